Source: an optimization exercise on an open RTL-to-GDS flow (aim: small area). Production flows keep margins and buffers that such runs may drop. The RTL was checked by simulation tests, not by an equivalence proof against the original design. The runs stand in the order in which they began. Some may have run side by side, so a run need not build on the results above it, and the first need not be the original design. Not every run is shown, and edits may drop behaviour that the tests do not exercise. No activity file was given, so power comes from the tool's default toggle rates.

`flow/design.v`:
```
`timescale 1ns / 1ps
module counter(clk , rst , count
    );
    input clk,rst;
    output [6:0] count;
    reg [6:0] count;
    always@(posedge clk)
    begin
        if(rst)
        count <= 7'b1;
        else if(count<77)
        count <= count + 1;
    end
endmodule
`timescale 1ns / 1ps
module SIPO(a,b,clk,count
    );
    input [63:0] a;input clk;input [6:0] count;
    output [1599:0] b;
    reg [1599:0] c;
    assign b=c;
    always@(posedge clk)
    begin
     if(count<27)
     c<={a,c[1599:64]};
     else
     c<=c;      
    end
endmodule
`timescale 1ns / 1ps
module PISO(a,b,clk,count
    );
    input [1599:0] a;input clk; input [6:0] count;
    output  [63:0] b;reg [1599:0]c;
   assign b=c[1599:1536];
   always@(posedge clk)
   begin
        if(count ==52)
        c<=a;
      if(count<77&&count>52)
      begin
           c<={c[1535:0],64'd0};
      end  
   end
endmodule
module stringtostate (str,a00,a01,a02,a03,a04,a10,a11,a12,a13,a14,a20,a21,a22,a23,a24,a30,a31,a32,a33,a34,a40,a41,a42,a43,a44);
input [1599:0] str;
output [63:0]a00,a01,a02,a03,a04;
output [63:0]a10,a11,a12,a13,a14;
output [63:0]a20,a21,a22,a23,a24;
output [63:0]a30,a31,a32,a33,a34;
output [63:0]a40,a41,a42,a43,a44;
assign  a00[63:0]= str[63:0];
assign  a01[63:0]= str[383:320];
assign  a02[63:0]= str[703:640];
assign  a03[63:0]= str[1023:960];
assign  a04[63:0]= str[1343:1280];
assign  a10[63:0]= str[127:64];
assign  a11[63:0]= str[447:384];
assign  a12[63:0]= str[767:704];
assign  a13[63:0]= str[1087:1024];
assign  a14[63:0]= str[1407:1344];
assign  a20[63:0]= str[191:128];
assign  a21[63:0]= str[511:448];
assign  a22[63:0]= str[831:768];
assign  a23[63:0]= str[1151:1088];
assign  a24[63:0]= str[1471:1408];
assign  a30[63:0]= str[255:192];
assign  a31[63:0]= str[575:512];
assign  a32[63:0]= str[895:832];
assign  a33[63:0]= str[1215:1152];
assign  a34[63:0]= str[1535:1472];
assign  a40[63:0]= str[319:256];
assign  a41[63:0]= str[639:576];
assign  a42[63:0]= str[959:896];
assign  a43[63:0]= str[1279:1216];
assign  a44[63:0]= str[1599:1536];
endmodule
`timescale 1ns / 1ps
module statetostring(a00,a01,a02,a03,a04,a10,a11,a12,a13,a14,a20,a21,a22,a23,a24,a30,a31,a32,a33,a34,a40,a41,a42,a43,a44,str);
input [63:0]a00,a01,a02,a03,a04;
input [63:0]a10,a11,a12,a13,a14;
input [63:0]a20,a21,a22,a23,a24;
input [63:0]a30,a31,a32,a33,a34;
input [63:0]a40,a41,a42,a43,a44;
output [1599:0] str;
assign str[1599:0]={a00,a10,a20,a30,a40,a01,a11,a21,a31,a41,a02,a12,a22,a32,a42,a03,a13,a23,a33,a43,a04,a14,a24,a34,a44};
endmodule
`timescale 1ns / 1ps
module ROL(offset,a,b
    );
    input [31:0] offset;input [63:0]a;output [63:0]b;
    assign b= (a<<offset) ^ (a>>64-offset); 
endmodule
`timescale 1ns / 1ps
module theta(a00,a01,a02,a03,a04,a10,a11,a12,a13,a14,a20,a21,a22,a23,a24,a30,a31,a32,a33,a34,a40,a41,a42,a43,a44,
b00,b01,b02,b03,b04,b10,b11,b12,b13,b14,b20,b21,b22,b23,b24,b30,b31,b32,b33,b34,b40,b41,b42,b43,b44
    );
input [63:0]a00,a01,a02,a03,a04;
input [63:0]a10,a11,a12,a13,a14;
input [63:0]a20,a21,a22,a23,a24;
input [63:0]a30,a31,a32,a33,a34;
input [63:0]a40,a41,a42,a43,a44;
output [63:0]b00,b01,b02,b03,b04;
output [63:0]b10,b11,b12,b13,b14;
output [63:0]b20,b21,b22,b23,b24;
output [63:0]b30,b31,b32,b33,b34;
output [63:0]b40,b41,b42,b43,b44;
wire [63:0] C [4:0];
assign C[0]=a00^a01^a02^a03^a04;
assign C[1]=a10^a11^a12^a13^a14;
assign C[2]=a20^a21^a22^a23^a24;
assign C[3]=a30^a31^a32^a33^a34;
assign C[4]=a40^a41^a42^a43^a44;
wire [63:0] D [4:0];
wire [63:0] E [4:0];
  ROL A1 (1,C[0],E[0]);
  ROL A2 (1,C[1],E[1]);
  ROL A3 (1,C[2],E[2]);
  ROL A4 (1,C[3],E[3]);
  ROL A5 (1,C[4],E[4]);
assign D[0]=C[4]^E[1];
assign D[1]=C[0]^E[2];
assign D[2]=C[1]^E[3];
assign D[3]=C[2]^E[4];
assign D[4]=C[3]^E[0];
assign b00 = a00^D[0],b01=a01^D[0],b02=a02^D[0],b03=a03^D[0],b04=a04^D[0];
assign b10 = a10^D[1],b11=a11^D[1],b12=a12^D[1],b13=a13^D[1],b14=a14^D[1];
assign b20 = a20^D[2],b21=a21^D[2],b22=a22^D[2],b23=a23^D[2],b24=a24^D[2];
assign b30 = a30^D[3],b31=a31^D[3],b32=a32^D[3],b33=a33^D[3],b34=a34^D[3];
assign b40 = a40^D[4],b41=a41^D[4],b42=a42^D[4],b43=a43^D[4],b44=a44^D[4];
endmodule
`timescale 1ns / 1ps
module rhoo(a00,a01,a02,a03,a04,a10,a11,a12,a13,a14,a20,a21,a22,a23,a24,a30,a31,a32,a33,a34,a40,a41,a42,a43,a44,
b00,b01,b02,b03,b04,b10,b11,b12,b13,b14,b20,b21,b22,b23,b24,b30,b31,b32,b33,b34,b40,b41,b42,b43,b44
    );
input [63:0]a00,a01,a02,a03,a04;
input [63:0]a10,a11,a12,a13,a14;
input [63:0]a20,a21,a22,a23,a24;
input [63:0]a30,a31,a32,a33,a34;
input [63:0]a40,a41,a42,a43,a44;
output [63:0]b00,b01,b02,b03,b04;
output [63:0]b10,b11,b12,b13,b14;
output [63:0]b20,b21,b22,b23,b24;
output [63:0]b30,b31,b32,b33,b34;
output [63:0]b40,b41,b42,b43,b44;
    ROL A1 (0,a00,b00);
    ROL A2 (1,a10,b10);
    ROL A3 (3,a02,b02);
    ROL A4 (6,a21,b21);
    ROL A5 (10,a12,b12);
    ROL A6 (15,a23,b23);
    ROL A7 (21,a33,b33);
    ROL A8 (28,a30,b30);
    ROL A9 (36,a01,b01);
    ROL A10(45,a13,b13);
    ROL A11 (55,a31,b31);
    ROL A12 (2,a14,b14);
    ROL A13 (14,a44,b44);
    ROL A14 (27,a40,b40);
    ROL A15 (41,a03,b03);
    ROL A16 (56,a34,b34);
    ROL A17 (8,a43,b43);
    ROL A18 (25,a32,b32);
    ROL A19 (43,a22,b22);
    ROL A20 (62,a20,b20);
    ROL A21 (18,a04,b04);
    ROL A22 (39,a42,b42);
    ROL A23 (61,a24,b24);
    ROL A24 (20,a41,b41);
    ROL A25 (44,a11,b11);
endmodule
`timescale 1ns / 1ps
module pi(a00,a01,a02,a03,a04,a10,a11,a12,a13,a14,a20,a21,a22,a23,a24,a30,a31,a32,a33,a34,a40,a41,a42,a43,a44,
b00,b01,b02,b03,b04,b10,b11,b12,b13,b14,b20,b21,b22,b23,b24,b30,b31,b32,b33,b34,b40,b41,b42,b43,b44
    );
input [63:0]a00,a01,a02,a03,a04;
input [63:0]a10,a11,a12,a13,a14;
input [63:0]a20,a21,a22,a23,a24;
input [63:0]a30,a31,a32,a33,a34;
input [63:0]a40,a41,a42,a43,a44;
output [63:0]b00,b01,b02,b03,b04;
output [63:0]b10,b11,b12,b13,b14;
output [63:0]b20,b21,b22,b23,b24;
output [63:0]b30,b31,b32,b33,b34;
output [63:0]b40,b41,b42,b43,b44;
assign b00=a00,b01=a30,b02=a10,b03=a40,b04=a20;
assign b10=a11,b11=a41,b12=a21,b13=a01,b14=a31;
assign b20=a22,b21=a02,b22=a32,b23=a12,b24=a42;
assign b30=a33,b31=a13,b32=a43,b33=a23,b34=a03;
assign b40=a44,b41=a24,b42=a04,b43=a34,b44=a14;
endmodule
`timescale 1ns / 1ps
module Xita(a00,a01,a02,a03,a04,a10,a11,a12,a13,a14,a20,a21,a22,a23,a24,a30,a31,a32,a33,a34,a40,a41,a42,a43,a44,
b00,b01,b02,b03,b04,b10,b11,b12,b13,b14,b20,b21,b22,b23,b24,b30,b31,b32,b33,b34,b40,b41,b42,b43,b44
    );
input [63:0]a00,a01,a02,a03,a04;
input [63:0]a10,a11,a12,a13,a14;
input [63:0]a20,a21,a22,a23,a24;
input [63:0]a30,a31,a32,a33,a34;
input [63:0]a40,a41,a42,a43,a44;
output [63:0]b00,b01,b02,b03,b04;
output [63:0]b10,b11,b12,b13,b14;
output [63:0]b20,b21,b22,b23,b24;
output [63:0]b30,b31,b32,b33,b34;
output [63:0]b40,b41,b42,b43,b44;
assign b00 = a00^((~(a10))&a20),b10 = a10^((~(a20))&a30),b20 = a20^((~(a30))&a40),b30 = a30^((~(a40))&a00),b40 = a40^((~(a00))&a10);
assign b01 = a01^((~(a11))&a21),b11 = a11^((~(a21))&a31),b21 = a21^((~(a31))&a41),b31 = a31^((~(a41))&a01),b41 = a41^((~(a01))&a11);
assign b02 = a02^((~(a12))&a22),b12 = a12^((~(a22))&a32),b22 = a22^((~(a32))&a42),b32 = a32^((~(a42))&a02),b42 = a42^((~(a02))&a12);
assign b03 = a03^((~(a13))&a23),b13 = a13^((~(a23))&a33),b23 = a23^((~(a33))&a43),b33 = a33^((~(a43))&a03),b43 = a43^((~(a03))&a13);
assign b04 = a04^((~(a14))&a24),b14 = a14^((~(a24))&a34),b24 = a24^((~(a34))&a44),b34 = a34^((~(a44))&a04),b44 = a44^((~(a04))&a14);
endmodule
`timescale 1ns / 1ps
module thota(a00,a01,a02,a03,a04,a10,a11,a12,a13,a14,a20,a21,a22,a23,a24,a30,a31,a32,a33,a34,a40,a41,a42,a43,a44,
b00,b01,b02,b03,b04,b10,b11,b12,b13,b14,b20,b21,b22,b23,b24,b30,b31,b32,b33,b34,b40,b41,b42,b43,b44
,ir
    );
input [63:0]a00,a01,a02,a03,a04;
input [63:0]a10,a11,a12,a13,a14;
input [63:0]a20,a21,a22,a23,a24;
input [63:0]a30,a31,a32,a33,a34;
input [63:0]a40,a41,a42,a43,a44;
input [6:0]ir;
output [63:0]b00,b01,b02,b03,b04;
output [63:0]b10,b11,b12,b13,b14;
output [63:0]b20,b21,b22,b23,b24;
output [63:0]b30,b31,b32,b33,b34;
output [63:0]b40,b41,b42,b43,b44;
wire [63:0] rc;
assign rc= ir==0?64'h0000000000000001:ir==1?64'h0000000000008082:ir==2?64'h800000000000808a:
ir==3?64'h8000000080008000:ir==4?64'h000000000000808b:ir==5?64'h0000000080000001:
ir==6?64'h8000000080008081:ir==7?64'h8000000000008009:ir==8?64'h000000000000008a:ir==9?64'h0000000000000088
:ir==10?64'h0000000080008009:ir==11?64'h000000008000000a:ir==12?64'h000000008000808b:
ir==13?64'h800000000000008b:ir==14?64'h8000000000008089:ir==15?64'h8000000000008003:
ir==16?64'h8000000000008002:ir==17?64'h8000000000000080:ir==18?64'h000000000000800a:
ir==19?64'h800000008000000a:ir==20?64'h8000000080008081:ir==21?64'h8000000000008080:
ir==22?64'h0000000080000001:ir==23?64'h8000000080008008:0;
assign b00 = a00^rc,b01 = a01,b02 = a02,b03 = a03,b04 = a04;
assign b10 = a10,b11 = a11,b12 = a12,b13 = a13,b14 = a14;
assign b20 = a20,b21 = a21,b22 = a22,b23 = a23,b24 = a24;
assign b30 = a30,b31 = a31,b32 = a32,b33 = a33,b34 = a34;
assign b40 = a40,b41 = a41,b42 = a42,b43 = a43,b44 = a44;
endmodule
`timescale 1ns / 1ps
module round(a00,a01,a02,a03,a04,a10,a11,a12,a13,a14,a20,a21,a22,a23,a24,a30,a31,a32,a33,a34,a40,a41,a42,a43,a44,
b00,b01,b02,b03,b04,b10,b11,b12,b13,b14,b20,b21,b22,b23,b24,b30,b31,b32,b33,b34,b40,b41,b42,b43,b44
,ir
    );
input [6:0] ir;   
input [63:0]a00,a01,a02,a03,a04;
input [63:0]a10,a11,a12,a13,a14;
input [63:0]a20,a21,a22,a23,a24;
input [63:0]a30,a31,a32,a33,a34;
input [63:0]a40,a41,a42,a43,a44;
output [63:0]b00,b01,b02,b03,b04;
output [63:0]b10,b11,b12,b13,b14;
output [63:0]b20,b21,b22,b23,b24;
output [63:0]b30,b31,b32,b33,b34;
output [63:0]b40,b41,b42,b43,b44;
wire [63:0]c00,c01,c02,c03,c04;
wire [63:0]c10,c11,c12,c13,c14;
wire [63:0]c20,c21,c22,c23,c24;
wire [63:0]c30,c31,c32,c33,c34;
wire [63:0]c40,c41,c42,c43,c44;
wire [63:0]d00,d01,d02,d03,d04;
wire [63:0]d10,d11,d12,d13,d14;
wire [63:0]d20,d21,d22,d23,d24;
wire [63:0]d30,d31,d32,d33,d34;
wire [63:0]d40,d41,d42,d43,d44;
wire [63:0]e00,e01,e02,e03,e04;
wire [63:0]e10,e11,e12,e13,e14;
wire [63:0]e20,e21,e22,e23,e24;
wire [63:0]e30,e31,e32,e33,e34;
wire [63:0]e40,e41,e42,e43,e44;
wire [63:0]f00,f01,f02,f03,f04;
wire [63:0]f10,f11,f12,f13,f14;
wire [63:0]f20,f21,f22,f23,f24;
wire [63:0]f30,f31,f32,f33,f34;
wire [63:0]f40,f41,f42,f43,f44;
theta A1(a00,a01,a02,a03,a04,a10,a11,a12,a13,a14,a20,a21,a22,a23,a24,a30,a31,a32,a33,a34,a40,a41,a42,a43,a44
,c00,c01,c02,c03,c04,c10,c11,c12,c13,c14,c20,c21,c22,c23,c24,c30,c31,c32,c33,c34,c40,c41,c42,c43,c44);
rhoo A2(c00,c01,c02,c03,c04,c10,c11,c12,c13,c14,c20,c21,c22,c23,c24,c30,c31,c32,c33,c34,c40,c41,c42,c43,c44,
d00,d01,d02,d03,d04,d10,d11,d12,d13,d14,d20,d21,d22,d23,d24,d30,d31,d32,d33,d34,d40,d41,d42,d43,d44);
pi A3(d00,d01,d02,d03,d04,d10,d11,d12,d13,d14,d20,d21,d22,d23,d24,d30,d31,d32,d33,d34,d40,d41,d42,d43,d44,
e00,e01,e02,e03,e04,e10,e11,e12,e13,e14,e20,e21,e22,e23,e24,e30,e31,e32,e33,e34,e40,e41,e42,e43,e44);
Xita A4(e00,e01,e02,e03,e04,e10,e11,e12,e13,e14,e20,e21,e22,e23,e24,e30,e31,e32,e33,e34,e40,e41,e42,e43,e44,
f00,f01,f02,f03,f04,f10,f11,f12,f13,f14,f20,f21,f22,f23,f24,f30,f31,f32,f33,f34,f40,f41,f42,f43,f44);
thota A5(f00,f01,f02,f03,f04,f10,f11,f12,f13,f14,f20,f21,f22,f23,f24,f30,f31,f32,f33,f34,f40,f41,f42,f43,f44,
b00,b01,b02,b03,b04,b10,b11,b12,b13,b14,b20,b21,b22,b23,b24,b30,b31,b32,b33,b34,b40,b41,b42,b43,b44,ir-7'd28);
endmodule
`timescale 1ns / 1ps
module Keccakf(string1 ,string2 , count,clk);
input [1599:0]string1;input [6:0]count;input clk;
output [1599:0] string2;
wire [63:0]a00,a01,a02,a03,a04;
wire [63:0]a10,a11,a12,a13,a14;
wire [63:0]a20,a21,a22,a23,a24;
wire [63:0]a30,a31,a32,a33,a34;
wire [63:0]a40,a41,a42,a43,a44;
wire [63:0]d00,d01,d02,d03,d04;
wire [63:0]d10,d11,d12,d13,d14;
wire [63:0]d20,d21,d22,d23,d24;
wire [63:0]d30,d31,d32,d33,d34;
wire [63:0]d40,d41,d42,d43,d44;
reg [63:0]e00,e01,e02,e03,e04;
reg [63:0]e10,e11,e12,e13,e14;
reg [63:0]e20,e21,e22,e23,e24;
reg [63:0]e30,e31,e32,e33,e34;
reg [63:0]e40,e41,e42,e43,e44;
wire [63:0]c00,c01,c02,c03,c04;
wire [63:0]c10,c11,c12,c13,c14;
wire [63:0]c20,c21,c22,c23,c24;
wire [63:0]c30,c31,c32,c33,c34;
wire [63:0]c40,c41,c42,c43,c44;
assign d00=e00,d01=e01,d02=e02,d03=e03,d04=e04;
assign d10=e10,d11=e11,d12=e12,d13=e13,d14=e14;
assign d20=e20,d21=e21,d22=e22,d23=e23,d24=e24;
assign d30=e30,d31=e31,d32=e32,d33=e33,d34=e34;
assign d40=e40,d41=e41,d42=e42,d43=e43,d44=e44;
stringtostate S1 (string1,a00,a01,a02,a03,a04,a10,a11,a12,a13,a14,a20,a21,a22,a23,a24,a30,a31,a32,a33,a34,a40,a41,a42,a43,a44);
 round A2(d00,d01,d02,d03,d04,d10,d11,d12,d13,d14,d20,d21,d22,d23,d24,d30,d31,d32,d33,d34,d40,d41,d42,d43,d44,
 c00,c01,c02,c03,c04,c10,c11,c12,c13,c14,c20,c21,c22,c23,c24,c30,c31,c32,c33,c34,c40,c41,c42,c43,c44,count);
always@( posedge clk)
begin
        if(count ==27)
        begin
        e00<=a00;e01<=a01;e02<=a02;e03<=a03;e04<=a04;
        e10<=a10;e11<=a11;e12<=a12;e13<=a13;e14<=a14;
        e20<=a20;e21<=a21;e22<=a22;e23<=a23;e24<=a24;
        e30<=a30;e31<=a31;e32<=a32;e33<=a33;e34<=a34;
        e40<=a40;e41<=a41;e42<=a42;e43<=a43;e44<=a44;
        end
        if(count<52&&count>27)
        begin
           e00<=c00;e01<=c01;e02<=c02;e03<=c03;e04<=c04;
           e10<=c10;e11<=c11;e12<=c12;e13<=c13;e14<=c14;
           e20<=c20;e21<=c21;e22<=c22;e23<=c23;e24<=c24;
           e30<=c30;e31<=c31;e32<=c32;e33<=c33;e34<=c34;
           e40<=c40;e41<=c41;e42<=c42;e43<=c43;e44<=c44;
        end
end
statetostring O1 (d00,d01,d02,d03,d04,d10,d11,d12,d13,d14,d20,d21,d22,d23,d24,d30,d31,d32,d33,d34,d40,d41,d42,d43,d44,string2);
endmodule
`timescale 1ns / 1ps
module completekeccak(a,b,clk,rst
    );
    input [63:0]a;output [63:0] b;input clk;input rst;wire [6:0]count;wire[1599:0] keccakin;wire[1599:0] keccakout;
    counter C (clk,rst,count);
    SIPO s1 (a,keccakin,clk,count);
    Keccakf K1(keccakin,keccakout,count,clk);
    PISO P1(keccakout,b,clk,count);
endmodule
```
`flow/run.sh`:
```
#!/bin/bash
# synth_recipe.tcl (not shown) runs the flow's synth.tcl, then flattens the netlist and writes it again
# the make line also repeats each setting of config.mk as NAME=value (left out here)
make -C /OpenROAD-flow-scripts/flow DESIGN_CONFIG=/design/flow/config.mk WORK_HOME=/design/flow/orfs CLKGATE_MAP_FILE= SYNTH_SCRIPT=/design/flow/synth_recipe.tcl finish
```
`flow/config.mk`:
```
export PLATFORM = sky130hd
export DESIGN_NAME = completekeccak
export DESIGN_NICKNAME = completekeccak
export VERILOG_FILES = /design/flow/design.v
export SDC_FILE = /design/flow/constraint.sdc
export NUM_CORES = 4
export LEC_CHECK = 0
export CAP_MARGIN = 20
export CORE_MARGIN = 2
export CORE_UTILIZATION = 30
export PLACE_DENSITY = 0.45
export SLEW_MARGIN = 20
```
`flow/constraint.sdc`:
```
create_clock -name core_clock -period 10.0 [get_ports {clk}]
set_input_delay 2.0000 -clock core_clock [delete_from_list [all_inputs] [get_ports {clk}]]
set_output_delay 2.0000 -clock core_clock [all_outputs]
set_load 0.01 [all_outputs]
```
==> results.json, run 1 <==
{
  "die_area_mm2": 0.7932,
  "ys_seq_area_frac": 0.6091,
  "skew_ns": 0.07945,
  "setup_viol": 0,
  "fill_cells": 77120,
  "vias": 163500,
  "cts_resized": 0,
  "grt_first_pass_wirelength_um": 1586000,
  "tns_ns": 0,
  "clk_pin_slew_ns": 0.06,
  "clock_latency_ns": 1.16,
  "row_count": 325,
  "grt_setup_unrepaired": "false",
  "layout_setup_ws_ns": 4.656,
  "overflow": 0,
  "grt_use_total": 0.3071,
  "cp_cell_sequence": "nor2_1, o22a_4, buf_12, inv_8, buf_12, buf_4, buf_4",
  "critPathBufInv": 5,
  "post_drt_wl_per_cell_um": 39.79,
  "met3_usage": 0.1155,
  "synth_seq_cells": 4807,
  "dp_slack_ns": 4.900,
  "postSynthAreaPerCell_um2": 11.87,
  "multi_input_area_mm2": 0.09517,
  "synth_area_mm2": 0.2358,
  "synth_cells": 19870,
  "syn_to_final_growth_pct": 18.64,
  "arrival_ns": 6.09,
  "gp_congestion": 1.026,
  "synth-adder-area-share": 0.0002122,
  "core_mm2": 0.7832,
  "drv_slew": 0,
  "yosysTopAreaCell": "edfxtp_1",
  "crit_required_ns": 10.75,
  "seqCellArea_mm2": 0.1436,
  "totalWireLength_um": 1257000,
  "grtUsageMet1": 0.3856,
  "reg_top3": "P1.c: 1600 flops, s1.c: 1600 flops",
  "num-nets-final": 20620,
  "end_kind": "flop",
  "ctsHoldBuffers": 0,
  "timing.max_cap.violations": 0,
  "slowest_delay_ns": 0.90,
  "final_cells": 31600,
  "synth_top_area_share": 0.6031,
  "crit_path_start_kind": "flop",
  "cts_tree": "done",
  "synth_top_family_by_area": "XOR/XNOR gates",
  "grt.busiest_layer": "met2",
  "via_per_inst": 5.176,
  "worst_pin_slew_ns": 1.395,
  "cts.sinks": 4807,
  "status": "no timing/DRC/antenna violations",
  "cp_slowest_cell": "dfxtp_1",
  "post-cts-setup-buffers": 0,
  "remaining_drc_errors": 0,
  "yosysWarnings": 5,
  "slew_headroom": 0.06348,
  "synthSimpleGateAreaFrac": 0.1059,
  "path_class": "flop to flop",
  "hp-class": "flop to flop",
  "cp_top_family": "buffers and inverters",
  "dpl.cell_count": 30410,
  "dr.first_iter.drc_count": 25250,
  "die_h_um": 890.6,
  "start_util": 0.3011,
  "drive_gt1_frac": 0.1407,
  "synth.most_common_cell": "nand2_1",
  "synth_edf_count": 4736,
  "fp.dieW_um": 890.6,
  "finalCriticalPeriod_ns": 5.344,
  "fmax_mhz": 187.1,
  "synth_cell_types": 61,
  "ys_dominant_reg_cell": "edfxtp_1",
  "synthMuxAreaShare": 0.00004775,
  "cts_max_level": 6,
  "synth_nets": 19940,
  "clock-root-buffer": "clkbuf_16",
  "ant_nets": 0,
  "numCtsBuffers": 593,
  "first_pass_iters": 6,
  "first_global_vias": 148600,
  "synth_xor_area_frac": 0.1974,
  "grt_max_degree": 245,
  "gr-usage-met2": 0.4289,
  "antenna_found_initial": 143,
  "synth_commonest_cells": "nand2_1, edfxtp_1, o21ai_0",
  "fin_crit_sh": 0.5344,
  "synth_compound_area_frac": 0.07060,
  "dpl.hpwl_um": 1019000,
  "hold_viol_final": 0,
  "synth.area.top_cells": "edfxtp_1, xnor2_1, nand2_1, o21ai_0, xor2_1",
  "clockBufferDepth": 4,
  "cp_max_fo": 76,
  "portBuffers": 129,
  "synthArstFlopShare": 0,
  "io_pins": 130,
  "fin_hold_ws_ns": 0.4024
}
[cell usage in the layout (no fill, tap or decap), types with 129 or more instances in the layout]
| master | netlist | final |
|---|---|---|
| nor2_1 | 627 | 625 |
| nor2b_1 | 307 | 307 |
| clkbuf_16 | 0 | 601 |
| xnor3_1 | 325 | 325 |
| nand2_1 | 5286 | 5285 |
| edfxtp_1 | 4736 | 4736 |
| clkbuf_1 | 803 | 144 |
| o21ai_1 | 311 | 317 |
| xor2_2 | 84 | 158 |
| xnor2_1 | 2661 | 1913 |
| xnor2_2 | 282 | 1007 |
| buf_4 | 65 | 842 |
| o21ai_0 | 2835 | 2829 |
| xor2_1 | 1136 | 1038 |
| clkdlybuf4s50_1 | 0 | 129 |
[kinds of logic (layout without fill, tap and decap cells)]
group | Yosys count | in the layout
compound gates | 3255 | 3255
xor+xnor | 4489 | 4489
fa+ha+maj | 4 | 4
buf+inv | 966 | 2116
flops | 4807 | 4807
mux | 1 | 1
other cells | 0 | 108
simple gates | 6351 | 6351
[per-layer routing]
| metal | vias up | wire, um |
|---|---|---|
| met2 | 8245 | 513000 |
| li1 | 69450 | - |
| met4 | 70 | 112400 |
| met5 | - | 1231 |
| met1 | 84320 | 483000 |
| met3 | 1456 | 147700 |
[final timing paths]
path / start / to / slack (ns) / cells after the start
hold / removal: s1.c[1378] / s1.c[1314] / 0.40 / 0
setup reg to reg: C.count[2] / P1.c[504] / 4.66 / 7
setup / recovery: C.count[2] / P1.c[504] / 4.66 / 7
hold reg to reg: s1.c[1378] / s1.c[1314] / 0.40 / 0
[area by class of cell]
cell class,count,share of cell area
multi-input cells,14100,0.3402
well taps,10460,0.04680
repair buffers,1038,0.03179
inverters,7,0.0001208
clock inverters,308,0.01013
flip-flops and latches,4807,0.5134
diodes,108,0.0009660
clock buffers,763,0.05657
[stage by stage]
| step | cell area, um2 | util |
|---|---|---|
| 5_1_grt | 279500 | 0.3569 |
| 6_report | 279800 | 0.3572 |
| 3_5_place_dp | 260600 | 0.3327 |
| 4_1_cts | 279300 | 0.3566 |
| 2_1_floorplan | 235900 | - |
| 3_3_place_gp | 260100 | 0.3321 |
Power of run 1 is not shown: the default activity estimate is doubtful for this run.
==> run 2, diff against run 1 <==
==> flow/design.v (replaced) <==
module completekeccak(a, b, clk, rst);
  input [63:0] a;
  output [63:0] b;
  input clk;
  input rst;
  reg [6:0] cnt;
  reg [1599:0] s;
  always @(posedge clk)
    if (rst) cnt <= 7'd1;
    else if (cnt != 7'd76) cnt <= cnt + 7'd1;
  wire ld    = cnt <= 7'd26;
  wire rnd   = cnt >= 7'd27 && cnt <= 7'd50;
  wire hold  = cnt == 7'd76;
  reg [63:0] rc;
  always @* begin
    case (cnt)
      7'd27: rc = 64'h0000000000000001;  7'd28: rc = 64'h0000000000008082;
      7'd29: rc = 64'h800000000000808a;  7'd30: rc = 64'h8000000080008000;
      7'd31: rc = 64'h000000000000808b;  7'd32: rc = 64'h0000000080000001;
      7'd33: rc = 64'h8000000080008081;  7'd34: rc = 64'h8000000000008009;
      7'd35: rc = 64'h000000000000008a;  7'd36: rc = 64'h0000000000000088;
      7'd37: rc = 64'h0000000080008009;  7'd38: rc = 64'h000000008000000a;
      7'd39: rc = 64'h000000008000808b;  7'd40: rc = 64'h800000000000008b;
      7'd41: rc = 64'h8000000000008089;  7'd42: rc = 64'h8000000000008003;
      7'd43: rc = 64'h8000000000008002;  7'd44: rc = 64'h8000000000000080;
      7'd45: rc = 64'h000000000000800a;  7'd46: rc = 64'h800000008000000a;
      7'd47: rc = 64'h8000000080008081;  7'd48: rc = 64'h8000000000008080;
      7'd49: rc = 64'h0000000080000001;  7'd50: rc = 64'h8000000080008008;
      default: rc = 64'h0;
    endcase
  end
  function [63:0] rotl(input [63:0] x, input integer n);
    rotl = (n == 0) ? x : ((x << n) | (x >> (64 - n)));
  endfunction
  function integer rhoff(input integer i);
    case (i)
      0: rhoff = 0;   1: rhoff = 1;   2: rhoff = 62;  3: rhoff = 28;  4: rhoff = 27;
      5: rhoff = 36;  6: rhoff = 44;  7: rhoff = 6;   8: rhoff = 55;  9: rhoff = 20;
      10: rhoff = 3;  11: rhoff = 10; 12: rhoff = 43; 13: rhoff = 25; 14: rhoff = 39;
      15: rhoff = 41; 16: rhoff = 45; 17: rhoff = 15; 18: rhoff = 21; 19: rhoff = 8;
      20: rhoff = 18; 21: rhoff = 2;  22: rhoff = 61; 23: rhoff = 56; default: rhoff = 14;
    endcase
  endfunction
  reg [63:0] A [0:24];
  reg [63:0] B [0:24];
  reg [63:0] C [0:4];
  reg [63:0] D [0:4];
  reg [1599:0] r;
  integer x, y;
  always @* begin
    for (x = 0; x < 25; x = x + 1) A[x] = s[64*x +: 64];
    for (x = 0; x < 5; x = x + 1)
      C[x] = A[x] ^ A[x+5] ^ A[x+10] ^ A[x+15] ^ A[x+20];
    for (x = 0; x < 5; x = x + 1)
      D[x] = C[(x+4)%5] ^ rotl(C[(x+1)%5], 1);
    for (x = 0; x < 5; x = x + 1)
      for (y = 0; y < 5; y = y + 1)
        B[y + 5*((2*x+3*y)%5)] = rotl(A[x+5*y] ^ D[x], rhoff(x+5*y));
    for (x = 0; x < 5; x = x + 1)
      for (y = 0; y < 5; y = y + 1)
        r[64*(x+5*y) +: 64] = B[x+5*y] ^ (~B[(x+1)%5+5*y] & B[(x+2)%5+5*y]) ^ ((x+5*y == 0) ? rc : 64'h0);
  end
  always @(posedge clk) begin
    if (rnd) s <= r;
    else begin
      s[1535:0] <= s[1599:64];
      s[1599:1536] <= ld ? a : hold ? s[1599:1536] : s[63:0];
    end
  end
  assign b = s[64*23 +: 64];
endmodule
==> run 2 against run 1 <==
Effect of this change:
- still clean
- sequential share of layout area is 28 points lower
- critical endpoint is now b[11]
- final area shrank 49%
- clock skew shrank 0.0044 ns
- critical path depth fell by 6
==> results.json, run 2 <==
{
  "status": "no timing/DRC/antenna violations",
  "synth_seq_cells": 1614,
  "finalCriticalPeriod_ns": 4.535,
  "cts_tree": "done",
  "synth_cell_types": 44,
  "die_h_um": 656.4,
  "cp_slowest_cell": "dfxtp_1",
  "ff2ff_path_depth": 7,
  "post-cts-setup-buffers": 0,
  "p_int_w": 0.02493,
  "skew_ns": 0.07507,
  "timing.rr.start": "cnt[0]",
  "fin_hold_ws_ns": 0.4399,
  "timing.max_cap.violations": 0,
  "top_register": "s",
  "start_util": 0.3014,
  "clk_pin_slew_ns": 0.07,
  "p_leak_nw": 68.83,
  "hold_path_depth": 2,
  "end_kind": "primary output",
  "grt_first_pass_wirelength_um": 1032000,
  "hold_viol_final": 0,
  "grt_max_degree": 236,
  "clock_latency_ns": 1.03,
  "synth_cells": 11140,
  "sw_frac_of_total": 0.5651,
  "combPwrFrac": 0.720,
  "synth_edf_count": 64,
  "reg_top3": "s: 1600 flops, cnt: 7 flops",
  "clkPwrFrac": 0.151,
  "die_area_mm2": 0.4309,
  "io_pins": 130,
  "arrival_ns": 2.54,
  "fmax_mhz": 220.5,
  "rrSetupSlack_ns": 5.79,
  "first_pass_iters": 5,
  "gp_congestion": 1.096,
  "core_mm2": 0.4237,
  "cts.sinks": 1614,
  "synth_nets": 11220,
  "synth_top_area_share": 0.3242,
  "synth_area_mm2": 0.1277,
  "whs_endpoint": "s[309]",
  "clockBufferDepth": 4,
  "largest_register_ffs": 1600,
  "tns_ns": 0,
  "dpl.hpwl_um": 741700,
  "cp_top_family": "flip-flops",
  "synthArstFlopShare": 0,
  "ys_seq_area_frac": 0.2580,
  "p_sw_w": 0.03240,
  "fp.dieW_um": 656.4,
  "antenna_found_initial": 134,
  "clock-root-buffer": "clkbuf_16",
  "powerDensity_mw_per_mm2": 398.8,
  "vdd_drop_max_v": 0.0001951,
  "slowest_delay_ns": 0.85,
  "synth_commonest_cells": "xnor2_1, xnor3_1, nand2_1",
  "numCtsBuffers": 224,
  "first_global_vias": 81330,
  "fin_crit_sh": 0.4535,
  "via_per_inst": 5.258,
  "ys_dominant_reg_cell": "dfxtp_1",
  "crit_required_ns": 8.00,
  "cts_resized": 0,
  "cp_cell_sequence": "clkdlybuf4s50_1",
  "totalWireLength_um": 852400,
  "grt_setup_unrepaired": "false",
  "power_frac_seq": 0.129,
  "hp-class": "flop to flop",
  "cp_max_fo": 4,
  "synth.most_common_cell": "xnor2_1",
  "yosysTopAreaCell": "xnor3_1",
  "slew_headroom": 0.08568,
  "dr.first_iter.drc_count": 12860,
  "portBuffers": 129,
  "remaining_drc_errors": 0,
  "ctsHoldBuffers": 0,
  "overflow": 0,
  "final_common_cell": "xnor2_1",
  "grt_use_total": 0.3858,
  "vias": 90610,
  "critPathBufInv": 1,
  "worst_pin_slew_ns": 1.371,
  "path_class": "flop to primary output",
  "ant_nets": 0,
  "postSynthAreaPerCell_um2": 11.46,
  "synth.area.top_cells": "xnor3_1, dfxtp_1, xnor2_1, nand2b_1, o21ai_1",
  "setup_viol": 0,
  "crit_path_start_kind": "flop",
  "reg2reg_to": "s[1586]",
  "num-nets-final": 11370,
  "final_cell_mix": "xnor2_1, xnor3_1, nand2_1",
  "cts_max_level": 4,
  "syn_to_final_growth_pct": 12.59,
  "hp-start": "s[373]",
  "drv_slew": 0,
  "drive_gt1_frac": 0.08159,
  "post_drt_wl_per_cell_um": 49.46,
  "row_count": 239,
  "yosysWarnings": 5
}
==> run 2: per-stage QoR <==
step / power (W) / area, um2 / std cells / utilization / worst slack [ns]
detailed placement: 0.04708 / 136100 / 16730 / 0.3212 / 5.472
global placement: 0.04716 / 136100 / 16730 / 0.3212 / 5.246
CTS: 0.05590 / 143500 / 17150 / 0.3388 / 5.407
floorplan: 0.02718 / 127700 / 11140 / - / 6.411
global route: 0.05688 / 143600 / 17150 / 0.3388 / 5.518
finish: 0.05733 / 143800 / 17230 / 0.3393 / 5.465
==> run 2: worst reg2reg max path, stage by stage (launching register included) <==
cell     delay [ns]
dfxtp_1        0.45
ha_1           0.42
nor2_1         0.22
a21oi_1        0.13
o21ai_4        0.83
buf_12         0.59
buf_12         0.76
o21ai_0        0.49
==> run 2: worst max path at each step <==
stage / start / to / depth (start not counted) / slack, ns
after CTS: s[1483] / b[11] / 1 / 5.41
final: s[1483] / b[11] / 1 / 5.46
after detailed placement: rst / flop / 6 / 5.47
after floorplan: rst / flop / 9 / 6.41
after global placement: rst / flop / 6 / 5.25
after global routing: s[1483] / b[11] / 1 / 5.52
==> run 2: kinds of logic (layout without fill, tap and decap cells) <==
kind of cell | after synthesis | count (layout) | synth area share
multiplexers | 67 | 67 | 0.005869
XOR/XNOR | 4174 | 4174 | 0.5335
AND/OR/NAND/NOR | 3252 | 3252 | 0.1247
AO/OA/AOI/OAI | 1644 | 1644 | 0.06501
other | 0 | 85 | 0
buffers and inverters | 380 | 724 | 0.01197
adder cells (fa/ha/maj) | 9 | 9 | 0.0008819
flip-flops | 1614 | 1614 | 0.2580
==> run 2: area by class of cell <==
type | count | area [um2]
tap | 5663 | 7086
multi-input combinational | 9146 | 93270
sequential | 1614 | 32950
fill | 42210 | 280000
timing repair buffer | 301 | 2770
inverter | 10 | 40.04
clock buffer | 352 | 6678
antenna | 85 | 212.7
clock inverter | 61 | 773.2
==> run 2: power by group through the flow <==
stage | clock network (W) | logic (W) | registers (W)
detailed placement | 0 | 0.0396 | 0.00752
global placement | 0 | 0.0396 | 0.00752
finish | 0.00864 | 0.0413 | 0.00740
CTS | 0.00866 | 0.0398 | 0.00739
global route | 0.00886 | 0.0406 | 0.00742
floorplan | 0 | 0.0199 | 0.00724
==> run 2: routing by layer <==
metal	up-vias	global-route usage	wire length [um]
li1	37690	-	-
met1	46920	0.4905	344500
met2	4910	0.5344	340800
met3	1049	0.1273	87930
met4	38	0.3029	78810
met5	-	0	253
==> run 3, diff against run 2 <==
==> flow/design.v (replaced) <==
module kx2(input [63:0] a, input [63:0] b, output [63:0] y);
  assign y = a ^ b;
endmodule
module kxn2(input [63:0] a, input [63:0] b, output [63:0] y);
  assign y = ~(a ^ b);
endmodule
module knor(input [63:0] a, input [63:0] b, output [63:0] y);
  assign y = ~(a | b);
endmodule
module knand(input [63:0] a, input [63:0] b, output [63:0] y);
  assign y = ~(a & b);
endmodule
module kandn1(input a, input b, output y);
  assign y = a | ~b;
endmodule
module kandn(input [63:0] a, input [63:0] b, output [63:0] y);
  kandn1 u [63:0] (.a(a), .b(b), .y(y));
endmodule
module kmux1(input s, input ns, input p, input q, output y);
  assign y = ~((s | p) & (ns | q));
endmodule
module kmux(input s, input ns, input [63:0] p, input [63:0] q, output [63:0] y);
  kmux1 u [63:0] (.s(s), .ns(ns), .p(p), .q(q), .y(y));
endmodule
module kp241(input a, input s0, input s24, input ld, input rot, input hold, output y);
  assign y = ~((~a & ld) | (s0 & rot) | (s24 & hold));
endmodule
module kp24(input [63:0] a, input [63:0] s0, input [63:0] s24, input ld, input rot, input hold,
            output [63:0] y);
  kp241 u [63:0] (.a(a), .s0(s0), .s24(s24), .ld(ld), .rot(rot), .hold(hold), .y(y));
endmodule
module completekeccak(a, b, clk, rst);
  input [63:0] a;
  output [63:0] b;
  input clk;
  input rst;
  function integer rhoff(input integer i);
    case (i)
      0: rhoff = 0;   1: rhoff = 1;   2: rhoff = 62;  3: rhoff = 28;  4: rhoff = 27;
      5: rhoff = 36;  6: rhoff = 44;  7: rhoff = 6;   8: rhoff = 55;  9: rhoff = 20;
      10: rhoff = 3;  11: rhoff = 10; 12: rhoff = 43; 13: rhoff = 25; 14: rhoff = 39;
      15: rhoff = 41; 16: rhoff = 45; 17: rhoff = 15; 18: rhoff = 21; 19: rhoff = 8;
      20: rhoff = 18; 21: rhoff = 2;  22: rhoff = 61; 23: rhoff = 56; default: rhoff = 14;
    endcase
  endfunction
  function integer pol(input integer p);
    pol = (p % 2 == 0) ? 1 : 0;
  endfunction
  function integer kap(input integer x);
    kap = pol(x) ^ pol(x+5) ^ pol(x+10) ^ pol(x+15) ^ pol(x+20);
  endfunction
  function integer bet(input integer x);
    bet = x % 2;
  endfunction
  function integer pidx(input integer l);
    pidx = (l / 5) + 5 * ((2 * (l % 5) + 3 * (l / 5)) % 5);
  endfunction
  reg [6:0] cnt;
  always @(posedge clk)
    if (rst) cnt <= 7'd1;
    else if (cnt != 7'd76) cnt <= cnt + 7'd1;
  wire ld   = cnt <= 7'd26;
  wire rnd  = cnt >= 7'd27 && cnt <= 7'd50;
  wire hold = cnt == 7'd76;
  wire rot  = cnt >= 7'd51 && cnt <= 7'd75;
  wire nrnd = ~rnd;
  reg [63:0] rc;
  always @* begin
    case (cnt)
      7'd27: rc = 64'h0000000000000001;  7'd28: rc = 64'h0000000000008082;
      7'd29: rc = 64'h800000000000808a;  7'd30: rc = 64'h8000000080008000;
      7'd31: rc = 64'h000000000000808b;  7'd32: rc = 64'h0000000080000001;
      7'd33: rc = 64'h8000000080008081;  7'd34: rc = 64'h8000000000008009;
      7'd35: rc = 64'h000000000000008a;  7'd36: rc = 64'h0000000000000088;
      7'd37: rc = 64'h0000000080008009;  7'd38: rc = 64'h000000008000000a;
      7'd39: rc = 64'h000000008000808b;  7'd40: rc = 64'h800000000000008b;
      7'd41: rc = 64'h8000000000008089;  7'd42: rc = 64'h8000000000008003;
      7'd43: rc = 64'h8000000000008002;  7'd44: rc = 64'h8000000000000080;
      7'd45: rc = 64'h000000000000800a;  7'd46: rc = 64'h800000008000000a;
      7'd47: rc = 64'h8000000080008081;  7'd48: rc = 64'h8000000000008080;
      7'd49: rc = 64'h0000000080000001;  7'd50: rc = 64'h8000000080008008;
      default: rc = 64'h0;
    endcase
  end
  reg  [1599:0] s;       
  wire [1599:0] nx;      
  always @(posedge clk) s <= nx;
  assign b = s[64*23 +: 64];
  wire [63:0] c01 [0:4], c23 [0:4], c03 [0:4], ch [0:4], dh [0:4];
  wire [1599:0] ap;      
  wire [1599:0] bb;      
  wire [1599:0] q;       
  wire [1599:0] pp;      
  genvar x, l;
  generate
    for (x = 0; x < 5; x = x + 1) begin : col
      kx2 u0 (.a(s[64*x +: 64]),      .b(s[64*(x+5) +: 64]),  .y(c01[x]));
      kx2 u1 (.a(s[64*(x+10) +: 64]), .b(s[64*(x+15) +: 64]), .y(c23[x]));
      kx2 u2 (.a(c01[x]),             .b(c23[x]),             .y(c03[x]));
      kx2 u3 (.a(c03[x]),             .b(s[64*(x+20) +: 64]), .y(ch[x]));
    end
    for (x = 0; x < 5; x = x + 1) begin : dcol
      kx2 u (.a(ch[(x+4)%5]), .b({ch[(x+1)%5][62:0], ch[(x+1)%5][63]}), .y(dh[x]));
    end
    for (l = 0; l < 25; l = l + 1) begin : lane
      if ((pol(l) ^ kap((l%5+4)%5) ^ kap((l%5+1)%5) ^ bet(pidx(l)%5)) == 1) begin : n
        kxn2 u (.a(s[64*l +: 64]), .b(dh[l%5]), .y(ap[64*l +: 64]));
      end else begin : p
        kx2 u (.a(s[64*l +: 64]), .b(dh[l%5]), .y(ap[64*l +: 64]));
      end
      if (rhoff(l) == 0) begin : r0
        assign bb[64*pidx(l) +: 64] = ap[64*l +: 64];
      end else begin : r
        assign bb[64*pidx(l) +: 64] = {ap[64*l +: 64-rhoff(l)], ap[64*l+64-rhoff(l) +: rhoff(l)]};
      end
    end
    for (l = 0; l < 25; l = l + 1) begin : chi
      localparam integer X = l % 5, Y = l / 5;
      localparam integer B1 = (X+1)%5 + 5*Y, B2 = (X+2)%5 + 5*Y;
      localparam integer P1 = bet((X+1)%5), P2 = bet((X+2)%5);
      localparam integer TINV = (P1 == 0 && P2 == 1) ? 0 : 1;
      wire [63:0] t, o;
      if (P1 == 0 && P2 == 1) begin : tn
        knor u (.a(bb[64*B1 +: 64]), .b(bb[64*B2 +: 64]), .y(t));
      end else if (P1 == 1 && P2 == 0) begin : ta
        knand u (.a(bb[64*B1 +: 64]), .b(bb[64*B2 +: 64]), .y(t));
      end else if (P1 == 0) begin : tb
        kandn u (.a(bb[64*B1 +: 64]), .b(bb[64*B2 +: 64]), .y(t));
      end else begin : tc
        kandn u (.a(bb[64*B2 +: 64]), .b(bb[64*B1 +: 64]), .y(t));
      end
      if ((bet(X) ^ TINV ^ pol(l) ^ 1) == 1) begin : n
        kxn2 u (.a(bb[64*l +: 64]), .b(t), .y(o));
      end else begin : p
        kx2 u (.a(bb[64*l +: 64]), .b(t), .y(o));
      end
      if (l == 0) begin : i
        assign q[64*l +: 64] = o ^ rc;
      end else begin : ni
        assign q[64*l +: 64] = o;
      end
    end
    for (l = 0; l < 24; l = l + 1) begin : sh
      assign pp[64*l +: 64] = s[64*(l+1) +: 64];
    end
  endgenerate
  kp24 u24 (.a(a), .s0(s[0 +: 64]), .s24(s[64*24 +: 64]), .ld(ld), .rot(rot), .hold(hold),
            .y(pp[64*24 +: 64]));
  kmux um [24:0] (.s(rnd), .ns(nrnd), .p(pp), .q(q), .y(nx));
endmodule
--- a/flow/config.mk
+++ b/flow/config.mk
@@ -6,7 +6,12 @@
 export NUM_CORES = 4
 export LEC_CHECK = 0
-export CAP_MARGIN = 20
+export CAP_MARGIN = 30
 export CORE_MARGIN = 2
-export CORE_UTILIZATION = 30
-export PLACE_DENSITY = 0.45
-export SLEW_MARGIN = 20
+export CORE_UTILIZATION = 50
+export CTS_BUF_LIST = sky130_fd_sc_hd__clkbuf_16
+export CTS_CLUSTER_DIAMETER = 100
+export CTS_CLUSTER_SIZE = 20
+export PLACE_DENSITY = 0.6
+export SLEW_MARGIN = 30
+export SYNTH_HIERARCHICAL = 1
+export SYNTH_MINIMUM_KEEP_SIZE = 0
==> run 3 against run 2 <==
Effect of this change:
- register-to-register slack got worse by 0.26 ns
- still clean on timing, DRC and antenna
- utilization is 23 points higher
- clock power fell by about 50%
- count of clock-buffer cells in the layout shrank 255
- critical endpoint is now s[1399]
- sequential share of layout area increased by 7.5 points
- global-route usage is 20 points higher
- largest power group unchanged
- combinational power fell by 19%
==> results.json, run 3 <==
{
  "status": "no timing/DRC/antenna violations",
  "skew_ns": 0.03440,
  "p_int_w": 0.01788,
  "tns_ns": 0,
  "sw_frac_of_total": 0.6039,
  "dpl.hpwl_um": 489200,
  "gp_congestion": 1.250,
  "antenna_found_initial": 39,
  "grt_setup_unrepaired": "false",
  "hp-start": "s[578]",
  "cp_cell_sequence": "ha_1, nor3_1, nor3_1, a21oi_1, nor2_4, buf_12, buf_12, o22ai_1",
  "dp_slack_ns": 5.805,
  "start_util": 0.5039,
  "slew_headroom": 0.04114,
  "synth_commonest_cells": "xor2_1, dfxtp_1, o22ai_1",
  "via_per_inst": 6.643,
  "yosysTopAreaCell": "dfxtp_1",
  "postSynthAreaPerCell_um2": 9.390,
  "overflow": 0,
  "hp-class": "flop to flop",
  "clock_latency_ns": 0.84,
  "multi_input_area_mm2": 0.06439,
  "numCtsBuffers": 92,
  "vias": 85760,
  "end_kind": "flop",
  "final_common_cell": "xor2_1",
  "fmax_mhz": 223.7,
  "vdd_drop_max_v": 0.0003033,
  "synth.area.top_cells": "dfxtp_1, xor2_1, xnor2_1, o22ai_1, nand2_1",
  "cts_tree": "done",
  "ant_nets": 0,
  "cts.sinks": 1614,
  "p_leak_nw": 42.07,
  "ctsHoldBuffers": 0,
  "post_drt_wl_per_cell_um": 45.25,
  "first_pass_iters": 10,
  "totalWireLength_um": 584200,
  "finalCriticalPeriod_ns": 4.469,
  "timing.rr.start": "cnt[1]",
  "worst_pin_slew_ns": 1.438,
  "fill_cells": 16620,
  "portBuffers": 129,
  "die_area_mm2": 0.1906,
  "post-cts-setup-buffers": 0,
  "yosysWarnings": 7,
  "final_cell_mix": "xor2_1, dfxtp_1, o22ai_1",
  "clkPwrFrac": 0.095,
  "rrSetupSlack_ns": 5.53,
  "clk_pin_slew_ns": 0.10,
  "synth_seq_cells": 1614,
  "largest_register_ffs": 1600,
  "die_h_um": 436.5,
  "reg_top3": "s: 1600 flops, cnt: 7 flops",
  "first_global_vias": 77020,
  "top_register": "s",
  "dpl.cell_count": 12750,
  "ys_dominant_reg_cell": "dfxtp_1",
  "num-nets-final": 10440,
  "arrival_ns": 5.09,
  "grt_first_pass_wirelength_um": 741200,
  "timing.max_cap.violations": 0,
  "drv_slew": 0,
  "ys_seq_area_frac": 0.3454,
  "reg2reg_to": "s[1399]",
  "ff2ff_path_depth": 8,
  "p_sw_w": 0.02726,
  "power_frac_seq": 0.164,
  "remaining_drc_errors": 0,
  "powerDensity_mw_per_mm2": 425.0,
  "syn_to_final_growth_pct": 13.54,
  "whs_endpoint": "s[514]",
  "synth_nets": 10040,
  "setup_viol": 0,
  "synth_cell_types": 43,
  "combPwrFrac": 0.740,
  "row_count": 158,
  "synth_area_mm2": 0.09355,
  "hold_path_depth": 1,
  "core_mm2": 0.1856,
  "final_cells": 12910,
  "crit_required_ns": 10.62,
  "drive_gt1_frac": 0.07342,
  "grt_use_total": 0.5889,
  "cts_resized": 0,
  "synth.most_common_cell": "xor2_1",
  "synth_edf_count": 0,
  "clock-root-buffer": "clkbuf_16",
  "cp_max_fo": 204,
  "synth_top_area_share": 0.3454,
  "synth_cells": 9962,
  "grt_max_degree": 217,
  "crit_path_start_kind": "flop",
  "hold_viol_final": 0,
  "cts_max_level": 3,
  "power_w": 0.04514,
  "cp_slowest_cell": "nor2_4",
  "layout_setup_ws_ns": 5.531,
  "io_pins": 130,
  "path_class": "flop to flop",
  "clockBufferDepth": 3,
  "slowest_delay_ns": 0.77,
  "fin_hold_ws_ns": 0.5206,
  "fin_crit_sh": 0.4469,
  "seqCellArea_mm2": 0.03231,
  "dr.first_iter.drc_count": 15470,
  "fp.dieW_um": 436.5,
  "synthArstFlopShare": 0
}
==> run 3: cell count changes in the layout (fill, tap and decap cells not counted), moves of 570 or more <==
| cell | previous run | this run |
|---|---|---|
| xnor2_1 | 1854 | 1104 |
| nand2b_1 | 1395 | 329 |
| o21ai_1 | 1463 | 0 |
| nand2_1 | 1682 | 656 |
| xnor3_1 | 1814 | 0 |
| xor2_1 | 76 | 3320 |
| nor2_1 | 84 | 654 |
| o22ai_1 | 2 | 1600 |
==> run 3: worst max-delay path, delay by kind of cell (launching register included) <==
family	cells	cell delay [ns]
buffers and inverters	2	1.25
AND/OR/NAND/NOR	3	1.03
flip-flops	1	0.54
adder cells (fa/ha/maj)	1	0.43
AO/OA/AOI/OAI	2	0.32
==> run 3: kinds of logic after synthesis <==
logic type | Yosys count | synth area share
AOI/OAI and AO/OA | 1701 | 0.1166
and+or+nand+nor | 1670 | 0.07669
DFF | 1614 | 0.3454
buffers and inverters | 153 | 0.009068
xor gates and xnor gates | 4813 | 0.4508
muxes | 2 | 0.0002140
adders and majority gates | 9 | 0.001204
==> run 3: area by class of cell <==
class	instances	share of cell area
antenna	51	0.001202
clock buffer	97	0.02285
clock inverter	12	0.001131
inverter	75	0.002674
multi-input combinational	8195	0.6062
sequential	1614	0.3042
tap	2480	0.02921
timing repair buffer	386	0.03248
==> run 3: how the worst max path moves through the flow <==
stage | from | end | slack, ns
5_1_grt | cnt[0] | s[1292] | 5.48
3_3_place_gp | rst | flop | 5.71
4_1_cts | s[1503] | b[31] | 5.73
3_5_place_dp | rst | flop | 5.80
6_report | cnt[1] | s[1399] | 5.53
2_1_floorplan | cnt[0] | s[0] | -8.47
==> run 3: power groups by stage <==
stage	sequential, W	clock [W]	combinational, W
floorplan	0.00729	0	0.0157
global placement	0.00749	0	0.0293
global route	0.00743	0.00440	0.0324
CTS	0.00737	0.00419	0.0301
detailed placement	0.00752	0	0.0299
finish	0.00742	0.00431	0.0334
==> run 3: through the flow <==
step | utilization | instance area, um2
2_1_floorplan | - | 93560
5_1_grt | 0.5715 | 106100
3_3_place_gp | 0.5416 | 100500
3_5_place_dp | 0.5505 | 102200
4_1_cts | 0.5642 | 104700
6_report | 0.5722 | 106200
==> run 3: per-module statistics from Yosys (local to each module, per instance), excerpt <==
module | flops+latches | area, um2
knand | 0 | 240.2
kx2 | 0 | 560.5
kxn2 | 0 | 560.5
kp241 | 0 | 13.76
knor | 0 | 240.2
completekeccak | 1614 | 33810
kmux1 | 0 | 6.256
kandn1 | 0 | 6.256
==> run 3: per-layer routing <==
| metal | routed length (um) | track usage |
|---|---|---|
| met2 | 211500 | 0.7468 |
| met4 | 75270 | 0.5977 |
| met3 | 104400 | 0.3923 |
| met1 | 190200 | 0.6216 |
| met5 | 2774 | 0.07485 |
==> run 4, diff against run 3 <==
--- a/flow/config.mk
+++ b/flow/config.mk
@@ -8,9 +8,9 @@
 export CAP_MARGIN = 30
 export CORE_MARGIN = 2
-export CORE_UTILIZATION = 50
+export CORE_UTILIZATION = 40
 export CTS_BUF_LIST = sky130_fd_sc_hd__clkbuf_16
 export CTS_CLUSTER_DIAMETER = 100
 export CTS_CLUSTER_SIZE = 20
-export PLACE_DENSITY = 0.6
+export PLACE_DENSITY = 0.5
 export SLEW_MARGIN = 30
 export SYNTH_HIERARCHICAL = 1
==> run 4 against run 3 <==
Effect of this change:
- count of clock-buffer cells in the layout increased by 10
- total power increased by 3.6%
- cell count increased by 5.1%
- largest cell class unchanged
- via count decreased by 2.0%
- combinational power increased by 3%
- still clean on timing, DRC and antenna
- critical path depth decreased by 7
- register-to-register slack improved by 0.09 ns
- clock power increased by 12%
- routed wire length increased by 8.2%
- sequential cell count unchanged
- fmax increased by 0.63%
==> results.json, run 4 <==
{
  "status": "no timing/DRC/antenna violations",
  "cts.sinks": 1614,
  "top_register": "s",
  "gp_congestion": 1.189,
  "crit_required_ns": 8.00,
  "die_area_mm2": 0.2378,
  "cp_top_family": "flip-flops",
  "combPwrFrac": 0.738,
  "power_frac_seq": 0.159,
  "grt_first_pass_wirelength_um": 790200,
  "cp_cell_sequence": "clkdlybuf4s50_1",
  "synth_commonest_cells": "xor2_1, dfxtp_1, o22ai_1",
  "row_count": 177,
  "critPathBufInv": 1,
  "syn_to_final_growth_pct": 16.08,
  "postSynthAreaPerCell_um2": 9.390,
  "yosysTopAreaCell": "dfxtp_1",
  "largest_register_ffs": 1600,
  "setup_viol": 0,
  "vias": 84030,
  "core_mm2": 0.2325,
  "drive_gt1_frac": 0.08945,
  "final_cells": 13570,
  "timing.max_cap.violations": 0,
  "first_pass_iters": 9,
  "arrival_ns": 2.44,
  "powerDensity_mw_per_mm2": 430.8,
  "fp.dieW_um": 487.6,
  "ys_seq_area_frac": 0.3454,
  "dr.first_iter.drc_count": 13990,
  "path_class": "flop to primary output",
  "timing.rr.start": "s[232]",
  "yosysWarnings": 7,
  "synthArstFlopShare": 0,
  "clock-root-buffer": "clkbuf_16",
  "overflow": 0,
  "post-cts-setup-buffers": 0,
  "slowest_delay_ns": 0.93,
  "cts_tree": "done",
  "cts_resized": 0,
  "cp_max_fo": 4,
  "clk_pin_slew_ns": 0.10,
  "synth_area_mm2": 0.09355,
  "grt_max_degree": 199,
  "hold_viol_final": 0,
  "clockBufferDepth": 3,
  "end_kind": "primary output",
  "final_common_cell": "xor2_1",
  "skew_ns": 0.05774,
  "synth.area.top_cells": "dfxtp_1, xor2_1, xnor2_1, o22ai_1, nand2_1",
  "clock_latency_ns": 0.86,
  "hp-class": "flop to flop",
  "reg_top3": "s: 1600 flops, cnt: 7 flops",
  "p_sw_w": 0.02836,
  "clkPwrFrac": 0.103,
  "post_drt_wl_per_cell_um": 46.61,
  "fmax_mhz": 225.1,
  "vdd_drop_max_v": 0.0001890,
  "grt_setup_unrepaired": "false",
  "cts_max_level": 3,
  "antenna_found_initial": 52,
  "synth_edf_count": 0,
  "fin_hold_ws_ns": 0.5104,
  "drv_slew": 0,
  "p_int_w": 0.01842,
  "start_util": 0.4023,
  "ant_nets": 0,
  "num-nets-final": 10500,
  "numCtsBuffers": 103,
  "via_per_inst": 6.194,
  "first_global_vias": 76330,
  "portBuffers": 129,
  "io_pins": 130,
  "p_leak_nw": 42.79,
  "totalWireLength_um": 632300,
  "tns_ns": 0,
  "cp_slowest_cell": "dfxtp_1",
  "synth_nets": 10040,
  "finalCriticalPeriod_ns": 4.442,
  "slew_headroom": 0.1004,
  "remaining_drc_errors": 0,
  "synth_cell_types": 43,
  "die_h_um": 487.6,
  "grt_use_total": 0.5148,
  "synth.most_common_cell": "xor2_1",
  "worst_pin_slew_ns": 1.348,
  "synth_top_area_share": 0.3454,
  "crit_path_start_kind": "flop",
  "fill_cells": 22470,
  "ys_dominant_reg_cell": "dfxtp_1",
  "synth_cells": 9962,
  "power_w": 0.04678,
  "sw_frac_of_total": 0.6062,
  "hp-start": "s[824]",
  "crit_start": "s[1504]",
  "dpl.cell_count": 13360,
  "dpl.hpwl_um": 542100,
  "final_cell_mix": "xor2_1, dfxtp_1, o22ai_1",
  "synth_seq_cells": 1614,
  "fin_crit_sh": 0.4442,
  "ctsHoldBuffers": 0
}
==> run 4: changes by cell type in the layout (fill, tap and decap cells not counted), moves of 14 or more <==
cell,change
buf_4,+52
xor2_1,-67
inv_6,+14
xnor2_2,+15
xnor2_1,-18
xor2_2,+62
==> run 4: cells by family (layout without fill, tap and decap cells) <==
family | after synthesis | count (layout) | synth area share
AOI/OAI and AO/OA | 1701 | 1701 | 0.1166
xor gates and xnor gates | 4813 | 4813 | 0.4508
adders and majority gates | 9 | 9 | 0.001204
buffers and inverters | 153 | 666 | 0.009068
DFF | 1614 | 1614 | 0.3454
muxes | 2 | 2 | 0.0002140
other | 0 | 48 | 0
and+or+nand+nor | 1670 | 1670 | 0.07669
==> run 4: modules after synthesis (local to each module, per instance), a selection <==
module / cells inside / area, um2 / times used / flip-flops and latches
completekeccak: 1834 / 33810 / 1 / 1614
kmux1: 1 / 6.256 / 1600 / 0
kx2: 64 / 560.5 / 57 / 0
knand: 64 / 240.2 / 10 / 0
kandn1: 1 / 6.256 / 320 / 0
kxn2: 64 / 560.5 / 18 / 0
kp241: 2 / 13.76 / 64 / 0
knor: 64 / 240.2 / 10 / 0
==> run 4: power by group through the flow <==
stage / Sequential [W] / Combinational, W / Clock [W]
after floorplan: 0.00729 / 0.0157 / 0
after global placement: 0.00751 / 0.0314 / 0
after detailed placement: 0.00753 / 0.0320 / 0
after CTS: 0.00739 / 0.0322 / 0.00480
after global routing: 0.00744 / 0.0338 / 0.00501
final: 0.00743 / 0.0345 / 0.00484
==> run 4: through the flow <==
stage	setup slack [ns]	area (um2)	util
after floorplan	-8.471	93560	-
after detailed placement	5.688	104500	0.4494
final	5.558	108600	0.4670
after CTS	5.567	107700	0.4630
after global routing	5.513	108500	0.4665
after global placement	5.586	102400	0.4405
==> run 4: area by class of cell <==
cell class                      instances  area (um2)  area share
Antenna cell                           48       120.1    0.001106
Clock buffer                          107        2678     0.02466
Clock inverter                         50       493.0    0.004540
Inverter                               75       284.0    0.002615
Multi-Input combinational cell       8195       65120      0.5996
Sequential cell                      1614       32310      0.2975
Tap cell                             3043        3807     0.03506
Timing Repair Buffer                  434        3784     0.03484
==> run 4: per-layer routing <==
layer / wire, um / track usage / vias to the layer above / share of wire
li1: - / - / 34290 / -
met1: 229200 / 0.5997 / 42170 / 0.36
met2: 237300 / 0.6760 / 6111 / 0.38
met3: 88810 / 0.2377 / 1434 / 0.14
met4: 76800 / 0.5106 / 18 / 0.12
met5: 122 / 0 / - / 0.00019
==> run 4: final timing paths <==
kind | endpoint | slack [ns] | cells after the start
setup / recovery | b[32] | 5.56 | 1
hold reg to reg | s[760] | 0.51 | 1
hold / removal | s[760] | 0.51 | 1
setup reg to reg | s[1219] | 5.62 | 8
==> run 5, diff against run 4 <==
==> flow/flow/run.sh (new file) <==
#!/bin/bash
set -euo pipefail
bash standard.sh 'BUFFER_PORTS_ARGS=-buffer_cell sky130_fd_sc_hd__buf_1' finish > flow_make.log 2>&1
==> flow/standard.sh (new file) <==
#!/bin/bash
# synth_recipe.tcl (not shown) runs the flow's synth.tcl, then flattens the netlist and writes it again
# the make line also repeats each setting of config.mk as NAME=value (left out here)
make -C /OpenROAD-flow-scripts/flow DESIGN_CONFIG=/design/flow/config.mk WORK_HOME=/design/flow/orfs CLKGATE_MAP_FILE= SYNTH_SCRIPT=/design/flow/synth_recipe.tcl "${@:-finish}"
--- a/flow/config.mk
+++ b/flow/config.mk
@@ -6,12 +6,12 @@
 export NUM_CORES = 4
 export LEC_CHECK = 0
-export CAP_MARGIN = 30
+export CAP_MARGIN = 28
 export CORE_MARGIN = 2
-export CORE_UTILIZATION = 40
+export CORE_UTILIZATION = 68
 export CTS_BUF_LIST = sky130_fd_sc_hd__clkbuf_16
 export CTS_CLUSTER_DIAMETER = 100
 export CTS_CLUSTER_SIZE = 20
-export PLACE_DENSITY = 0.5
-export SLEW_MARGIN = 30
+export PLACE_DENSITY = 0.78
+export SLEW_MARGIN = 28
 export SYNTH_HIERARCHICAL = 1
 export SYNTH_MINIMUM_KEEP_SIZE = 0
removed: flow/run.sh
==> run 5 against run 4 <==
Effect of this change:
- the flow now stops in global routing
- area after synthesis unchanged
- synthesized cell count unchanged
==> results.json, run 5 <==
{
  "status": "aborted with a tool error",
  "lastStage": "global routing",
  "error": "[ERROR GRT-0116] Global routing finished with congestion. Check the congestion regions in the DRC Viewer.",
  "ctsHoldBuffers": 0,
  "grt_use_total": 0.8040,
  "io_pins": 130,
  "synth_top_area_share": 0.3454,
  "grt_first_pass_wirelength_um": 819900,
  "fp.dieW_um": 374.9,
  "row_count": 136,
  "synth_seq_cells": 1614,
  "postSynthAreaPerCell_um2": 9.390,
  "synth.most_common_cell": "xor2_1",
  "start_util": 0.6829,
  "synth.area.top_cells": "dfxtp_1, xor2_1, xnor2_1, o22ai_1, nand2_1",
  "yosysWarnings": 7,
  "synth_area_mm2": 0.09355,
  "synth_edf_count": 0,
  "dpl.hpwl_um": 423300,
  "clock-root-buffer": "clkbuf_16",
  "post-cts-setup-buffers": 0,
  "gp_congestion": 1.439,
  "synth_nets": 10040,
  "synthArstFlopShare": 0,
  "overflow": 1296,
  "cts_resized": 0,
  "synth_commonest_cells": "xor2_1, dfxtp_1, o22ai_1",
  "yosysTopAreaCell": "dfxtp_1",
  "ys_seq_area_frac": 0.3454,
  "clockBufferDepth": 3,
  "ys_dominant_reg_cell": "dfxtp_1",
  "first_global_vias": 91240,
  "synth_cells": 9962,
  "grt_max_degree": 221,
  "portBuffers": 129,
  "numCtsBuffers": 90,
  "cts_max_level": 3,
  "die_h_um": 374.9,
  "synth_cell_types": 43,
  "cts.sinks": 1614
}
run 5: power by group through the flow:
stage | registers [W] | clock network, W | logic, W
after CTS | 0.00734 | 0.00392 | 0.0276
after detailed placement | 0.00749 | 0 | 0.0273
after global placement | 0.00747 | 0 | 0.0267
after floorplan | 0.00729 | 0 | 0.0157
run 5: modules after synthesis (local to each module, per instance), excerpt:
| module | flops+latches | area (um2) |
|---|---|---|
| knor | 0 | 240.2 |
| kandn1 | 0 | 6.256 |
| kp241 | 0 | 13.76 |
| kmux1 | 0 | 6.256 |
| kx2 | 0 | 560.5 |
| knand | 0 | 240.2 |
| completekeccak | 1614 | 33810 |
| kxn2 | 0 | 560.5 |
run 5: worst max path at each step:
stage                 from      end  cells past startpoint
floorplan           cnt[0]     s[0]                      7
global placement    cnt[0]  s[1549]                     10
detailed placement  cnt[0]    s[14]                      9
CTS                 cnt[0]  s[1465]                      9
run 5: cells by family after synthesis:
logic type	share of synthesized area
flops	0.3454
mux	0.0002140
fa+ha+maj	0.001204
xor+xnor	0.4508
compound gates	0.1166
buf+inv	0.009068
simple gates	0.07669
run 5: per-layer routing:
layer	GRT usage	GRT overflow
met1	0.8405	12
met2	0.9340	754
met3	0.6921	14
met4	0.7043	513
met5	0.3852	3
run 5: stage by stage:
step / instance area (um2) / instances / hold WS, ns / total power (W) / setup slack (ns)
after floorplan: 93560 / 9962 / 0.4946 / 0.02294 / -8.471
after global placement: 97610 / 12010 / 0.5028 / 0.03421 / 6.049
after detailed placement: 98330 / 12010 / 0.5093 / 0.03483 / 5.951
after CTS: 100700 / 12110 / 0.5201 / 0.03887 / 5.921
==> run 6, diff against run 5 <==
--- a/flow/config.mk
+++ b/flow/config.mk
@@ -6,12 +6,12 @@
 export NUM_CORES = 4
 export LEC_CHECK = 0
-export CAP_MARGIN = 28
+export CAP_MARGIN = 30
 export CORE_MARGIN = 2
-export CORE_UTILIZATION = 68
+export CORE_UTILIZATION = 57
 export CTS_BUF_LIST = sky130_fd_sc_hd__clkbuf_16
 export CTS_CLUSTER_DIAMETER = 100
 export CTS_CLUSTER_SIZE = 20
-export PLACE_DENSITY = 0.78
-export SLEW_MARGIN = 28
+export PLACE_DENSITY = 0.67
+export SLEW_MARGIN = 30
 export SYNTH_HIERARCHICAL = 1
 export SYNTH_MINIMUM_KEEP_SIZE = 0
==> run 6 against run 5 <==
Effect of this change:
- now clean on timing, DRC and antenna
- synthesized cell count unchanged
- area after synthesis unchanged
==> results.json, run 6 <==
{
  "clock-root-buffer": "clkbuf_16",
  "placed_cell_area_mm2": 0.1004,
  "grt_use_total": 0.6451,
  "hold_viol_final": 0,
  "yosysWarnings": 7,
  "synth_cells": 9962,
  "slowest_delay_ns": 0.84,
  "io_pins": 130,
  "clock_latency_ns": 0.81,
  "hold_path_depth": 1,
  "synthArstFlopShare": 0,
  "row_count": 148,
  "post-cts-setup-buffers": 0,
  "setup_viol": 0,
  "grt_max_degree": 220,
  "totalWireLength_um": 563600,
  "p_leak_nw": 41.47,
  "cts_resized": 0,
  "synth_nets": 10040,
  "overflow": 0,
  "reg2reg_to": "s[1031]",
  "antenna_found_initial": 25,
  "top_register": "s",
  "synth_area_mm2": 0.09355,
  "layout_setup_ws_ns": 5.529,
  "yosysTopAreaCell": "dfxtp_1",
  "drv_slew": 0,
  "synth_edf_count": 0,
  "tns_ns": 0,
  "ff2ff_path_depth": 8,
  "cp_max_fo": 5,
  "clockBufferDepth": 3,
  "whs_endpoint": "s[1324]",
  "postSynthAreaPerCell_um2": 9.390,
  "final_cells": 12570,
  "ctsHoldBuffers": 0,
  "first_global_vias": 77760,
  "crit_path_start_kind": "flop",
  "drive_gt1_frac": 0.06678,
  "final_area_mm2": 0.1039,
  "fmax_mhz": 223.7,
  "ant_nets": 0,
  "synth.area.top_cells": "dfxtp_1, xor2_1, xnor2_1, o22ai_1, nand2_1",
  "gp_congestion": 1.313,
  "synth_seq_cells": 1614,
  "dr.first_iter.drc_count": 18600,
  "grt_setup_unrepaired": "false",
  "powerDensity_mw_per_mm2": 429.8,
  "fp.dieW_um": 409.1,
  "fin_crit_sh": 0.4471,
  "vdd_drop_max_v": 0.0002261,
  "finalCriticalPeriod_ns": 4.471,
  "status": "no timing/DRC/antenna violations",
  "ys_dominant_reg_cell": "dfxtp_1",
  "end_kind": "flop",
  "num-nets-final": 10440,
  "worst_pin_slew_ns": 1.369,
  "ys_seq_area_frac": 0.3454,
  "clk_pin_slew_ns": 0.10,
  "hp-class": "flop to flop",
  "crit_required_ns": 10.64,
  "syn_to_final_growth_pct": 11.06,
  "vias": 87610,
  "dp_slack_ns": 5.774,
  "final_cell_mix": "xor2_1, dfxtp_1, o22ai_1",
  "die_area_mm2": 0.1674,
  "cpMostUsedCell": "xor2_1",
  "synth_commonest_cells": "xor2_1, dfxtp_1, o22ai_1",
  "core_mm2": 0.1630,
  "grt_first_pass_wirelength_um": 721900,
  "cts_tree": "done",
  "cts_max_level": 3,
  "via_per_inst": 6.972,
  "start_util": 0.5741,
  "fill_cells": 14020,
  "skew_ns": 0.03656,
  "largest_register_ffs": 1600,
  "timing.max_cap.violations": 0,
  "reg_top3": "s: 1600 flops, cnt: 7 flops",
  "cts.sinks": 1614,
  "timing.rr.start": "s[508]",
  "remaining_drc_errors": 0,
  "dpl.hpwl_um": 471300,
  "numCtsBuffers": 90,
  "synth_top_area_share": 0.3454,
  "slew_headroom": 0.08651,
  "portBuffers": 129,
  "hp-start": "s[1388]",
  "final_common_cell": "xor2_1",
  "cp_cell_sequence": "xor2_1, xor2_1, xor2_1, xor2_1, xor2_1, nor2_1, xnor2_1, o22ai_1",
  "first_pass_iters": 33,
  "post_drt_wl_per_cell_um": 44.86,
  "cp_slowest_cell": "xnor2_1",
  "die_h_um": 409.1,
  "path_class": "flop to flop",
  "synth.most_common_cell": "xor2_1",
  "arrival_ns": 5.11,
  "rrSetupSlack_ns": 5.53,
  "synth_cell_types": 43,
  "dpl.cell_count": 12440
}
run 6: Yosys stat by module (local to each module, per instance), excerpt:
module          times used  cells inside  flip-flops and latches
kmux1                 1600             1                       0
kxn2                    18            64                       0
completekeccak           1          1834                    1614
kp241                   64             2                       0
kandn1                 320             1                       0
knor                    10            64                       0
knand                   10            64                       0
run 6: worst max-delay path by stage:
stage                     startpoint      end  slack [ns]
after global routing          cnt[0]   s[184]        5.44
after floorplan               cnt[0]     s[0]       -8.47
final                         s[508]  s[1031]        5.53
after global placement        cnt[0]   s[144]        5.89
after CTS                     cnt[0]  s[1489]        5.75
after detailed placement      cnt[0]  s[1489]        5.77
run 6: through the flow:
stage          hold slack, ns    util  total power [W]
2_1_floorplan          0.4946       -          0.02294
3_3_place_gp           0.5057  0.6075          0.03626
3_5_place_dp           0.5132  0.6162          0.03684
4_1_cts                0.5152  0.6304          0.04084
5_1_grt                0.5355  0.6372          0.04331
6_report               0.5272  0.6376          0.04466
run 6: final cells by class:
type / count / area, um2 / share of cell area
timing repair buffer: 384 / 2580 / 0.02483
sequential: 1614 / 32310 / 0.3110
multi-input combinational: 8195 / 63620 / 0.6123
antenna: 27 / 67.56 / 0.0006503
inverter: 75 / 282.8 / 0.002722
clock inverter: 4 / 35.03 / 0.0003372
clock buffer: 91 / 2277 / 0.02192
tap: 2175 / 2721 / 0.02619
run 6: cell families (layout without fill, tap and decap cells):
| kind of cell | Yosys count | in the layout | synth area share |
|---|---|---|---|
| other | 0 | 27 | 0 |
| adder cells (fa/ha/maj) | 9 | 9 | 0.001204 |
| AND/OR/NAND/NOR | 1670 | 1670 | 0.07669 |
| flip-flops | 1614 | 1614 | 0.3454 |
| multiplexers | 2 | 2 | 0.0002140 |
| XOR/XNOR | 4813 | 4813 | 0.4508 |
| AO/OA/AOI/OAI | 1701 | 1701 | 0.1166 |
| buffers and inverters | 153 | 554 | 0.009068 |
run 6: metal layers:
metal | part of all wire | track usage | vias to the layer above
li1 | - | - | 34180
met1 | 0.31 | 0.6618 | 41980
met2 | 0.35 | 0.8171 | 8601
met3 | 0.19 | 0.4456 | 2797
met4 | 0.14 | 0.6742 | 50
met5 | 0.0058 | 0.1118 | -
run 6: power by group:
group / switching (W) / internal (W)
combinational: 0.0240 / 0.00916
clock: 0.00246 / 0.00163
sequential: 0.000629 / 0.00679
total: 0.0271 / 0.0176
run 6: worst max-delay path: cells and delay by family (launching register included):
family           cells  cell delay (ns)
XOR/XNOR             6             3.36
AO/OA/AOI/OAI        1             0.19
AND/OR/NAND/NOR      1             0.12
flip-flops           1             0.63
==> run 7, diff against run 6 <==
--- a/flow/config.mk
+++ b/flow/config.mk
@@ -8,9 +8,9 @@
 export CAP_MARGIN = 30
 export CORE_MARGIN = 2
-export CORE_UTILIZATION = 57
+export CORE_UTILIZATION = 50
 export CTS_BUF_LIST = sky130_fd_sc_hd__clkbuf_16
 export CTS_CLUSTER_DIAMETER = 100
 export CTS_CLUSTER_SIZE = 20
-export PLACE_DENSITY = 0.67
+export PLACE_DENSITY = 0.6
 export SLEW_MARGIN = 30
 export SYNTH_HIERARCHICAL = 1
==> run 7 against run 6 <==
Effect of this change:
- worst hold slack worse by 0.0079 ns
- routed wire length increased by 3.7%
- sequential share of layout area is 0.25 points lower
- area after synthesis is the same
- largest power group unchanged
- highest routed layer unchanged
==> results.json, run 7 <==
{
  "final_area_mm2": 0.1048,
  "finalCriticalPeriod_ns": 4.393,
  "cpMostUsedCell": "xor2_1",
  "cp_top_family": "XOR/XNOR gates",
  "syn_to_final_growth_pct": 11.98,
  "combPwrFrac": 0.743,
  "slowest_delay_ns": 1.00,
  "first_pass_iters": 9,
  "grt_setup_unrepaired": "false",
  "gp_congestion": 1.255,
  "post_drt_wl_per_cell_um": 45.29,
  "cp_max_fo": 5,
  "cts_resized": 0,
  "power_w": 0.04523,
  "post-cts-setup-buffers": 0,
  "skew_ns": 0.04519,
  "synth_area_mm2": 0.09355,
  "cp_cell_sequence": "xor2_1, xor2_1, xor2_1, xor2_1, xor2_1, nand2b_1, xor2_1, o22ai_1",
  "p_leak_nw": 41.60,
  "critPathBufInv": 0,
  "fin_crit_sh": 0.4393,
  "arrival_ns": 5.04,
  "cts.sinks": 1614,
  "antenna_found_initial": 39,
  "clkPwrFrac": 0.093,
  "num-nets-final": 10450,
  "hold_viol_final": 0,
  "grt_first_pass_wirelength_um": 735500,
  "die_h_um": 436.5,
  "top_register": "s",
  "slew_headroom": 0.05918,
  "clk_pin_slew_ns": 0.09,
  "vdd_drop_max_v": 0.0002722,
  "placed_cell_area_mm2": 0.1013,
  "powerDensity_mw_per_mm2": 431.8,
  "clockBufferDepth": 3,
  "synth.area.top_cells": "dfxtp_1, xor2_1, xnor2_1, o22ai_1, nand2_1",
  "fin_util": 0.5643,
  "tns_ns": 0,
  "synthArstFlopShare": 0,
  "ys_seq_area_frac": 0.3454,
  "path_class": "flop to flop",
  "dr.first_iter.drc_count": 15050,
  "crit_required_ns": 10.65,
  "timing.max_cap.violations": 0,
  "clock_latency_ns": 0.83,
  "synth_seq_cells": 1614,
  "synth.most_common_cell": "xor2_1",
  "totalWireLength_um": 584600,
  "cts_max_level": 3,
  "start_util": 0.5039,
  "portBuffers": 129,
  "drive_gt1_frac": 0.06847,
  "fill_cells": 16760,
  "clock-root-buffer": "clkbuf_16",
  "yosysTopAreaCell": "dfxtp_1",
  "status": "no timing/DRC/antenna violations",
  "largest_register_ffs": 1600,
  "grt_max_degree": 204,
  "via_per_inst": 6.560,
  "power_frac_seq": 0.164,
  "io_pins": 130,
  "synth_nets": 10040,
  "vias": 84680,
  "p_sw_w": 0.02749,
  "fp.dieW_um": 436.5,
  "overflow": 0,
  "ant_nets": 0,
  "drv_slew": 0,
  "grt_use_total": 0.5876,
  "ys_dominant_reg_cell": "dfxtp_1",
  "ctsHoldBuffers": 0,
  "core_mm2": 0.1856,
  "hp-class": "flop to flop",
  "synth_edf_count": 0,
  "final_common_cell": "xor2_1",
  "die_area_mm2": 0.1906,
  "cts_tree": "done",
  "synth_cell_types": 43,
  "synth_top_area_share": 0.3454,
  "dpl.hpwl_um": 494900,
  "setup_viol": 0,
  "sw_frac_of_total": 0.6077,
  "fmax_mhz": 227.7,
  "postSynthAreaPerCell_um2": 9.390,
  "remaining_drc_errors": 0,
  "synth_cells": 9962,
  "p_int_w": 0.01774,
  "synth_commonest_cells": "xor2_1, dfxtp_1, o22ai_1",
  "end_kind": "flop",
  "reg_top3": "s: 1600 flops, cnt: 7 flops",
  "crit_path_start_kind": "flop",
  "cp_slowest_cell": "xor2_1",
  "row_count": 158,
  "numCtsBuffers": 92,
  "yosysWarnings": 7,
  "worst_pin_slew_ns": 1.401,
  "first_global_vias": 76230,
  "final_cell_mix": "xor2_1, dfxtp_1, o22ai_1"
}
-- run 7: cell counts after synthesis --
Identical to the previous run, type by type.
-- run 7: final cells by class --
class | instances | area (um2) | share of cell area
Multi-Input combinational cell | 8195 | 63820 | 0.6092
Sequential cell | 1614 | 32310 | 0.3085
Tap cell | 2480 | 3103 | 0.02962
Timing Repair Buffer | 395 | 2675 | 0.02554
Clock buffer | 95 | 2377 | 0.02269
Inverter | 75 | 284.0 | 0.002711
Antenna cell | 44 | 110.1 | 0.001051
Clock inverter | 10 | 72.57 | 0.0006928
-- run 7: power groups by stage --
stage / registers (W) / clock network (W) / logic (W)
2_1_floorplan: 0.00729 / 0 / 0.0157
3_3_place_gp: 0.00749 / 0 / 0.0298
3_5_place_dp: 0.00751 / 0 / 0.0304
4_1_cts: 0.00736 / 0.00409 / 0.0306
5_1_grt: 0.00742 / 0.00430 / 0.0325
6_report: 0.00741 / 0.00419 / 0.0336
-- run 7: per-module statistics from Yosys (local to each module, per instance), a selection --
| module | cells inside | copies in the design | flip-flops and latches | cell area [um2] |
|---|---|---|---|---|
| completekeccak | 1834 | 1 | 1614 | 33810 |
| kandn1 | 1 | 320 | 0 | 6.256 |
| kmux1 | 1 | 1600 | 0 | 6.256 |
| knand | 64 | 10 | 0 | 240.2 |
| knor | 64 | 10 | 0 | 240.2 |
| kp241 | 2 | 64 | 0 | 13.76 |
| kx2 | 64 | 57 | 0 | 560.5 |
| kxn2 | 64 | 18 | 0 | 560.5 |
-- run 7: kinds of logic (layout without fill, tap and decap cells) --
group / Yosys count / count (layout) / synth area share
AOI/OAI and AO/OA: 1701 / 1701 / 0.1166
xor gates and xnor gates: 4813 / 4813 / 0.4508
adders and majority gates: 9 / 9 / 0.001204
buffers and inverters: 153 / 575 / 0.009068
DFF: 1614 / 1614 / 0.3454
muxes: 2 / 2 / 0.0002140
other: 0 / 44 / 0
and+or+nand+nor: 1670 / 1670 / 0.07669
-- run 7: path summary, 6_finish.rpt --
kind | from | to | slack [ns] | cells past startpoint
setup / recovery | s[850] | s[1197] | 5.61 | 8
hold / removal | s[1154] | s[1090] | 0.52 | 1
setup reg to reg | s[850] | s[1197] | 5.61 | 8
hold reg to reg | s[1154] | s[1090] | 0.52 | 1
-- run 7: routing by layer --
layer  routed length [um]  vias up  GRT usage  share of wire
met3               100100     1881     0.3662           0.17
li1                     -    34190          -              -
met5                 1814        -   0.007813         0.0031
met4                77060       26     0.6113           0.13
met1               191500    41650     0.6253           0.33
met2               214100     6932     0.7582           0.37
-- run 7: metrics by stage --
stage	hold WS (ns)	setup slack (ns)	std cells
2_1_floorplan	0.4946	-8.471	9962
3_3_place_gp	0.5046	5.934	12760
3_5_place_dp	0.5119	5.862	12760
4_1_cts	0.5140	5.857	12860
5_1_grt	0.5393	5.808	12870
6_report	0.5193	5.607	12910
==> run 8, diff against run 7 <==
--- a/flow/design.v
+++ b/flow/design.v
@@ -65,22 +65,69 @@
   wire rot  = cnt >= 7'd51 && cnt <= 7'd75;
   wire nrnd = ~rnd;
-  reg [63:0] rc;
-  always @* begin
-    case (cnt)
-      7'd27: rc = 64'h0000000000000001;  7'd28: rc = 64'h0000000000008082;
-      7'd29: rc = 64'h800000000000808a;  7'd30: rc = 64'h8000000080008000;
-      7'd31: rc = 64'h000000000000808b;  7'd32: rc = 64'h0000000080000001;
-      7'd33: rc = 64'h8000000080008081;  7'd34: rc = 64'h8000000000008009;
-      7'd35: rc = 64'h000000000000008a;  7'd36: rc = 64'h0000000000000088;
-      7'd37: rc = 64'h0000000080008009;  7'd38: rc = 64'h000000008000000a;
-      7'd39: rc = 64'h000000008000808b;  7'd40: rc = 64'h800000000000008b;
-      7'd41: rc = 64'h8000000000008089;  7'd42: rc = 64'h8000000000008003;
-      7'd43: rc = 64'h8000000000008002;  7'd44: rc = 64'h8000000000000080;
-      7'd45: rc = 64'h000000000000800a;  7'd46: rc = 64'h800000008000000a;
-      7'd47: rc = 64'h8000000080008081;  7'd48: rc = 64'h8000000000008080;
-      7'd49: rc = 64'h0000000080000001;  7'd50: rc = 64'h8000000080008008;
-      default: rc = 64'h0;
-    endcase
-  end
+  wire [63:0] rc;
+  assign rc[0] = (cnt == 7'd27) | (cnt == 7'd31) | (cnt == 7'd32) | (cnt == 7'd33) | (cnt == 7'd34) | (cnt == 7'd37) | (cnt == 7'd39) | (cnt == 7'd40) | (cnt == 7'd41) | (cnt == 7'd42) | (cnt == 7'd47) | (cnt == 7'd49);
+  assign rc[1] = (cnt == 7'd28) | (cnt == 7'd29) | (cnt == 7'd31) | (cnt == 7'd35) | (cnt == 7'd38) | (cnt == 7'd39) | (cnt == 7'd40) | (cnt == 7'd42) | (cnt == 7'd43) | (cnt == 7'd45) | (cnt == 7'd46);
+  assign rc[2] = 1'b0;
+  assign rc[3] = (cnt == 7'd29) | (cnt == 7'd31) | (cnt == 7'd34) | (cnt == 7'd35) | (cnt == 7'd36) | (cnt == 7'd37) | (cnt == 7'd38) | (cnt == 7'd39) | (cnt == 7'd40) | (cnt == 7'd41) | (cnt == 7'd45) | (cnt == 7'd46) | (cnt == 7'd50);
+  assign rc[4] = 1'b0;
+  assign rc[5] = 1'b0;
+  assign rc[6] = 1'b0;
+  assign rc[7] = (cnt == 7'd28) | (cnt == 7'd29) | (cnt == 7'd31) | (cnt == 7'd33) | (cnt == 7'd35) | (cnt == 7'd36) | (cnt == 7'd39) | (cnt == 7'd40) | (cnt == 7'd41) | (cnt == 7'd44) | (cnt == 7'd47) | (cnt == 7'd48);
+  assign rc[8] = 1'b0;
+  assign rc[9] = 1'b0;
+  assign rc[10] = 1'b0;
+  assign rc[11] = 1'b0;
+  assign rc[12] = 1'b0;
+  assign rc[13] = 1'b0;
+  assign rc[14] = 1'b0;
+  assign rc[15] = (cnt == 7'd28) | (cnt == 7'd29) | (cnt == 7'd30) | (cnt == 7'd31) | (cnt == 7'd33) | (cnt == 7'd34) | (cnt == 7'd37) | (cnt == 7'd39) | (cnt == 7'd41) | (cnt == 7'd42) | (cnt == 7'd43) | (cnt == 7'd45) | (cnt == 7'd47) | (cnt == 7'd48) | (cnt == 7'd50);
+  assign rc[16] = 1'b0;
+  assign rc[17] = 1'b0;
+  assign rc[18] = 1'b0;
+  assign rc[19] = 1'b0;
+  assign rc[20] = 1'b0;
+  assign rc[21] = 1'b0;
+  assign rc[22] = 1'b0;
+  assign rc[23] = 1'b0;
+  assign rc[24] = 1'b0;
+  assign rc[25] = 1'b0;
+  assign rc[26] = 1'b0;
+  assign rc[27] = 1'b0;
+  assign rc[28] = 1'b0;
+  assign rc[29] = 1'b0;
+  assign rc[30] = 1'b0;
+  assign rc[31] = (cnt == 7'd30) | (cnt == 7'd32) | (cnt == 7'd33) | (cnt == 7'd37) | (cnt == 7'd38) | (cnt == 7'd39) | (cnt == 7'd46) | (cnt == 7'd47) | (cnt == 7'd49) | (cnt == 7'd50);
+  assign rc[32] = 1'b0;
+  assign rc[33] = 1'b0;
+  assign rc[34] = 1'b0;
+  assign rc[35] = 1'b0;
+  assign rc[36] = 1'b0;
+  assign rc[37] = 1'b0;
+  assign rc[38] = 1'b0;
+  assign rc[39] = 1'b0;
+  assign rc[40] = 1'b0;
+  assign rc[41] = 1'b0;
+  assign rc[42] = 1'b0;
+  assign rc[43] = 1'b0;
+  assign rc[44] = 1'b0;
+  assign rc[45] = 1'b0;
+  assign rc[46] = 1'b0;
+  assign rc[47] = 1'b0;
+  assign rc[48] = 1'b0;
+  assign rc[49] = 1'b0;
+  assign rc[50] = 1'b0;
+  assign rc[51] = 1'b0;
+  assign rc[52] = 1'b0;
+  assign rc[53] = 1'b0;
+  assign rc[54] = 1'b0;
+  assign rc[55] = 1'b0;
+  assign rc[56] = 1'b0;
+  assign rc[57] = 1'b0;
+  assign rc[58] = 1'b0;
+  assign rc[59] = 1'b0;
+  assign rc[60] = 1'b0;
+  assign rc[61] = 1'b0;
+  assign rc[62] = 1'b0;
+  assign rc[63] = (cnt == 7'd29) | (cnt == 7'd30) | (cnt == 7'd33) | (cnt == 7'd34) | (cnt == 7'd40) | (cnt == 7'd41) | (cnt == 7'd42) | (cnt == 7'd43) | (cnt == 7'd44) | (cnt == 7'd46) | (cnt == 7'd47) | (cnt == 7'd48) | (cnt == 7'd50);
   reg  [1599:0] s;       
   wire [1599:0] nx;      
==> run 8 against run 7 <==
Effect of this change:
- register-to-register slack better by 0.02 ns
- sequential share of layout area down 0.21 points
- global-route usage up 0.84 points
- total power decreased by 0.19%
- critical endpoint is now s[1004]
- cell count about the same
- still clean
- routed wire length grew 0.74%
- area after synthesis fell by 0.34%
==> results.json, run 8 <==
{
  "status": "no timing/DRC/antenna violations",
  "num-nets-final": 10440,
  "final_cells": 12910,
  "yosysTopAreaCell": "dfxtp_1",
  "syn_to_final_growth_pct": 12.62,
  "dpl.hpwl_um": 497800,
  "vias": 85400,
  "row_count": 158,
  "postSynthAreaPerCell_um2": 9.392,
  "fmax_mhz": 228.9,
  "cp_cell_sequence": "xor2_1, xor2_1, xor2_1, xor2_1, xor2_1, nand2_1, xor2_1, o22ai_1",
  "ys_seq_area_frac": 0.3451,
  "clockBufferDepth": 3,
  "clk_pin_slew_ns": 0.10,
  "grt_use_total": 0.5961,
  "largest_register_ffs": 1600,
  "fp.dieW_um": 435.8,
  "start_util": 0.5028,
  "drv_slew": 0,
  "grt_setup_unrepaired": "false",
  "cts_tree": "done",
  "cp_max_fo": 5,
  "path_class": "flop to flop",
  "hp-start": "s[443]",
  "ant_nets": 0,
  "hp-class": "flop to flop",
  "via_per_inst": 6.615,
  "synth_area_mm2": 0.09323,
  "die_h_um": 435.8,
  "reg_top3": "s: 1600 flops, cnt: 7 flops",
  "cts.sinks": 1607,
  "crit_start": "s[1224]",
  "overflow": 0,
  "cpMostUsedCell": "xor2_1",
  "synth_cells": 9926,
  "timing.rr.start": "s[1224]",
  "dpl.cell_count": 12760,
  "crit_required_ns": 10.65,
  "synth_cell_types": 44,
  "synth.area.top_cells": "dfxtp_1, xor2_1, xnor2_1, o22ai_1, nand2_1",
  "synth.most_common_cell": "xor2_1",
  "powerDensity_mw_per_mm2": 429.9,
  "hold_viol_final": 0,
  "clock_latency_ns": 0.83,
  "arrival_ns": 5.02,
  "post_drt_wl_per_cell_um": 45.62,
  "first_pass_iters": 10,
  "slew_headroom": 0.1555,
  "numCtsBuffers": 91,
  "drive_gt1_frac": 0.07572,
  "grt_first_pass_wirelength_um": 747300,
  "finalCriticalPeriod_ns": 4.368,
  "power_w": 0.04514,
  "portBuffers": 129,
  "synth_seq_cells": 1607,
  "dr.first_iter.drc_count": 15070,
  "setup_viol": 0,
  "fin_crit_sh": 0.4368,
  "fill_cells": 17110,
  "post-cts-setup-buffers": 0,
  "yosysWarnings": 7,
  "end_kind": "flop",
  "crit_path_start_kind": "flop",
  "synth_commonest_cells": "xor2_1, dfxtp_1, o22ai_1",
  "tns_ns": 0,
  "gp_congestion": 1.240,
  "synth_nets": 9996,
  "synthArstFlopShare": 0,
  "totalWireLength_um": 589000,
  "ys_dominant_reg_cell": "dfxtp_1",
  "vdd_drop_max_v": 0.0001902,
  "timing.max_cap.violations": 0,
  "core_mm2": 0.1854,
  "ctsHoldBuffers": 0,
  "cts_resized": 0,
  "synth_top_area_share": 0.3451,
  "remaining_drc_errors": 0,
  "skew_ns": 0.03740,
  "top_register": "s",
  "grt_max_degree": 198,
  "final_cell_mix": "xor2_1, dfxtp_1, o22ai_1",
  "fin_util": 0.5662,
  "die_area_mm2": 0.1899,
  "antenna_found_initial": 41,
  "cp_slowest_cell": "xor2_1",
  "worst_pin_slew_ns": 1.263,
  "clock-root-buffer": "clkbuf_16",
  "slowest_delay_ns": 0.93,
  "cts_max_level": 3,
  "final_common_cell": "xor2_1",
  "synth_edf_count": 0,
  "p_leak_nw": 41.70,
  "io_pins": 130,
  "first_global_vias": 76190
}
-- run 8: cell types whose count changed after synthesis, sizes merged, moves of 4 or more --
cell and change:
dfxtp -7, ha -5, inv -4, nand2b -5, nand3 -4, o221ai -6
o22ai +5, or3 -4
-- run 8: path summary, 6_finish.rpt --
check | to | slack [ns] | cells past startpoint
worst max-delay path | s[1004] | 5.63 | 8
worst min-delay path | s[379] | 0.53 | 1
worst max register to register | s[1004] | 5.63 | 8
worst min register to register | s[379] | 0.53 | 1
-- run 8: area by class of cell --
| class | instances | area, um2 | share of cell area |
|---|---|---|---|
| clock buffer | 93 | 2327 | 0.02216 |
| clock inverter | 9 | 136.4 | 0.001299 |
| sequential | 1607 | 32170 | 0.3064 |
| inverter | 71 | 267.8 | 0.002550 |
| timing repair buffer | 428 | 2983 | 0.02841 |
| antenna | 49 | 122.6 | 0.001168 |
| tap | 2480 | 3103 | 0.02955 |
| multi-input combinational | 8173 | 63890 | 0.6085 |
-- run 8: Yosys stat by module (local to each module, per instance), a selection --
module / cells / flip-flops and latches
completekeccak: 1798 / 1607
kx2: 64 / 0
kxn2: 64 / 0
knand: 64 / 0
knor: 64 / 0
kp241: 2 / 0
kandn1: 1 / 0
kmux1: 1 / 0
-- run 8: critical path, delay by kind of cell (launching register included) --
kind / cells / cell delay, ns
AOI/OAI and AO/OA: 1 / 0.18
xor gates and xnor gates: 6 / 3.15
DFF: 1 / 0.66
and+or+nand+nor: 1 / 0.19
-- run 8: cell families (layout without fill, tap and decap cells) --
kind of cell,count (synthesis),after routing,share of synthesized area
flip-flops,1607,1607,0.3451
adder cells (fa/ha/maj),4,4,0.0005369
AO/OA/AOI/OAI,1704,1704,0.1173
other,0,49,0
AND/OR/NAND/NOR,1653,1653,0.07624
XOR/XNOR,4812,4812,0.4521
buffers and inverters,146,601,0.008737
-- run 8: metal layers --
layer | vias to the layer above | GRT usage | part of all wire | wire length (um)
met5 | - | 0.05166 | 0.0029 | 1736
met4 | 26 | 0.6149 | 0.13 | 78120
met3 | 2072 | 0.3864 | 0.18 | 104500
met2 | 7413 | 0.7540 | 0.36 | 211600
met1 | 41730 | 0.6360 | 0.33 | 193000
li1 | 34160 | - | - | -
-- run 8: report_power, final --
part	total, W	internal, W	switching (W)
combinational	0.0335	0.00932	0.0242
sequential	0.00740	0.00677	0.000635
clock	0.00426	0.00174	0.00252
total	0.0451	0.0178	0.0273
-- run 8: stage by stage --
stage / instance area [um2] / hold WS, ns / setup WS (ns)
after floorplan: 93240 / 0.4946 / -8.753
after global placement: 99860 / 0.5044 / 5.989
after detailed placement: 101500 / 0.5124 / 6.075
after CTS: 104000 / 0.5147 / 6.001
after global routing: 104900 / 0.5415 / 5.716
final: 105000 / 0.5294 / 5.632
==> run 9, diff against run 8 <==
--- a/flow/config.mk
+++ b/flow/config.mk
@@ -8,9 +8,9 @@
 export CAP_MARGIN = 30
 export CORE_MARGIN = 2
-export CORE_UTILIZATION = 50
+export CORE_UTILIZATION = 54
 export CTS_BUF_LIST = sky130_fd_sc_hd__clkbuf_16
 export CTS_CLUSTER_DIAMETER = 100
 export CTS_CLUSTER_SIZE = 20
-export PLACE_DENSITY = 0.6
+export PLACE_DENSITY = 0.64
 export SLEW_MARGIN = 30
 export SYNTH_HIERARCHICAL = 1
==> run 9 against run 8 <==
Effect of this change:
- count of clock-buffer cells in the layout up 2
- die area fell by 7.3%
- area after synthesis stayed put
- critical path depth rose by 1
- first-iteration DRC count is 8.4% higher
- critical path type unchanged
- setup slack got worse by 0.22 ns
- sequential cell count did not move
- via count increased by 0.18%
- utilization up 4.0 points
- clock power is 2% lower
- non-clock buffer count decreased by 27
- combinational power decreased by 2%
==> results.json, run 9 <==
{
  "vias": 85550,
  "status": "no timing/DRC/antenna violations",
  "synth_top_area_share": 0.3451,
  "sw_frac_of_total": 0.6034,
  "cts_tree": "done",
  "worst_pin_slew_ns": 1.351,
  "drv_slew": 0,
  "synth_cell_types": 44,
  "p_sw_w": 0.02684,
  "clockBufferDepth": 3,
  "totalWireLength_um": 563000,
  "arrival_ns": 5.22,
  "portBuffers": 129,
  "synth-adder-area-share": 0.0005368,
  "ff2ff_path_depth": 9,
  "fill_cells": 15060,
  "p_leak_nw": 41.46,
  "io_pins": 130,
  "synth_compound_area_frac": 0.1173,
  "drive_gt1_frac": 0.06966,
  "clk_pin_slew_ns": 0.09,
  "ant_nets": 0,
  "ys_dominant_reg_cell": "dfxtp_1",
  "vdd_drop_max_v": 0.0002141,
  "ys_seq_area_frac": 0.3451,
  "power_w": 0.04448,
  "final_cell_mix": "xor2_1, dfxtp_1, o22ai_1",
  "slowest_delay_ns": 0.65,
  "timing.max_cap.violations": 0,
  "cts.sinks": 1607,
  "dr.first_iter.drc_count": 16330,
  "rrSetupSlack_ns": 5.42,
  "end_kind": "flop",
  "setup_viol": 0,
  "combPwrFrac": 0.740,
  "synth.area.top_cells": "dfxtp_1, xor2_1, xnor2_1, o22ai_1, nand2_1",
  "synth_nets": 9996,
  "clkPwrFrac": 0.094,
  "slew_headroom": 0.09825,
  "numCtsBuffers": 90,
  "grt_use_total": 0.6180,
  "cts_resized": 0,
  "fmax_mhz": 218.2,
  "powerDensity_mw_per_mm2": 427.4,
  "hp-class": "flop to flop",
  "via_per_inst": 6.735,
  "critPathCapture": "s[1432]",
  "die_area_mm2": 0.1760,
  "p_int_w": 0.01764,
  "cp_slowest_cell": "buf_12",
  "reg_top3": "s: 1600 flops, cnt: 7 flops",
  "hold_viol_final": 0,
  "synth_commonest_cells": "xor2_1, dfxtp_1, o22ai_1",
  "seqCellArea_mm2": 0.03217,
  "final_area_mm2": 0.1041,
  "synth_seq_cells": 1607,
  "row_count": 152,
  "grt_first_pass_wirelength_um": 717200,
  "synth_xor_area_frac": 0.4521,
  "synthSimpleGateAreaFrac": 0.07624,
  "final_common_cell": "xor2_1",
  "synth_edf_count": 0,
  "crit_required_ns": 10.64,
  "dp_slack_ns": 5.723,
  "skew_ns": 0.05080,
  "postSynthAreaPerCell_um2": 9.392,
  "post_drt_wl_per_cell_um": 44.32,
  "core_mm2": 0.1715,
  "start_util": 0.5435,
  "largest_register_ffs": 1600,
  "antenna_found_initial": 33,
  "synth_area_mm2": 0.09323,
  "fp.dieW_um": 419.5,
  "crit_start": "cnt[1]",
  "power_frac_seq": 0.166,
  "crit_path_start_kind": "flop",
  "finalCriticalPeriod_ns": 4.583,
  "placed_cell_area_mm2": 0.1008,
  "tns_ns": 0,
  "post-cts-setup-buffers": 0,
  "yosysTopAreaCell": "dfxtp_1",
  "synthMuxAreaShare": 0,
  "synth_cells": 9926,
  "cp_cell_sequence": "ha_1, nor3_1, nor3_1, a21oi_1, or2_4, buf_12, buf_12, buf_12, o22ai_1",
  "layout_setup_ws_ns": 5.417,
  "cpMostUsedCell": "buf_12",
  "grt_setup_unrepaired": "false",
  "yosysWarnings": 7,
  "first_pass_iters": 10,
  "fin_crit_sh": 0.4583,
  "cp_max_fo": 182,
  "gp_congestion": 1.294,
  "clock-root-buffer": "clkbuf_16",
  "synth.most_common_cell": "xor2_1",
  "synth_top_family_by_area": "XOR/XNOR gates",
  "reg2reg_to": "s[1432]",
  "synthArstFlopShare": 0,
  "path_class": "flop to flop",
  "cts_max_level": 3,
  "fin_util": 0.6066,
  "remaining_drc_errors": 0,
  "syn_to_final_growth_pct": 11.63,
  "clock_latency_ns": 0.82,
  "dpl.hpwl_um": 474700,
  "ctsHoldBuffers": 0,
  "first_global_vias": 76650,
  "top_register": "s",
  "die_h_um": 419.5,
  "grt_max_degree": 232,
  "multi_input_area_mm2": 0.06349,
  "timing.rr.start": "cnt[1]",
  "num-nets-final": 10410,
  "overflow": 0
}
## run 9: through the flow
| stage | std cells | hold WS [ns] |
|---|---|---|
| 6_report | 12700 | 0.5159 |
| 5_1_grt | 12660 | 0.5380 |
| 4_1_cts | 12660 | 0.5230 |
| 3_5_place_dp | 12560 | 0.5124 |
| 3_3_place_gp | 12560 | 0.5046 |
| 2_1_floorplan | 9926 | 0.4946 |
## run 9: modules after synthesis (local to each module, per instance), excerpt
module | copies in the design | flip-flops and latches | area [um2] | cells
completekeccak | 1 | 1607 | 33490 | 1798
kx2 | 57 | 0 | 560.5 | 64
kmux1 | 1600 | 0 | 6.256 | 1
knand | 10 | 0 | 240.2 | 64
kxn2 | 18 | 0 | 560.5 | 64
knor | 10 | 0 | 240.2 | 64
kandn1 | 320 | 0 | 6.256 | 1
## run 9: how the worst min path moves through the flow
| stage | to | cells after the start | from |
|---|---|---|---|
| after global routing | s[44] | 1 | s[108] |
| after detailed placement | s[1208] | 1 | s[1272] |
| final | s[747] | 1 | s[811] |
| after global placement | s[1331] | 1 | s[1395] |
| after CTS | s[1318] | 1 | s[1382] |
| after floorplan | s[576] | 1 | s[640] |
## run 9: area by class of cell
| class | count | share of cell area |
|---|---|---|
| diodes | 42 | 0.001010 |
| clock buffers | 95 | 0.02284 |
| clock inverters | 4 | 0.0002525 |
| inverters | 71 | 0.002573 |
| multi-input cells | 8173 | 0.6101 |
| flip-flops and latches | 1607 | 0.3091 |
| well taps | 2310 | 0.02777 |
| repair buffers | 401 | 0.02631 |
## run 9: cell families (layout without fill, tap and decap cells)
family / after synthesis / after routing
xor+xnor: 4812 / 4812
compound gates: 1704 / 1704
simple gates: 1653 / 1653
flops: 1607 / 1607
buf+inv: 146 / 571
fa+ha+maj: 4 / 4
other cells: 0 / 42
## run 9: critical path: cells and delay by family, from the launching register on
kind,cells,cell delay (ns)
flops,1,0.39
simple gates,3,0.90
buf+inv,3,1.67
fa+ha+maj,1,0.44
compound gates,2,0.47
## run 9: power groups by stage
stage	clock [W]	sequential, W	combinational [W]
after floorplan	0	0.00726	0.0156
after global placement	0	0.00746	0.0289
after detailed placement	0	0.00748	0.0295
after CTS	0.00405	0.00733	0.0297
after global routing	0.00427	0.00738	0.0317
final	0.00417	0.00739	0.0329
## run 9: metal layers
layer	up-vias	global-route usage	part of all wire
met1	41620	0.6363	0.32
met3	2262	0.4292	0.19
li1	34130	-	-
met4	44	0.6413	0.13
met2	7499	0.7792	0.36
met5	-	0.1173	0.0055

[static timing again, ports no longer ideal]
How much do the figures lean on ideal ports? The routed layouts below were timed once more, with nothing changed but the port constraints. Step 1: set_driving_cell puts a clkbuf_16 on clk and a buf_2 on each other input, an assumption about the parent block. Step 2 moves the port delays by t, midway between the first and last clock arrival at a register: inputs arrive t later, outputs are due t later. That takes back most of the time a late clock gives input paths. a / b / c = ideal / step 1 / step 2; a / b = the first two.
run | t, ns | slack for setup (ns) | worst register clock-pin slew, ns
run 1 | 1.262 | 4.656 / 4.656 / 4.656 | 0.08 / 0.08
run 2 | 1.119 | 5.465 / 5.337 / 5.298 | 0.07 / 0.07
run 3 | 0.926 | 5.531 / 5.531 / 5.531 | 0.11 / 0.11
run 4 | 0.926 | 5.558 / 5.459 / 5.623 | 0.11 / 0.11
run 6 | 0.892 | 5.529 / 5.529 / 5.529 | 0.10 / 0.10
run 7 | 0.913 | 5.607 / 5.607 / 5.607 | 0.11 / 0.11
run 8 | 0.917 | 5.632 / 5.632 / 5.632 | 0.11 / 0.11
run 9 | 0.903 | 5.417 / 5.417 / 5.417 | 0.11 / 0.11
After both steps setup and hold are still met in every run listed. For run 2, which loses most, drivers alone change the setup slack by -0.128 ns; drivers and shift together by -0.167 ns.
